What follows belongs to an exercise in optimizing a design on an open flow for small area, a short achievable clock period and few clock cycles; a production flow would make more cautious choices.
Function was checked by simulation only, so behaviour that the tests miss may differ from the original.
The runs stand in the order in which they began. Some may have run side by side, so a run need not build on the results above it, and the first need not be the original design.
The series may have gaps, and a smaller design here may also do less where the tests do not look.
Power and IR drop assume default switching activity.

$ cat flow/design.v
module bram (
    input logic clk,
    input logic [7:0] addr,
    input logic [7:0] din,
    output logic [7:0] dout,
    input logic en,
    input logic wren
);
  logic [7:0] mem[256];
  always_ff @(posedge clk) begin
    if (en) begin
      if (wren) begin
        mem[addr] <= din;
        dout <= din;
      end else begin
        dout <= mem[addr];
      end
    end
  end
endmodule
module ct_rom (
    input logic clk,
    input logic [7:0] addr,
    output logic [7:0] dout
);
  logic [7:0] rom[256];
  initial $readmemh("ct.hex", rom);
  always_ff @(posedge clk) begin
    dout <= rom[addr];
  end
endmodule
module init (
    input logic rst_n,
    input logic clk,
    output logic rdy,
    input  logic en,
    output logic [7:0] ram_addr,
    output logic [7:0] ram_din,
    output logic ram_wren
);
  logic [8:0] i;
  logic running;
  always_ff @(posedge clk or negedge rst_n) begin
    if (~rst_n) begin
      rdy <= 0;
      i <= 0;
      running <= 0;
      ram_wren <= 0;
    end else begin
      if (~running) begin
        rdy <= 1;
      end
      if (~running && en) begin
        rdy <= 0;
        i <= 0;
        running <= 1;
        ram_wren <= 1;
      end
      if (running) begin
        i <= i + 1;
        if (i == 256) begin
          running  <= 0;
          ram_wren <= 0;
        end
      end
    end
  end
  always_ff @(posedge clk) begin
    if (running) begin
      ram_addr <= i;
      ram_din  <= i;
    end
  end
endmodule
module ksa #(
    parameter KEY_LENGTH = 3
) (
    input logic rst_n,
    input logic clk,
    output logic rdy,
    input  logic en,
    output logic [7:0] ram_addr,
    input logic [7:0] ram_dout,
    output logic [7:0] ram_din,
    output logic ram_wren,
    input logic [KEY_LENGTH-1:0][7:0] key
);
  logic [7:0] i, j;
  logic [7:0] si, sj;
  typedef enum {
    RESET,
    ADDR_SI,
    FETCH_SI,
    COPY_SI,
    UPDATE_J,
    ADDR_SJ,
    FETCH_SJ,
    COPY_SJ,
    STORE_SI,
    STORE_SJ,
    DONE
  } ksa_step_t;
  ksa_step_t current_step, next_step;
  always_ff @(posedge clk or negedge rst_n) begin
    if (~rst_n) current_step <= RESET;
    else current_step <= next_step;
  end
  always_comb begin
    next_step = current_step;
    case (current_step)
      RESET: begin
        if (en) next_step = ADDR_SI;
      end
      ADDR_SI: next_step = FETCH_SI;
      FETCH_SI: next_step = COPY_SI;
      COPY_SI: next_step = UPDATE_J;
      UPDATE_J: next_step = ADDR_SJ;
      ADDR_SJ: next_step = FETCH_SJ;
      FETCH_SJ: next_step = COPY_SJ;
      COPY_SJ: next_step = STORE_SI;
      STORE_SI: next_step = STORE_SJ;
      STORE_SJ: begin
        if (i == 0) next_step = DONE;
        else next_step = ADDR_SI;
      end
      DONE: next_step = RESET;
      default: next_step = RESET;
    endcase
  end
  always_ff @(posedge clk or negedge rst_n) begin
    if (~rst_n) begin
      i  <= 0;
      j  <= 0;
      si <= 0;
      sj <= 0;
    end else begin
      case (next_step)
        RESET: begin
          i  <= 0;
          j  <= 0;
          si <= 0;
          sj <= 0;
        end
        ADDR_SI: begin
        end
        FETCH_SI: begin
        end
        COPY_SI: begin
          si <= ram_dout;
        end
        UPDATE_J: begin
          j <= (j + si + key[i%KEY_LENGTH]) % 256;
        end
        ADDR_SJ: begin
        end
        FETCH_SJ: begin
        end
        COPY_SJ: begin
          sj <= ram_dout;
        end
        STORE_SI: begin
        end
        STORE_SJ: begin
          i <= i + 1;
        end
        DONE: begin
        end
        default: begin
        end
      endcase
    end
  end
  always_ff @(posedge clk) begin
    case (next_step)
      ADDR_SI: begin
        ram_din  <= 0;
        ram_addr <= i;
      end
      ADDR_SJ: begin
        ram_addr <= j;
      end
      STORE_SI: begin
        ram_addr <= j;
        ram_din  <= si;
      end
      STORE_SJ: begin
        ram_addr <= i;
        ram_din <= sj;
      end
      DONE: begin
      end
      default: begin
      end
    endcase
  end
  always_ff @(posedge clk or negedge rst_n) begin
    if (~rst_n) begin
      ram_wren <= 0;
    end else begin
      case (next_step)
        ADDR_SI: ram_wren <= 0;
        ADDR_SJ: ram_wren <= 0;
        STORE_SI: ram_wren <= 1;
        STORE_SJ: ram_wren <= 1;
        DONE: ram_wren <= 0;
        default: begin
        end
      endcase
    end
  end
  assign rdy = (current_step == RESET);
endmodule
module prga (
    input logic rst_n,
    input logic clk,
    output logic rdy,
    input  logic en,
    output logic [7:0] s_addr,
    input logic [7:0] s_dout,
    output logic [7:0] s_din,
    output logic s_wren,
    output logic [7:0] ct_addr,
    input  logic [7:0] ct_dout,
    output logic [7:0] pt_addr,
    output logic [7:0] pt_din,
    output logic pt_wren
);
  typedef enum {
    RESET,
    ADDR_LENGTH,
    FETCH_LENGTH,
    COPY_LENGTH,
    UPDATE_I,
    ADDR_SI,
    FETCH_SI,
    COPY_SI,
    UPDATE_J,
    ADDR_SJ,
    FETCH_SJ,
    COPY_SJ,
    STORE_SI,
    STORE_SJ,
    ADDR_PAD,
    FETCH_PAD,
    COPY_PAD,
    ADDR_CT,
    FETCH_CT,
    STORE_PT,
    DONE
  } prga_step_t;
  prga_step_t current_step, next_step;
  logic [7:0] i, j, k, len, si, sj, pad;
  always_ff @(posedge clk or negedge rst_n) begin
    if (~rst_n) current_step <= RESET;
    else current_step <= next_step;
  end
  always_comb begin
    case (current_step)
      RESET:
      if (en) next_step = ADDR_LENGTH;
      else next_step = RESET;
      STORE_PT:
      if (k == len) next_step = DONE;
      else next_step = UPDATE_I;
      DONE: next_step = RESET;
      default: next_step = prga_step_t'(current_step + 1);
    endcase
  end
  always_ff @(posedge clk or negedge rst_n) begin
    if (~rst_n) begin
      i   <= 0;
      j   <= 0;
      k   <= 0;
      len <= 0;
      si  <= 0;
      sj  <= 0;
      pad <= 0;
    end else begin
      case (next_step)
        RESET: begin
          i   <= 0;
          j   <= 0;
          k   <= 0;
          len <= 0;
          si  <= 0;
          sj  <= 0;
          pad <= 0;
        end
        ADDR_LENGTH: begin
        end
        FETCH_LENGTH: begin
        end
        COPY_LENGTH: begin
          len <= ct_dout;
        end
        UPDATE_I: begin
          i <= (i + 1) % 256;
        end
        ADDR_SI: begin
        end
        FETCH_SI: begin
        end
        COPY_SI: begin
          si <= s_dout;
        end
        UPDATE_J: begin
          j <= (j + si) % 256;
        end
        ADDR_SJ: begin
        end
        FETCH_SJ: begin
        end
        COPY_SJ: begin
          sj <= s_dout;
        end
        STORE_SI: begin
        end
        STORE_SJ: begin
        end
        ADDR_PAD: begin
        end
        FETCH_PAD: begin
        end
        COPY_PAD: begin
          pad <= s_dout;
        end
        ADDR_CT: begin
        end
        FETCH_CT: begin
        end
        STORE_PT: begin
          k <= k + 1;
        end
        DONE: begin
        end
        default: begin
        end
      endcase
    end
  end
  always_ff @(posedge clk) begin
    case (next_step)
      ADDR_LENGTH: begin
        ct_addr <= 0;
        pt_addr <= 0;
        pt_din  <= 0;
        s_addr  <= 0;
        s_din   <= 0;
      end
      COPY_LENGTH: begin
        pt_addr <= 0;
        pt_din <= ct_dout;
      end
      UPDATE_I: begin
      end
      ADDR_SI: begin
        s_addr <= i;
      end
      ADDR_SJ: begin
        s_addr <= j;
      end
      STORE_SI: begin
        s_addr <= j;
        s_din  <= si;
      end
      STORE_SJ: begin
        s_addr <= i;
        s_din  <= sj;
      end
      ADDR_PAD: begin
        s_addr <= (si + sj) % 256;
      end
      ADDR_CT: begin
        ct_addr <= k + 1;
      end
      STORE_PT: begin
        pt_addr <= k + 1;
        pt_din <= pad ^ ct_dout;
      end
      DONE: begin
      end
      default: begin
      end
    endcase
  end
  always_ff @(posedge clk or negedge rst_n) begin
    if (~rst_n) begin
      s_wren <= 0;
    end else begin
      case (next_step)
        ADDR_LENGTH: s_wren  <= 0;
        ADDR_SI: s_wren <= 0;
        ADDR_SJ: s_wren <= 0;
        STORE_SI: s_wren <= 1;
        STORE_SJ: s_wren <= 1;
        ADDR_PAD: s_wren <= 0;
        default: begin
        end
      endcase
    end
  end
  always_ff @(posedge clk or negedge rst_n) begin
    if (~rst_n) begin
      pt_wren <= 0;
    end else begin
      case (next_step)
        ADDR_LENGTH: pt_wren <= 0;
        COPY_LENGTH: pt_wren <= 1;
        UPDATE_I: pt_wren <= 0;
        STORE_PT: pt_wren <= 1;
        DONE: pt_wren <= 0;
        default: begin
        end
      endcase
    end
  end
  assign rdy = (current_step == RESET);
endmodule
module decrypt (
    input logic rst_n,
    input logic clk,
    input logic [23:0] key,
    input  logic [7:0] debug_addr,
    output logic [7:0] debug_data,
    output logic done
);
  logic [2:0][7:0] key_bytes;
  assign key_bytes[0] = key[23:16];
  assign key_bytes[1] = key[15:8];
  assign key_bytes[2] = key[7:0];
  logic init_rdy, init_en;
  logic [7:0] init_addr, init_din;
  logic init_wren;
  logic ksa_rdy, ksa_en;
  logic [7:0] ksa_addr, ksa_din;
  logic ksa_wren;
  logic prga_rdy, prga_en;
  logic [7:0] prga_addr, prga_din;
  logic prga_wren;
  logic [7:0] s_addr, s_din, s_dout;
  logic s_wren;
  logic [7:0] ct_addr, ct_dout;
  logic [7:0] pt_addr, prga_pt_addr, pt_din, pt_dout;
  logic pt_wren;
  typedef enum logic [3:0] {
    RESET,
    INIT_WAIT,
    INIT_RUNNING,
    KSA_WAIT,
    KSA_RUNNING,
    PRGA_WAIT,
    PRGA_RUNNING,
    DONE
  } state_t;
  state_t current_state, next_state;
  always_ff @(posedge clk or negedge rst_n) begin
    if (~rst_n) current_state <= RESET;
    else current_state <= next_state;
  end
  always_comb begin
    next_state = current_state;
    case (current_state)
      RESET: next_state = INIT_WAIT;
      INIT_WAIT: if (init_rdy) next_state = INIT_RUNNING;
      INIT_RUNNING: if (init_rdy) next_state = KSA_WAIT;
      KSA_WAIT: if (ksa_rdy) next_state = KSA_RUNNING;
      KSA_RUNNING: if (ksa_rdy) next_state = PRGA_WAIT;
      PRGA_WAIT: if (prga_rdy) next_state = PRGA_RUNNING;
      PRGA_RUNNING: if (prga_rdy) next_state = DONE;
      DONE: next_state = DONE;
      default: next_state = RESET;
    endcase
  end
  always_comb begin
    init_en = 0;
    ksa_en  = 0;
    prga_en = 0;
    case (current_state)
      RESET: begin
      end
      INIT_WAIT: begin
        if (init_rdy) init_en = 1;
      end
      INIT_RUNNING: begin
      end
      KSA_WAIT: begin
        if (ksa_rdy) ksa_en = 1;
      end
      KSA_RUNNING: begin
      end
      PRGA_WAIT: begin
        if (prga_rdy) prga_en = 1;
      end
      PRGA_RUNNING: begin
      end
      DONE: begin
      end
      default: begin
      end
    endcase
  end
  always_comb begin
    if (current_state == RESET || current_state == INIT_WAIT || current_state == INIT_RUNNING) begin
      s_addr = init_addr;
      s_din  = init_din;
      s_wren = init_wren;
    end else if (current_state == KSA_WAIT || current_state == KSA_RUNNING) begin
      s_addr = ksa_addr;
      s_din  = ksa_din;
      s_wren = ksa_wren;
    end else if (current_state == PRGA_WAIT || current_state == PRGA_RUNNING) begin
      s_addr = prga_addr;
      s_din  = prga_din;
      s_wren = prga_wren;
    end else begin
      s_addr = 0;
      s_din  = 0;
      s_wren = 0;
    end
  end
  assign pt_addr = (current_state == DONE) ? debug_addr : prga_pt_addr;
  assign debug_data = (current_state == DONE) ? pt_dout : 8'hFF;
  assign done = (current_state == DONE);
  init init_inst (
      .*,
      .rdy(init_rdy),
      .en(init_en),
      .ram_addr(init_addr),
      .ram_din(init_din),
      .ram_wren(init_wren)
  );
  ksa ksa_inst (
      .*,
      .key(key_bytes),
      .rdy(ksa_rdy),
      .en(ksa_en),
      .ram_addr(ksa_addr),
      .ram_dout(s_dout),
      .ram_din(ksa_din),
      .ram_wren(ksa_wren)
  );
  prga prga_inst (
      .*,
      .pt_addr(prga_pt_addr),
      .rdy(prga_rdy),
      .en(prga_en),
      .s_addr(prga_addr),
      .s_dout(s_dout),
      .s_din(prga_din),
      .s_wren(prga_wren)
  );
  bram s_ram (
      .*,
      .addr(s_addr),
      .dout(s_dout),
      .din (s_din),
      .en  (1),
      .wren(s_wren)
  );
  ct_rom ct_rom (
      .*,
      .addr(ct_addr),
      .dout(ct_dout)
  );
  bram pt_ram (
      .*,
      .addr(pt_addr),
      .dout(pt_dout),
      .din (pt_din),
      .en  (1),
      .wren(pt_wren)
  );
endmodule
$ cat flow/ct.hex
49
A7
FD
08
01
84
45
68
85
82
5C
85
97
43
4D
E7
07
25
0F
9A
EC
C2
6A
4E
A7
49
E0
EB
71
BC
AC
C7
D7
57
E9
E2
B1
1B
09
52
33
92
C1
B7
E8
4C
A1
D8
57
2F
FA
B8
72
B9
3A
FC
01
C3
E5
18
32
DF
BB
06
32
2E
4A
01
63
10
10
16
B5
D8
00
00
00
00
00
00
00
00
00
00
00
00
00
00
00
00
00
00
00
00
00
00
00
00
00
00
00
00
00
00
00
00
00
00
00
00
00
00
00
00
00
00
00
00
00
00
00
00
00
00
00
00
00
00
00
00
00
00
00
00
00
00
00
00
00
00
00
00
00
00
00
00
00
00
00
00
00
00
00
00
00
00
00
00
00
00
00
00
00
00
00
00
00
00
00
00
00
00
00
00
00
00
00
00
00
00
00
00
00
00
00
00
00
00
00
00
00
00
00
00
00
00
00
00
00
00
00
00
00
00
00
00
00
00
00
00
00
00
00
00
00
00
00
00
00
00
00
00
00
00
00
00
00
00
00
00
00
00
00
00
00
00
00
00
00
00
00
00
00
00
00
00
00
00
00
00
00
00
00
00
00
00
$ cat flow/run.sh
#!/bin/bash
# synth_recipe.tcl (not shown) runs the flow's synth.tcl, then flattens the netlist and writes it again
# the make line also repeats each setting of config.mk as NAME=value (left out here)
make -C /OpenROAD-flow-scripts/flow DESIGN_CONFIG=/design/flow/config.mk WORK_HOME=/design/flow/orfs CLKGATE_MAP_FILE= SYNTH_SCRIPT=/design/flow/synth_recipe.tcl finish
$ cat flow/config.mk
export PLATFORM = sky130hd
export DESIGN_NAME = decrypt
export DESIGN_NICKNAME = decrypt
export VERILOG_FILES = /design/flow/design.v
export SDC_FILE = /design/flow/constraint.sdc
export NUM_CORES = 4
export LEC_CHECK = 0
export CAP_MARGIN = 20
export CORE_MARGIN = 2
export CORE_UTILIZATION = 40
export PLACE_DENSITY = 0.6
export SLEW_MARGIN = 20
$ cat flow/constraint.sdc
create_clock -name core_clock -period 10.0 [get_ports {clk}]
set_input_delay 2.0000 -clock core_clock [delete_from_list [all_inputs] [get_ports {clk}]]
set_output_delay 2.0000 -clock core_clock [all_outputs]
set_load 0.01 [all_outputs]
==> results of run 1 <==
area by class of cell:
cell class                 count  area [um2]
antenna                        1        2.50
clock buffer                 534       11400
clock inverter               259        2580
fill                       35700      236000
inverter                      72         270
multi-input combinational   3145       40800
sequential                  4354      130000
tap                         5710        7140
timing repair buffer         180        1950
registers in the layout, indices dropped and copies added (netlist names), 9 cells and up, named ones only:
| signal | flops |
|---|---|
| pt_ram.mem | 2048 |
| s_ram.mem | 2048 |
| prga_inst.current_step | 32 |
| init_inst.i | 9 |
| ksa_inst.current_step | 32 |
through the flow:
stage | std cells | setup WS (ns) | hold WS (ns) | cell area (um2)
after floorplan | 8027 | 3.01 | 0.440 | 172000
final | 14300 | 2.60 | 0.492 | 194000
after CTS | 14200 | 2.39 | 0.484 | 194000
after global routing | 14300 | 2.08 | 0.512 | 194000
after global placement | 13500 | 2.90 | 0.456 | 180000
after detailed placement | 13500 | 2.93 | 0.475 | 180000
kinds of logic (layout without fill, tap and decap cells):
kind of cell,count (synthesis),count (layout),share of synthesized area
adder cells (fa/ha/maj),52,52,0.00421
flip-flops,4354,4354,0.752
AO/OA/AOI/OAI,438,438,0.0174
other,1,29,0.0000218
multiplexers,1395,1395,0.180
AND/OR/NAND/NOR,1161,1161,0.0300
XOR/XNOR,71,71,0.00365
buffers and inverters,528,1045,0.0122
worst register-to-register path: cells and delay by family (launching register included):
kind	cells	cell delay (ns)
xor gates and xnor gates	2	0.29
adders and majority gates	6	1.73
AOI/OAI and AO/OA	13	2.77
and+or+nand+nor	8	1.41
DFF	1	0.61
muxes	1	0.32
buffers and inverters	1	0.07
layer usage:
| metal | up-vias | share of wire |
|---|---|---|
| met3 | 595 | 0.059 |
| met1 | 43700 | 0.41 |
| met5 | - | 0.000053 |
| met2 | 2736 | 0.50 |
| met4 | 4 | 0.027 |
| li1 | 33800 | - |
worst paths after layout:
check	from	end	cells after the start
min	prga_inst.j[7]	prga_inst.j[7]	1
max reg2reg	ksa_inst.i[6]	ksa_inst.j[7]	31
min in group asynchronous	rst_n	ksa_inst.j[2]	1
max in group asynchronous	rst_n	prga_inst.current_step[29]	2
max	register	debug_data[6]	7
min reg2reg	prga_inst.j[7]	prga_inst.j[7]	1
placed cells by master, fill, tap and decap left out, drive strengths merged, types with 12 or more instances in the layout:
master | synthesis | layout
bufinv | 0 | 45
a21o | 17 | 17
and2 | 13 | 13
xnor2 | 42 | 42
o21ai | 122 | 122
ha | 42 | 42
o221ai | 18 | 18
o31ai | 21 | 21
nand4 | 18 | 18
clkinvlp | 0 | 18
mux4 | 1363 | 1363
mux2i | 22 | 22
xor2 | 29 | 29
clkdlybuf4s50 | 0 | 41
nor2 | 666 | 666
nor4 | 24 | 24
a31oi | 34 | 34
edfxtp | 4160 | 4160
nand2 | 215 | 215
nand2b | 24 | 24
a21oi | 79 | 79
a211oi | 12 | 12
buf | 148 | 139
dfxtp | 24 | 24
dfrtp | 170 | 170
nor2b | 29 | 29
clkinv | 2 | 189
and3 | 20 | 20
nand3 | 79 | 79
clkbuf | 308 | 534
nor3 | 36 | 36
conb | 1 | 28
inv | 70 | 79
a22o | 51 | 51
==> impl_metrics.py, run 1 <==
metrics = {
    "route": {
        "post_drt_via_cell_ratio": 5.67,
        "first_pass_iters": 6,
        "routed_wl_um": 397000,
        "wl_per_cell_um": 27.9,
        "drcViolationCount": 0,
        "dr_total_vias": 80800,
        "drt_iter0_markers": 9128,
        "ant_nets": 0,
    },
    "critical_path": {
        "path_class": "reg -> out",
        "critPathMostFrequentCell": "mux4_2",
        "reg2reg_setup_slack_ns": 2.66,
        "crit_path_top_delay_cell": "buf_4",
        "worst_path_largest_cell_delay_ns": 0.70,
        "crit_fanout": 37,
        "crit_chain": "buf_4 > mux4_2 > mux4_2 > mux4_2 > mux4_2 > nand2b_1 > clkdlybuf4s50_1",
        "start_kind": "register",
        "crit_arrival_ns": 5.40,
        "worstPathRequired_ns": 8.00,
        "cp-end-kind": "output pin",
        "crit_buf_inv": 2,
        "path_delay_family": "multiplexers",
    },
    "sta": {
        "rsz0062_at_grt": "no",
        "timing.final.crit_share": 0.740,
        "fin_tns_setup_ns": 0,
        "fin_skew_ns": 0.0609,
        "report.final.slew_viol_count": 0,
        "finalHoldViolCount": 0,
        "max_slew_margin": 0.232,
        "fin_crit_ns": 7.40,
        "fmax_ghz": 0.135,
        "worst_slew_pin_slew_ns": 1.15,
        "finalSetupViolations": 0,
    },
    "clock_network": {
        "post_cts_buffers": 0,
        "clkSlewWorstSetupHoldPaths_ns": 0.06,
        "cts_root_buffer": "clkbuf_16",
        "holdBufCountCts": 0,
        "cts_made_buffers": 434,
        "clkLatencyLatePin_ns": 0.99,
        "cts_buffer_depth": 4,
        "h-tree-depth": 5,
        "ctsResizeCount": 0,
        "cts_tree": "yes",
        "cts_sinks": 4354,
    },
    "global_route": {
        "grt_pass1_wl_um": 582000,
        "use_met3": 0.0245,
        "grtUsageMet2": 0.300,
        "grt_max_degree": 225,
        "gr-usage-all-layers": 0.180,
        "top_usage_layer": "met2",
        "grt_pass1_vias": 82500,
        "grt_util_met1": 0.250,
        "overflow": 0,
        "antenna_found_initial": 9,
    },
    "logic_synthesis": {
        "synth-seq-area-share": 0.752,
        "ys_ff_latch": 4354,
        "syn_area_mm2": 0.172,
        "async_reset_ff_frac": 0.0390,
        "synthTopCellsByArea": "edfxtp_1 (72%), mux4_2 (18%), dfrtp_1 (2.5%), nor2_1 (1.4%), clkbuf_1 (0.67%)",
        "ys_top_cells_by_count": "edfxtp_1 (4,160), mux4_2 (1,363), nor2_1 (651)",
        "synth_top_cell_by_area": "edfxtp_1",
        "yosys.area.top_type_share": 0.725,
        "synth.most_common_cell": "edfxtp_1",
        "syn_inst": 8000,
        "synthFlopType": "edfxtp_1",
        "synth-edff-count": 4160,
        "synth_warnings": 8,
        "ys_types": 94,
        "synth.avg_cell_area_um2": 21.5,
    },
    "die": {
        "design.core.area_mm2": 0.430,
        "core.rowCount": 241,
        "die_w_um": 660,
        "start_util": 0.401,
        "io_pins": 43,
        "die_area_mm2": 0.436,
        "die_h_um": 660,
    },
    "final_layout": {
        "area_growth_pct": 12.5,
        "layout.nets": 8273,
        "final_core_util": 0.451,
        "drive_gt1_frac": 0.258,
    },
    "job": {
        "cap_violations": 0,
    },
    "place": {
        "hpwl_um": 238000,
        "portBuffers": 42,
        "gp_congestion": 0.822,
    },
    "status": {
        "status": "finished clean",
    },
    "worst_hold_path": {
        "hold_class": "reg -> reg",
    },
}
Testbench counts, summed over its fixed seeds: cycles 89,808.
Power of run 1 is not shown: the default activity estimate is doubtful for this run.
==> inputs of run 2 (changes only) <==
==> flow/design.v (replaced) <==
module ct_rom (
    input  logic [7:0] addr,
    output logic [7:0] dout
);
  logic [7:0] rom[256];
  initial $readmemh("ct.hex", rom);
  assign dout = rom[addr];
endmodule
module decrypt (
    input logic rst_n,
    input logic clk,
    input logic [23:0] key,
    input  logic [7:0] debug_addr,
    output logic [7:0] debug_data,
    output logic done
);
  localparam int PT_LEN = 74;
  typedef enum logic [2:0] {
    INIT,
    KSA,
    TRANS,
    PRGA,
    FIN,
    DONE
  } phase_t;
  phase_t phase;
  logic [7:0] cnt;   
  logic [1:0] m3;   
  logic [7:0] q;   
  logic [7:0] ai;   
  logic pad_vld;   
  logic [7:0] R[256];
  logic [7:0] P[1:PT_LEN-1];
  logic [7:0] dd;
  logic [7:0] a, b, e, kb, t, pad, ct_byte, ct_len;
  assign a = R[0];
  assign e = q + a;
  assign b = R[8'(e+8'd1)];
  assign t = ai + R[255];
  assign pad = R[t];
  always_comb begin
    case (m3)
      2'd0: kb = key[23:16];
      2'd1: kb = key[15:8];
      default: kb = key[7:0];
    endcase
  end
  ct_rom ct_rom_i (
      .addr(8'(cnt - 8'd1)),
      .dout(ct_byte)
  );
  ct_rom ct_len_i (
      .addr(8'd0),
      .dout(ct_len)
  );
  always_ff @(posedge clk or negedge rst_n) begin
    if (~rst_n) begin
      phase <= INIT;
      cnt <= 0;
      m3 <= 0;
      pad_vld <= 0;
      done <= 0;
    end else begin
      pad_vld <= 0;
      case (phase)
        INIT: begin
          phase <= KSA;
          cnt <= 0;
          m3 <= 2'd1;
        end
        KSA: begin
          cnt <= cnt + 8'd1;
          m3 <= (m3 == 2'd2) ? 2'd0 : m3 + 2'd1;
          if (cnt == 8'd255) phase <= TRANS;
        end
        TRANS: begin
          phase <= PRGA;
          cnt <= 8'd1;
        end
        PRGA: begin
          cnt <= cnt + 8'd1;
          pad_vld <= 1;
          if (cnt == 8'(PT_LEN - 1)) phase <= FIN;
        end
        FIN: begin
          phase <= DONE;
          done <= 1;
        end
        default: ;
      endcase
    end
  end
  always_ff @(posedge clk) begin
    case (phase)
      INIT: q <= key[23:16] - 8'd1;
      KSA:
      if (cnt == 8'd255) begin
        q <= ~((e == 8'd0) ? a : R[1]);
      end else q <= e + kb - 8'd1;
      TRANS: q <= 8'd254;   
      default: begin
        q  <= e - 8'd1;
        ai <= a + ~cnt;
      end
    endcase
  end
  always_ff @(posedge clk) begin
    if (phase == INIT) begin
      for (int p = 0; p < 256; p++) R[p] <= 8'(p);
    end else begin
      for (int p = 0; p < 255; p++) R[p] <= (e == 8'(p)) ? a : R[p+1];
      R[255] <= b;
    end
  end
  always_ff @(posedge clk) begin
    for (int k = 1; k < PT_LEN; k++) if (pad_vld && cnt == 8'(k + 1)) P[k] <= pad ^ ct_byte;
  end
  always_ff @(posedge clk) begin
    if (debug_addr == 8'd0) dd <= ct_len;
    else if (debug_addr < 8'(PT_LEN)) dd <= P[debug_addr];
    else dd <= 8'hFF;
  end
  assign debug_data = dd;
endmodule
==> run 2 against run 1 <==
The flow now stops in 5_1_grt. Synthesized cell count grew 100%. Synthesized area shrank 25%.
==> impl_metrics.py, run 2 <==
metrics = {
    "status": {
        "status": "stopped before the end",
        "haltStage": "5_1_grt",
        "tool.error": "[ERROR GRT-0116] Global routing finished with congestion. Check the congestion regions in the DRC Viewer.",
    },
    "place": {
        "portBuffers": 42,
        "pre_cts_ws_ns": 1.64,
        "gp_congestion": 1.60,
        "hpwl_um": 1230000,
        "placed_area_mm2": 0.142,
    },
    "logic_synthesis": {
        "synth_top_cell_by_area": "dfxtp_1",
        "synth_warnings": 12,
        "ys_types": 99,
        "ys_top_cells_by_count": "nand2_1 (4,774), dfxtp_1 (2,064), a21oi_1 (1,365)",
        "syn_area_mm2": 0.129,
        "yosys.area.top_type_share": 0.321,
        "async_reset_ff_frac": 0.00562,
        "ys_ff_latch": 2671,
        "synthFlopType": "dfxtp_1",
        "synth-edff-count": 592,
        "syn_inst": 16100,
        "synth-seq-area-share": 0.461,
        "synth.avg_cell_area_um2": 8.02,
        "synth.most_common_cell": "nand2_1",
        "synthTopCellsByArea": "dfxtp_1 (32%), nand2_1 (14%), edfxtp_1 (14%), a21oi_1 (5.3%), a22oi_1 (5.3%)",
    },
    "clock_network": {
        "post_cts_buffers": 0,
        "cts_made_buffers": 283,
        "holdBufCountCts": 0,
        "cts_buffer_depth": 4,
        "cts_sinks": 2671,
        "cts_root_buffer": "clkbuf_16",
        "ctsResizeCount": 0,
        "h-tree-depth": 5,
    },
    "die": {
        "io_pins": 43,
        "die_h_um": 572,
        "start_util": 0.402,
        "core.rowCount": 208,
        "die_w_um": 572,
    },
    "global_route": {
        "grt_pass1_wl_um": 2250000,
        "overflow": 15400,
        "gr-usage-all-layers": 1.01,
        "grt_pass1_vias": 196000,
        "grt_max_degree": 185,
    },
}
[run 2: worst max path at each step]
stage | to | from | slack [ns]
after floorplan | P[10][2] | R[255][0] | 3.41
after global placement | P[27][1] | R[255][0] | 1.46
after detailed placement | P[21][1] | R[255][1] | 1.64
after CTS | P[45][1] | R[255][1] | 1.57
[run 2: per-layer routing]
metal  global-route usage  overflow
met5                0.897       248
met4                 1.02      3074
met3                0.971      1964
met2                 1.09      8036
met1                0.983      2085
[run 2: stage by stage]
| step | hold slack (ns) | instances |
|---|---|---|
| CTS | 0.442 | 20900 |
| detailed placement | 0.456 | 20400 |
| global placement | 0.449 | 20400 |
| floorplan | 0.431 | 16100 |
[run 2: kinds of logic after synthesis]
kind of cell	Yosys count	share of synthesized area
adder cells (fa/ha/maj)	57	0.00575
AND/OR/NAND/NOR	7570	0.246
AO/OA/AOI/OAI	4370	0.236
XOR/XNOR	60	0.00482
buffers and inverters	1251	0.0373
multiplexers	99	0.00804
flip-flops	2671	0.461
[run 2: power by group through the flow]
stage	logic (mW)	registers [mW]	clock network, mW
2_1_floorplan	18.7	18.9	0
3_3_place_gp	52.8	27.0	0
3_5_place_dp	52.9	26.9	0
4_1_cts	53.2	26.7	11.2
Testbench counts for the RTL of run 2, summed over its fixed seeds: cycles 7,968.
==> inputs of run 3 (changes only) <==
==> flow/design.v (replaced) <==
module ct_rom (
    input  logic [7:0] addr,
    output logic [7:0] dout
);
  logic [7:0] rom[256];
  initial $readmemh("ct.hex", rom);
  assign dout = rom[addr];
endmodule
module decrypt (
    input logic rst_n,
    input logic clk,
    input logic [23:0] key,
    input  logic [7:0] debug_addr,
    output logic [7:0] debug_data,
    output logic done
);
  localparam int PT_LEN = 74;
  typedef enum logic [2:0] {
    INIT,
    KSA,
    TRANS,
    PRGA,
    FIN,
    DONE
  } phase_t;
  phase_t phase;
  logic init;
  logic [23:0] kr;   
  logic [7:0] cnt;   
  logic [1:0] m3;   
  logic [7:0] km1;   
  logic [7:0] q;   
  logic [7:0] ai;   
  logic pad_vld;   
  logic [31:0] ce, tc;   
  logic [7:0] th, tg, tp;
  logic [7:0] Rs[256];   
  logic [7:0] Rd[256];   
  logic [7:0] P[1:PT_LEN-1];
  logic [7:0] dd;
  logic [7:0] a, r1, b, pad, ct_shift, ct_last, ct_len;
  logic [7:0] q_d, ai_d;
  logic [31:0] ce_d;
  logic [255:0] dec, tdec;
  assign init = (phase == INIT);
  assign a = Rs[0];
  assign r1 = Rs[1];
  sum_lines8 dec_e (
      .c(ce),
      .en(~init),
      .l(dec)
  );
  sum_chk8 chk_t (
      .h(th),
      .g(tg),
      .p(tp),
      .c(tc)
  );
  sum_lines8 dec_t (
      .c(tc),
      .en(1'b1),
      .l(tdec)
  );
  logic [31:0] ce_run, ce_init;
  sum_pre8 pre_e (
      .x(q_d),
      .y(Rd[0]),
      .c(ce_run)
  );
  sum_pre8 pre_e0 (
      .x(key[23:16]),
      .y(8'hFF),
      .c(ce_init)
  );
  assign ce_d = init ? ce_init : ce_run;
  always_ff @(posedge clk) begin
    ce <= ce_d;
    th <= ai_d ^ b;
    tg <= ai_d & b;
    tp <= ai_d | b;
  end
  logic [255:0] sel_b;
  logic [7:0][255:0] d_lane;
  always_comb begin
    for (int p = 0; p < 256; p++) begin
      sel_b[p] = dec[(p+255)%256];
      for (int l = 0; l < 8; l++) d_lane[l][p] = Rs[p][l];
    end
  end
  for (genvar l = 0; l < 8; l++) begin : g_rd
    or_sel256 u_b (.s(sel_b), .d(d_lane[l]), .y(b[l]));
    or_sel256 u_t (.s(tdec),  .d(d_lane[l]), .y(pad[l]));
  end
  ct_rom ct_len_i (
      .addr(8'd0),
      .dout(ct_len)
  );
  always_ff @(posedge clk or negedge rst_n) begin
    if (~rst_n) begin
      phase <= INIT;
      cnt <= 0;
      pad_vld <= 0;
      done <= 0;
    end else begin
      pad_vld <= 0;
      case (phase)
        INIT: begin
          phase <= KSA;
          cnt <= 0;
        end
        KSA: begin
          cnt <= cnt + 8'd1;
          if (cnt == 8'd255) phase <= TRANS;
        end
        TRANS: begin
          phase <= PRGA;
          cnt <= 8'd1;
        end
        PRGA: begin
          cnt <= cnt + 8'd1;
          pad_vld <= 1;
          if (cnt == 8'(PT_LEN - 1)) phase <= FIN;
        end
        FIN: begin
          phase <= DONE;
          done <= 1;
        end
        default: ;
      endcase
    end
  end
  always_ff @(posedge clk) kr <= key;
  always_ff @(posedge clk) begin
    logic [1:0] m;
    m = init ? 2'd1 : (m3 == 2'd2) ? 2'd0 : m3 + 2'd1;
    m3 <= m;
    if (init) km1 <= key[15:8] - 8'd1;
    else
      case (m)
        2'd0: km1 <= kr[23:16] - 8'd1;
        2'd1: km1 <= kr[15:8] - 8'd1;
        default: km1 <= kr[7:0] - 8'd1;
      endcase
  end
  always_comb begin
    logic [7:0] k;
    k = (phase == KSA) ? km1 : 8'hFF;
    q_d  = q + a + k;
    ai_d = a + ~cnt;
    case (phase)
      INIT: q_d = key[23:16] - 8'd1;
      KSA:
      if (cnt == 8'd255) q_d = ~(dec[0] ? a : r1);
      TRANS: q_d = 8'd254;   
      default: ;
    endcase
  end
  always_ff @(posedge clk) begin
    q  <= q_d;
    ai <= ai_d;
  end
  for (genvar p = 0; p < 255; p++) begin : g_ring
    logic sel, nsel;
    assign sel = dec[p];
    nsel_gate u_sel (
        .d(dec[p]),
        .init(init),
        .nsel(nsel)
    );
    for (genvar l = 0; l < 8; l++) begin : g_lane
      if (((p >> l) & 1) == 1) begin : g_f1
        ao221 u_d (
            .a1(sel), .a2(a[l]),
            .b1(nsel), .b2(Rs[p+1][l]),
            .c(init),
            .y(Rd[p][l])
        );
      end else begin : g_f0
        ao22 u_d (
            .a1(sel), .a2(a[l]),
            .b1(nsel), .b2(Rs[p+1][l]),
            .y(Rd[p][l])
        );
      end
    end
  end
  assign Rd[255] = b | {8{init}};
  always_ff @(posedge clk) begin
    for (int p = 0; p < 256; p++) Rs[p] <= Rd[p];
  end
  ct_rom ct_rom_s (
      .addr(8'(cnt - 8'd2)),
      .dout(ct_shift)
  );
  ct_rom ct_rom_73 (
      .addr(8'(PT_LEN - 1)),
      .dout(ct_last)
  );
  always_ff @(posedge clk) begin
    if (pad_vld) begin
      for (int k = 1; k < PT_LEN - 2; k++) P[k] <= P[k+1];
      P[PT_LEN-2] <= P[PT_LEN-1] ^ ct_shift;
      P[PT_LEN-1] <= pad;
    end
  end
  always_ff @(posedge clk) begin
    if (debug_addr == 8'd0) dd <= ct_len;
    else if (debug_addr == 8'(PT_LEN - 1)) dd <= P[PT_LEN-1] ^ ct_last;
    else if (debug_addr < 8'(PT_LEN)) dd <= P[debug_addr];
    else dd <= 8'hFF;
  end
  assign debug_data = dd;
endmodule
module sum_pre8 (
    input  logic [7:0] x,
    input  logic [7:0] y,
    output logic [31:0] c
);
  sum_chk8 chk (
      .h(x ^ y),
      .g(x & y),
      .p(x | y),
      .c(c)
  );
endmodule
module sum_chk8 (
    input  logic [7:0] h,
    input  logic [7:0] g,
    input  logic [7:0] p,
    output logic [31:0] c
);
  always_comb begin
    c[3:0] = {h[0], h[0], ~h[0], ~h[0]};
    for (int i = 1; i < 8; i++) begin
      c[4*i+0] = ~(h[i] ^ p[i-1]);
      c[4*i+1] = ~(h[i] ^ g[i-1]);
      c[4*i+2] = h[i] ^ p[i-1];
      c[4*i+3] = h[i] ^ g[i-1];
    end
  end
endmodule
module sum_lines8 (
    input  logic [31:0] c,
    input  logic en,   
    output logic [255:0] l
);
  logic [3:0] g0;
  logic [7:0] g1, g2, g3;
  always_comb begin
    for (int v = 0; v < 4; v++) g0[v] = c[{v[0], 1'b0}] & c[4+v] & en;
    for (int v = 0; v < 8; v++) begin
      g1[v] = c[8+v[1:0]] & c[12+v[2:1]];
      g2[v] = c[16+v[1:0]] & c[20+v[2:1]];
      g3[v] = c[24+v[1:0]] & c[28+v[2:1]];
    end
    for (int k = 0; k < 256; k++) begin
      logic [7:0] kk;
      kk = 8'(k);
      l[k] = g0[kk[1:0]] & g1[kk[3:1]] & g2[kk[5:3]] & g3[kk[7:5]];
    end
  end
endmodule
module or_sel256 (
    input logic [255:0] s,
    input logic [255:0] d,
    output logic y
);
  logic [15:0] grp;
  for (genvar g = 0; g < 16; g++) begin : g_grp
    or_sel16 u_g (
        .s(s[16*g+:16]),
        .d(d[16*g+:16]),
        .y(grp[g])
    );
  end
  or16 u_or (
      .x(grp),
      .y(y)
  );
endmodule
module or_sel16 (
    input logic [15:0] s,
    input logic [15:0] d,
    output logic y
);
  assign y = |(s & d);
endmodule
module or16 (
    input  logic [15:0] x,
    output logic y
);
  assign y = |x;
endmodule
module nsel_gate (
    input  logic d,
    input  logic init,
    output logic nsel
);
  assign nsel = ~(d | init);
endmodule
module ao22 (
    input  logic a1,
    input  logic a2,
    input  logic b1,
    input  logic b2,
    output logic y
);
  assign y = (a1 & a2) | (b1 & b2);
endmodule
module ao221 (
    input  logic a1,
    input  logic a2,
    input  logic b1,
    input  logic b2,
    input  logic c,
    output logic y
);
  assign y = (a1 & a2) | (b1 & b2) | c;
endmodule
==> flow/flow/run.sh (new file) <==
#!/bin/bash
# Standard layout, with one change: after the standard synthesis, the cells
# of the state ring's write muxes and select gates (tiny modules that Yosys's
# ABC maps one at a time, and so sizes up for an assumed heavy load) are set
# back to their smallest drive strength; the placer's repair sizes up any that
# need it. Timing repair aims at a 3.5 ns period (the clock stays at 10 ns).
set -euo pipefail
RES=orfs/results/${FLOW_PLATFORM}/decrypt/base
bash standard.sh synth > synth.log 2>&1
python3 flow/downsize.py $RES/1_2_yosys.v > downsize.log 2>&1
bash standard.sh SETUP_SLACK_MARGIN=6.5 TNS_END_PERCENT=10 > layout.log 2>&1
==> flow/flow/downsize.py (new file) <==
"""Set the state ring's write-mux cells, and the select gates that feed only
them, to drive strength 1 in a Yosys netlist (rewritten in place).

The ring's muxes are the cells that drive the D pin of an Rs[..] register.
Usage: downsize.py NETLIST"""
import re
import sys

path = sys.argv[1]
text = open(path).read()
inst_re = re.compile(r"^  (sky130_fd_sc_hd__\w+) (\S+)\s*\((.*?)\n  \);", re.M | re.S)
pin_re = re.compile(r"\.(\w+)\(([^()]*?)\s*\)")
OUT_PINS = {"X", "Y", "Q", "Q_N", "HI", "LO", "COUT", "SUM"}

cells = []
for m in inst_re.finditer(text):
    pins = {p: n.strip() for p, n in pin_re.findall(m.group(3))}
    cells.append([m.group(1), m.group(2), pins, m.start(1), m.end(1)])
driver = {}
loads = {}
for i, (typ, name, pins, _, _) in enumerate(cells):
    for p, n in pins.items():
        if p in OUT_PINS:
            driver[n] = i
        else:
            loads.setdefault(n, []).append(i)

small = {}
mux = set()
for typ, name, pins, _, _ in cells:
    if name.startswith("\\Rs[") and "D" in pins:
        d = driver.get(pins["D"])
        if d is not None and re.search(r"__a221?oi?_\d+$", cells[d][0]):
            mux.add(d)
sel = set()
for i in mux:
    for p in ("A1", "A2", "B1", "B2"):
        d = driver.get(cells[i][2][p])
        if d is not None and all(x in mux for x in loads[cells[i][2][p]]):
            sel.add(d)

count = {}
edits = []
for i in mux | sel:
    typ = cells[i][0]
    base, drive = typ.rsplit("_", 1)
    if drive != "1" and re.search(r"__(a221?oi?|nor2b?|and2b?|nand2b?)$", base):
        edits.append((cells[i][3], cells[i][4], base + "_1"))
        count[typ] = count.get(typ, 0) + 1
for s, e, new in sorted(edits, reverse=True):
    text = text[:s] + new + text[e:]
open(path, "w").write(text)
print(f"{len(mux)} ring muxes, {len(sel)} select gates; downsized: {count}")
==> flow/standard.sh (new file) <==
#!/bin/bash
# synth_recipe.tcl (not shown) runs the flow's synth.tcl, then flattens the netlist and writes it again
# the make line also repeats each setting of config.mk as NAME=value (left out here)
make -C /OpenROAD-flow-scripts/flow DESIGN_CONFIG=/design/flow/config.mk WORK_HOME=/design/flow/orfs CLKGATE_MAP_FILE= SYNTH_SCRIPT=/design/flow/synth_recipe.tcl "${@:-finish}"
==> flow/config.mk (replaced) <==
export PLATFORM = sky130hd
export DESIGN_NAME = decrypt
export DESIGN_NICKNAME = decrypt
export VERILOG_FILES = /design/flow/design.v
export SDC_FILE = /design/flow/constraint.sdc
export NUM_CORES = 4
export LEC_CHECK = 0
export CAP_MARGIN = 40
export CORE_MARGIN = 2
export CORE_UTILIZATION = 35
export CTS_CLUSTER_DIAMETER = 100
export CTS_CLUSTER_SIZE = 30
export PLACE_DENSITY = 0.6
export SETUP_SLACK_MARGIN = 5
export SLEW_MARGIN = 60
export SYNTH_HIERARCHICAL = 1
removed: flow/run.sh
==> run 3 against run 2 <==
Now clean on timing, DRC and antenna. Synthesized area shrank 3.6%. Synthesized cell count shrank 37%.
==> impl_metrics.py, run 3 <==
metrics = {
    "status": {
        "status": "finished clean",
    },
    "power_and_ir_drop": {
        "ir_drop_mv": 0.221,
        "leakage_nw": 57.6,
        "clkPwrFrac": 0.168,
        "netSwitchingFraction": 0.432,
        "powerDensity_mw_per_mm2": 281,
        "power_frac_comb": 0.377,
        "seq_power_share": 0.454,
        "power_mw": 42.6,
        "p_int_mw": 24.2,
        "switchingPower_mw": 18.4,
    },
    "critical_path": {
        "r2r-end": "tg[3]",
        "crit_arrival_ns": 4.79,
        "worstPathRequired_ns": 10.81,
        "path_class": "reg -> reg",
        "cp-end-kind": "register",
        "ff2ff_path_depth": 15,
        "r2r_start": "phase[1]",
        "start_kind": "register",
        "reg2reg_setup_slack_ns": 6.02,
        "crit_fanout": 9,
    },
    "route": {
        "drt_iter0_markers": 15500,
        "ant_nets": 0,
        "wl_per_cell_um": 36.8,
        "first_pass_iters": 6,
        "drcViolationCount": 0,
        "dr_total_vias": 113000,
        "routed_wl_um": 595000,
        "post_drt_via_cell_ratio": 6.98,
    },
    "final_layout": {
        "regMostFlops": "Rs",
        "fin_cells": 16200,
        "layout_common_cells": "dfxtp_1 (2,119), a22o_1 (2,072), a221o_1 (1,018)",
        "largest_register_ffs": 2048,
        "seqCellArea_mm2": 0.0610,
        "final_common_cell": "dfxtp_1",
        "layout.nets": 11500,
        "final_core_util": 0.430,
        "area_growth_pct": 22.3,
        "largestRegisters": "Rs x2048, P x584, ce x30",
        "drive_gt1_frac": 0.300,
        "nFillCells": 32500,
        "multi_input_area_mm2": 0.0665,
    },
    "global_route": {
        "antenna_found_initial": 23,
        "grt_pass1_wl_um": 833000,
        "overflow": 0,
        "grt_max_degree": 126,
        "grt_pass1_vias": 107000,
        "gr-usage-all-layers": 0.317,
    },
    "place": {
        "portBuffers": 42,
        "gp_congestion": 1.02,
        "hpwl_um": 407000,
        "dp_cells": 15500,
    },
    "logic_synthesis": {
        "synth_warnings": 32,
        "syn_inst": 10100,
        "syn_area_mm2": 0.124,
        "synth.avg_cell_area_um2": 12.3,
    },
    "sta": {
        "max_slew_margin": 0.554,
        "fmax_ghz": 0.251,
        "finalSetupViolations": 0,
        "rsz0062_at_grt": "yes",
        "fin_crit_ns": 3.98,
        "fin_skew_ns": 0.0944,
        "report.final.slew_viol_count": 0,
        "timing.final.crit_share": 0.398,
        "finalHoldViolCount": 0,
        "worst_slew_pin_slew_ns": 0.669,
        "fin_tns_setup_ns": 0,
    },
    "worst_hold_path": {
        "hold_class": "reg -> reg",
        "min_to": "P[16][7]",
        "min_from": "P[17][7]",
        "hold_depth": 0,
    },
    "clock_network": {
        "clkLatencyLatePin_ns": 0.93,
        "holdBufCountCts": 0,
        "cts_sinks": 2747,
        "cts_root_buffer": "clkbuf_16",
        "cts_tree": "yes",
        "clkSlewWorstSetupHoldPaths_ns": 0.11,
        "cts_buffer_depth": 4,
        "cts_made_buffers": 136,
        "h-tree-depth": 4,
    },
    "die": {
        "io_pins": 43,
        "design.core.area_mm2": 0.353,
        "die_w_um": 600,
        "start_util": 0.352,
        "die_h_um": 600,
        "core.rowCount": 218,
        "die_area_mm2": 0.360,
    },
    "job": {
        "cap_violations": 0,
    },
}
-- run 3: power by group through the flow --
stage          registers, mW  logic [mW]  clock network, mW
4_1_cts                 19.2        15.1               7.25
2_1_floorplan           17.7        6.43                  0
3_5_place_dp            19.3        12.7                  0
6_report                19.4        16.1               7.18
3_3_place_gp            19.3        11.9                  0
5_1_grt                 19.6        16.4               7.61
-- run 3: cell type report --
| class | count | share of cell area |
|---|---|---|
| Antenna cell | 5 | 0.0000824 |
| Clock buffer | 163 | 0.0238 |
| Clock inverter | 71 | 0.00671 |
| Inverter | 130 | 0.00344 |
| Multi-Input combinational cell | 6983 | 0.438 |
| Sequential cell | 2747 | 0.402 |
| Tap cell | 4730 | 0.0390 |
| Timing Repair Buffer | 1332 | 0.0877 |
-- run 3: timing repair --
| item | 4_1_cts | 5_1_grt |
|---|---|---|
| pin swaps | 237 | 58 |
| setup buffers | 366 | 41 |
| gates cloned | 37 | 3 |
| endpoints found under the setup margin | 1501 | 147 |
| resized for setup | 544 | 59 |
-- run 3: worst max-delay path by stage --
stage,from,to,slack [ns],depth (start not counted)
floorplan,phase[1],ce[27],5.19,14
global placement,debug_addr[4],dd[0],3.76,9
detailed placement,debug_addr[6],dd[4],4.74,10
CTS,phase[2],ce[31],6.18,20
global route,phase[1],th[6],6.02,18
finish,phase[1],tg[3],6.02,15
-- run 3: critical path, cell delays in order, from the launching register on --
cell and delay (ns):
dfrtp_2 0.44, nor2_4 0.18, nand2_8 0.09, nand3_4 0.12, buf_12 0.19, buf_16 0.17, buf_16 0.20, nor3_2 0.08
buf_6 0.16, a22o_1 0.24, a221oi_4 0.27, nand4_1 0.50, nor4_4 0.56, nand4_1 0.25, buf_4 0.21, ha_2 0.17
-- run 3: stage by stage --
stage	instance area [um2]	hold WS (ns)	setup slack (ns)
after detailed placement	140000	0.432	4.74
final	152000	0.421	6.02
after CTS	151000	0.440	6.18
after global routing	152000	0.454	6.02
after global placement	136000	0.426	3.76
after floorplan	125000	0.417	5.19
-- run 3: routing by layer --
metal	wire length, um	GRT usage	share of wire
met4	38900	0.174	0.065
met1	237000	0.421	0.40
met3	65200	0.0777	0.11
met5	282	0	0.00047
met2	254000	0.473	0.43
Testbench counts for the RTL of run 3, summed over its fixed seeds: cycles 7,968.
==> inputs of run 4 (changes only) <==
--- a/flow/design.v
+++ b/flow/design.v
@@ -1,10 +1,14 @@
 module ct_rom (
     input  logic [7:0] addr,
-    output logic [7:0] dout
+    output logic [7:0] dout,
+    output logic [7:0] len,
+    output logic [7:0] last
 );
   logic [7:0] rom[256];
   initial $readmemh("ct.hex", rom);
   assign dout = rom[addr];
+  assign len  = rom[0];
+  assign last = rom[73];
 endmodule
 module decrypt (
     input logic rst_n,
@@ -28,57 +32,80 @@
   logic [23:0] kr;   
   logic [7:0] cnt;   
   logic [1:0] m3;   
-  logic [7:0] km1;   
-  logic [7:0] q;   
+  logic [7:0] kreg;   
+  logic [7:0] qs, qc;   
+  logic init_f;   
   logic [7:0] ai;   
   logic pad_vld;   
-  logic [31:0] ce, tc;   
-  logic [7:0] th, tg, tp;
+  logic [27:0] ge;   
+  logic [31:0] tc;   
   logic [7:0] Rs[256];   
   logic [7:0] Rd[256];   
   logic [7:0] P[1:PT_LEN-1];
   logic [7:0] dd;
   logic [7:0] a, r1, b, pad, ct_shift, ct_last, ct_len;
-  logic [7:0] q_d, ai_d;
+  logic [7:0] ai_d;
   logic [31:0] ce_d;
   logic [255:0] dec, tdec;
-  assign init = (phase == INIT);
+  assign init = init_f;
   assign a = Rs[0];
   assign r1 = Rs[1];
-  sum_lines8 dec_e (
-      .c(ce),
-      .en(~init),
+  sum_and8 dec_e (
+      .g(ge),
       .l(dec)
   );
-  sum_chk8 chk_t (
-      .h(th),
-      .g(tg),
-      .p(tp),
-      .c(tc)
-  );
-  sum_lines8 dec_t (
+  logic [27:0] gt;
+  sum_pd8 pd_t (
       .c(tc),
-      .en(1'b1),
+      .g(gt)
+  );
+  sum_and8 dec_t (
+      .g(gt),
       .l(tdec)
   );
-  logic [31:0] ce_run, ce_init;
-  sum_pre8 pre_e (
-      .x(q_d),
-      .y(Rd[0]),
-      .c(ce_run)
+  logic [7:0] s1, c1, s2, c2, qs_d, qc_d, s3a, c3a, s3b, c3b;
+  logic [31:0] ce_a, ce_b, ce_init, ce_trans;
+  csa8 u_c1 (.x(qs), .y(qc), .z(a), .s(s1), .c(c1));
+  csa8 u_c2 (.x(s1), .y(c1), .z(kreg), .s(s2), .c(c2));
+  always_comb begin
+    if (init) begin
+      qs_d = key[23:16];
+      qc_d = 8'hFF;
+    end else if (phase == TRANS) begin
+      qs_d = 8'd254;   
+      qc_d = 8'd0;
+    end else begin
+      qs_d = s2;
+      qc_d = c2;
+    end
+  end
+  csa8 u_c3a (.x(qs_d), .y(qc_d), .z(a), .s(s3a), .c(c3a));
+  csa8 u_c3b (.x(qs_d), .y(qc_d), .z(r1), .s(s3b), .c(c3b));
+  sum_pre8 pre_a (.x(s3a), .y(c3a), .c(ce_a));
+  sum_pre8 pre_b (.x(s3b), .y(c3b), .c(ce_b));
+  sum_pre8 pre_i (.x(key[23:16]), .y(8'hFF), .c(ce_init));
+  sum_pre8 pre_t (.x(8'd255), .y(8'd0), .c(ce_trans));
+  always_comb begin
+    if (init) ce_d = ce_init;
+    else if (phase == KSA && cnt == 8'd255) ce_d = ce_trans;
+    else ce_d = dec[0] ? ce_a : ce_b;
+  end
+  logic [27:0] ge_d;
+  logic [31:0] tc_d;
+  sum_pd8 pd_e (
+      .c(ce_d),
+      .g(ge_d)
   );
-  sum_pre8 pre_e0 (
-      .x(key[23:16]),
-      .y(8'hFF),
-      .c(ce_init)
+  sum_pre8 pre_tc (
+      .x(ai_d),
+      .y(b),
+      .c(tc_d)
   );
-  assign ce_d = init ? ce_init : ce_run;
-  always_ff @(posedge clk) begin
-    ce <= ce_d;
-    th <= ai_d ^ b;
-    tg <= ai_d & b;
-    tp <= ai_d | b;
+  always_ff @(posedge clk or negedge rst_n) begin
+    if (~rst_n) ge <= '0;
+    else ge <= ge_d;
   end
+  always_ff @(posedge clk) tc <= tc_d;
   logic [255:0] sel_b;
   logic [7:0][255:0] d_lane;
   always_comb begin
@@ -91,10 +118,6 @@
     or_sel256 u_b (.s(sel_b), .d(d_lane[l]), .y(b[l]));
     or_sel256 u_t (.s(tdec),  .d(d_lane[l]), .y(pad[l]));
   end
-  ct_rom ct_len_i (
-      .addr(8'd0),
-      .dout(ct_len)
-  );
   always_ff @(posedge clk or negedge rst_n) begin
     if (~rst_n) begin
       phase <= INIT;
@@ -130,33 +153,27 @@
     end
   end
   always_ff @(posedge clk) kr <= key;
+  always_ff @(posedge clk or negedge rst_n) begin
+    if (~rst_n) init_f <= 1'b1;
+    else init_f <= 1'b0;
+  end
   always_ff @(posedge clk) begin
     logic [1:0] m;
     m = init ? 2'd1 : (m3 == 2'd2) ? 2'd0 : m3 + 2'd1;
     m3 <= m;
-    if (init) km1 <= key[15:8] - 8'd1;
-    else
+    if (init) kreg <= key[15:8] - 8'd1;
+    else if (phase == KSA && cnt != 8'd255)
       case (m)
-        2'd0: km1 <= kr[23:16] - 8'd1;
-        2'd1: km1 <= kr[15:8] - 8'd1;
-        default: km1 <= kr[7:0] - 8'd1;
+        2'd0: kreg <= kr[23:16] - 8'd1;
+        2'd1: kreg <= kr[15:8] - 8'd1;
+        default: kreg <= kr[7:0] - 8'd1;
       endcase
+    else kreg <= 8'hFF;
   end
-  always_comb begin
-    logic [7:0] k;
-    k = (phase == KSA) ? km1 : 8'hFF;
-    q_d  = q + a + k;
-    ai_d = a + ~cnt;
-    case (phase)
-      INIT: q_d = key[23:16] - 8'd1;
-      KSA:
-      if (cnt == 8'd255) q_d = ~(dec[0] ? a : r1);
-      TRANS: q_d = 8'd254;   
-      default: ;
-    endcase
-  end
+  assign ai_d = a + ~cnt;
   always_ff @(posedge clk) begin
-    q  <= q_d;
+    qs <= qs_d;
+    qc <= qc_d;
     ai <= ai_d;
   end
   for (genvar p = 0; p < 255; p++) begin : g_ring
@@ -188,19 +205,29 @@
   always_ff @(posedge clk) begin
     for (int p = 0; p < 256; p++) Rs[p] <= Rd[p];
   end
-  ct_rom ct_rom_s (
+  ct_rom ct_rom_i (
       .addr(8'(cnt - 8'd2)),
-      .dout(ct_shift)
+      .dout(ct_shift),
+      .len(ct_len),
+      .last(ct_last)
   );
-  ct_rom ct_rom_73 (
-      .addr(8'(PT_LEN - 1)),
-      .dout(ct_last)
-  );
-  always_ff @(posedge clk) begin
-    if (pad_vld) begin
-      for (int k = 1; k < PT_LEN - 2; k++) P[k] <= P[k+1];
-      P[PT_LEN-2] <= P[PT_LEN-1] ^ ct_shift;
-      P[PT_LEN-1] <= pad;
+  logic [7:0] Pd[1:PT_LEN-1];
+  always_comb begin
+    for (int k = 1; k < PT_LEN - 2; k++) Pd[k] = P[k+1];
+    Pd[PT_LEN-2] = P[PT_LEN-1] ^ ct_shift;
+    Pd[PT_LEN-1] = pad;
+  end
+  logic shift_n;
+  assign shift_n = ~pad_vld;
+  for (genvar k = 1; k < PT_LEN; k++) begin : g_pt
+    for (genvar l = 0; l < 8; l++) begin : g_lane
+      logic pd;
+      ao22 u_h (
+          .a1(pad_vld), .a2(Pd[k][l]),
+          .b1(shift_n), .b2(P[k][l]),
+          .y(pd)
+      );
+      always_ff @(posedge clk) P[k][l] <= pd;
     end
   end
   always_ff @(posedge clk) begin
@@ -211,6 +238,16 @@
   end
   assign debug_data = dd;
 endmodule
+module csa8 (
+    input  logic [7:0] x,
+    input  logic [7:0] y,
+    input  logic [7:0] z,
+    output logic [7:0] s,
+    output logic [7:0] c
+);
+  assign s = x ^ y ^ z;
+  assign c = {(x[6:0] & y[6:0]) | (x[6:0] & z[6:0]) | (y[6:0] & z[6:0]), 1'b0};
+endmodule
 module sum_pre8 (
     input  logic [7:0] x,
     input  logic [7:0] y,
@@ -239,24 +276,28 @@
     end
   end
 endmodule
-module sum_lines8 (
+module sum_pd8 (
     input  logic [31:0] c,
-    input  logic en,   
-    output logic [255:0] l
+    output logic [27:0] g
 );
-  logic [3:0] g0;
-  logic [7:0] g1, g2, g3;
   always_comb begin
-    for (int v = 0; v < 4; v++) g0[v] = c[{v[0], 1'b0}] & c[4+v] & en;
+    for (int v = 0; v < 4; v++) g[v] = c[{v[0], 1'b0}] & c[4+v];
     for (int v = 0; v < 8; v++) begin
-      g1[v] = c[8+v[1:0]] & c[12+v[2:1]];
-      g2[v] = c[16+v[1:0]] & c[20+v[2:1]];
-      g3[v] = c[24+v[1:0]] & c[28+v[2:1]];
+      g[4+v]  = c[8+v[1:0]] & c[12+v[2:1]];
+      g[12+v] = c[16+v[1:0]] & c[20+v[2:1]];
+      g[20+v] = c[24+v[1:0]] & c[28+v[2:1]];
     end
+  end
+endmodule
+module sum_and8 (
+    input  logic [27:0] g,
+    output logic [255:0] l
+);
+  always_comb begin
     for (int k = 0; k < 256; k++) begin
       logic [7:0] kk;
       kk = 8'(k);
-      l[k] = g0[kk[1:0]] & g1[kk[3:1]] & g2[kk[5:3]] & g3[kk[7:5]];
+      l[k] = g[kk[1:0]] & g[4+kk[3:1]] & g[12+kk[5:3]] & g[20+kk[7:5]];
     end
   end
 endmodule
==> flow/flow/run.sh (replaced) <==
#!/bin/bash
# Standard layout, with two changes. After the standard synthesis, the cells
# of the state ring's write muxes and select gates, and the read trees'
# a221oi cells (tiny modules that Yosys's ABC maps one at a time, and so sizes
# up for an assumed heavy load) are set back to their smallest drive strength;
# the placer's repair sizes up any that need it. The read trees' group
# outputs, which drive wires across the ring, are set to drive strength 2.
# Timing repair aims at a
# 3.5 ns period (the clock stays at 10 ns).
set -euo pipefail
RES=orfs/results/${FLOW_PLATFORM}/decrypt/base
bash standard.sh synth > synth.log 2>&1
python3 flow/downsize.py $RES/1_2_yosys.v > downsize.log 2>&1
bash standard.sh SETUP_SLACK_MARGIN=6.5 TNS_END_PERCENT=10 > layout.log 2>&1
--- a/flow/flow/downsize.py
+++ b/flow/flow/downsize.py
@@ -1,5 +1,7 @@
-"""Set the state ring's write-mux cells, and the select gates that feed only
-them, to drive strength 1 in a Yosys netlist (rewritten in place).
+"""Set the state ring's write-mux cells, the select gates that feed only
+them, and the read trees' first-level a221oi cells to drive strength 1 in a
+Yosys netlist (rewritten in place); and set the read trees' group outputs
+(nand4 cells that drive a nor4, across the ring) to drive strength 2.
 
 The ring's muxes are the cells that drive the D pin of an Rs[..] register.
 Usage: downsize.py NETLIST"""
@@ -39,14 +41,22 @@
         if d is not None and all(x in mux for x in loads[cells[i][2][p]]):
             sel.add(d)
 
+trees = set(i for i, c in enumerate(cells) if re.search(r"__a221oi_[24]$", c[0]))
+
 count = {}
 edits = []
-for i in mux | sel:
+for i in mux | sel | trees:
     typ = cells[i][0]
     base, drive = typ.rsplit("_", 1)
     if drive != "1" and re.search(r"__(a221?oi?|nor2b?|and2b?|nand2b?)$", base):
         edits.append((cells[i][3], cells[i][4], base + "_1"))
         count[typ] = count.get(typ, 0) + 1
+for i, (typ, name, pins, _, _) in enumerate(cells):
+    if typ == "sky130_fd_sc_hd__nand4_1":
+        out = pins.get("Y")
+        if out and any(cells[x][0].startswith("sky130_fd_sc_hd__nor4_") for x in loads.get(out, [])):
+            edits.append((cells[i][3], cells[i][4], "sky130_fd_sc_hd__nand4_2"))
+            count["nand4_1 up"] = count.get("nand4_1 up", 0) + 1
 for s, e, new in sorted(edits, reverse=True):
     text = text[:s] + new + text[e:]
 open(path, "w").write(text)
--- a/flow/config.mk
+++ b/flow/config.mk
@@ -8,8 +8,8 @@
 export CAP_MARGIN = 40
 export CORE_MARGIN = 2
 export CORE_UTILIZATION = 35
-export CTS_CLUSTER_DIAMETER = 100
-export CTS_CLUSTER_SIZE = 30
+export CTS_CLUSTER_DIAMETER = 80
+export CTS_CLUSTER_SIZE = 22
 export PLACE_DENSITY = 0.6
 export SETUP_SLACK_MARGIN = 5
 export SLEW_MARGIN = 60
==> run 4 against run 3 <==
Clock skew fell by 0.030 ns. Worst hold slack improved by 0.047 ns. First-iteration DRC count rose by 9.7%. Sequential power fell by 37%. Sequential share of layout area fell by 0.10 points. Flip-flop and latch count rose by 15. Non-clock buffer count fell by 889. Still clean.
==> impl_metrics.py, run 4 <==
metrics = {
    "critical_path": {
        "crit_start": "tc[0]",
        "cp.depth": 10,
        "crit_chain": "and2_2 > buf_6 > and4_1 > a22o_1 > a221oi_1 > nand4_2 > nor4_4 > buf_2 > nand4_1 > a22o_1",
        "r2r_start": "tc[0]",
        "endpoint": "P[73][1]",
        "crit_path_top_delay_cell": "and4_1",
        "cp-end-kind": "register",
        "path_class": "reg -> reg",
        "worst_path_largest_cell_delay_ns": 0.45,
        "reg2reg_setup_slack_ns": 6.27,
        "path_delay_family": "simple AND/OR/NAND/NOR gates",
        "critPathMostFrequentCell": "a22o_1",
        "crit_fanout": 41,
        "r2r-end": "P[73][1]",
        "worstPathRequired_ns": 10.85,
        "ff2ff_path_depth": 10,
        "crit_arrival_ns": 4.58,
        "start_kind": "register",
        "crit_buf_inv": 2,
    },
    "final_layout": {
        "largest_register_ffs": 2048,
        "nFillCells": 32400,
        "regMostFlops": "Rs",
        "largestRegisters": "Rs x2048, P x584, tc x30",
        "layout.nets": 10900,
        "drive_gt1_frac": 0.172,
        "multi_input_area_mm2": 0.0663,
        "layout_common_cells": "dfxtp_1 (2,694), a22o_1 (2,661), a221o_1 (1,018)",
        "area_growth_pct": 15.0,
        "final_common_cell": "dfxtp_1",
        "fin_cells": 15500,
        "seqCellArea_mm2": 0.0556,
        "final_core_util": 0.405,
    },
    "die": {
        "start_util": 0.352,
        "io_pins": 43,
        "design.core.area_mm2": 0.343,
        "core.rowCount": 215,
        "die_w_um": 591,
        "die_area_mm2": 0.350,
        "die_h_um": 591,
    },
    "place": {
        "gp_congestion": 1.00,
        "hpwl_um": 388000,
        "pre_cts_ws_ns": 4.69,
        "dp_cells": 15100,
        "portBuffers": 42,
    },
    "logic_synthesis": {
        "syn_inst": 10500,
        "synth.avg_cell_area_um2": 11.5,
        "syn_area_mm2": 0.121,
        "synth_warnings": 35,
    },
    "route": {
        "dr_total_vias": 114000,
        "post_drt_via_cell_ratio": 7.35,
        "drt_iter0_markers": 17000,
        "first_pass_iters": 7,
        "routed_wl_um": 579000,
        "wl_per_cell_um": 37.4,
        "drcViolationCount": 0,
        "ant_nets": 0,
    },
    "power_and_ir_drop": {
        "p_int_mw": 17.2,
        "clkPwrFrac": 0.290,
        "seq_power_share": 0.463,
        "power_mw": 26.7,
        "leakage_nw": 50.5,
        "power_frac_comb": 0.247,
        "netSwitchingFraction": 0.356,
        "switchingPower_mw": 9.48,
        "powerDensity_mw_per_mm2": 192,
        "ir_drop_mv": 0.176,
    },
    "sta": {
        "fin_skew_ns": 0.0640,
        "fin_crit_ns": 3.73,
        "finalHoldViolCount": 0,
        "report.final.slew_viol_count": 0,
        "max_slew_margin": 0.552,
        "timing.hold.ws_ns": 0.469,
        "fmax_ghz": 0.268,
        "worst_slew_pin_slew_ns": 0.671,
        "layout_setup_ws_ns": 6.27,
        "timing.final.crit_share": 0.373,
        "rsz0062_at_grt": "yes",
        "finalSetupViolations": 0,
    },
    "global_route": {
        "overflow": 0,
        "gr-usage-all-layers": 0.314,
        "grt_pass1_wl_um": 810000,
        "antenna_found_initial": 39,
        "grt_pass1_vias": 107000,
        "grt_max_degree": 108,
    },
    "clock_network": {
        "cts_tree": "yes",
        "cts_buffer_depth": 4,
        "clkSlewWorstSetupHoldPaths_ns": 0.09,
        "h-tree-depth": 4,
        "clkLatencyLatePin_ns": 0.97,
        "cts_sinks": 2762,
        "cts_root_buffer": "clkbuf_16",
        "holdBufCountCts": 0,
        "cts_made_buffers": 169,
    },
    "job": {
        "cap_violations": 0,
    },
    "status": {
        "status": "finished clean",
    },
    "worst_hold_path": {
        "hold_class": "reg -> reg",
    },
}
[run 4: changes by cell type in the layout (fill, tap and decap cells not counted), sizes merged, moves of 513 or more]
cell,previous run,this run
buf,1281,382
a22o,2077,2661
edfxtp,584,0
dfxtp,2150,2720
nor3,542,17
and4,2,515
[run 4: through the flow]
stage | instance area, um2 | setup TNS (ns)
after CTS | 137000 | 0
after global placement | 127000 | 0
after global routing | 139000 | 0
after detailed placement | 129000 | 0
final | 139000 | 0
after floorplan | 121000 | -2273.25
[run 4: power groups by stage]
stage	sequential [mW]	combinational, mW	clock (mW)
final	12.3	6.60	7.73
after floorplan	12.2	3.27	0
after global routing	12.4	6.73	8.17
after global placement	12.6	5.26	0
after CTS	12.3	6.02	7.81
after detailed placement	12.6	5.55	0
[run 4: metal layers]
metal | part of all wire | vias to the layer above | track usage
met3 | 0.11 | 1743 | 0.0872
met1 | 0.40 | 57200 | 0.410
met5 | 0.00028 | - | 0
li1 | - | 46700 | -
met2 | 0.42 | 7960 | 0.467
met4 | 0.066 | 20 | 0.172
[run 4: how the worst min path moves through the flow]
stage | start | endpoint | slack (ns) | cells past startpoint
6_report | done | done | 0.47 | 1
5_1_grt | P[10][1] | P[9][1] | 0.48 | 1
4_1_cts | Rs[232][3] | Rs[231][3] | 0.46 | 1
3_5_place_dp | done | done | 0.46 | 1
3_3_place_gp | done | done | 0.46 | 1
2_1_floorplan | P[1][5] | dd[5] | 0.43 | 2
[run 4: cell type report]
cell class              count  share of cell area
diodes                     27            0.000487
multi-input cells        7265               0.477
repair buffers            443              0.0384
inverters                 148             0.00416
clock buffers             192              0.0321
clock inverters            71             0.00605
flip-flops and latches   2762               0.401
well taps                4557              0.0411
[run 4: timing repair]
item	in CTS	in global routing
gates cloned	10	5
setup buffers	50	28
pin swaps	63	73
setup endpoints to repair	147	137
gates resized for setup	457	259
Testbench counts for the RTL of run 4, summed over its fixed seeds: cycles 7,968.
==> inputs of run 5 (changes only) <==
--- a/flow/config.mk
+++ b/flow/config.mk
@@ -7,10 +7,10 @@
 export LEC_CHECK = 0
 export CAP_MARGIN = 40
 export CORE_MARGIN = 2
-export CORE_UTILIZATION = 35
+export CORE_UTILIZATION = 45
 export CTS_CLUSTER_DIAMETER = 80
 export CTS_CLUSTER_SIZE = 22
-export PLACE_DENSITY = 0.6
+export PLACE_DENSITY = 0.65
 export SETUP_SLACK_MARGIN = 5
 export SLEW_MARGIN = 60
 export SYNTH_HIERARCHICAL = 1
==> run 5 against run 4 <==
Final area decreased by 0.43%. Die area shrank 22%. Critical path depth increased by 2. Register-to-register slack hardly changed. Power decreased by 0.33%. Clock skew is 0.014 ns lower. Sequential power hardly changed. Clock-buffer cell count is 7 lower. Global-route usage grew 7.6 points. Via count hardly changed. Synthesized cell count did not move. Critical path type unchanged. Largest power group unchanged. Highest routed layer unchanged.
==> impl_metrics.py, run 5 <==
metrics = {
    "critical_path": {
        "r2r-end": "P[73][1]",
        "start_kind": "register",
        "cp-end-kind": "register",
        "crit_arrival_ns": 4.53,
        "ff2ff_path_depth": 12,
        "path_class": "reg -> reg",
        "crit_fanout": 12,
        "reg2reg_setup_slack_ns": 6.26,
        "worstPathRequired_ns": 10.79,
        "r2r_start": "tc[8]",
    },
    "sta": {
        "report.final.slew_viol_count": 0,
        "fin_crit_ns": 3.74,
        "finalHoldViolCount": 0,
        "timing.hold.ws_ns": 0.464,
        "max_slew_margin": 0.553,
        "fmax_ghz": 0.268,
        "worst_slew_pin_slew_ns": 0.671,
        "timing.final.crit_share": 0.374,
        "rsz0062_at_grt": "yes",
        "finalSetupViolations": 0,
        "layout_setup_ws_ns": 6.26,
        "fin_skew_ns": 0.0503,
    },
    "global_route": {
        "gr-usage-all-layers": 0.390,
        "grt_pass1_wl_um": 786000,
        "grt_max_degree": 133,
        "antenna_found_initial": 37,
        "grt_pass1_vias": 106000,
        "overflow": 0,
    },
    "place": {
        "pre_cts_ws_ns": 4.91,
        "gp_congestion": 1.07,
        "portBuffers": 42,
        "hpwl_um": 377000,
    },
    "route": {
        "routed_wl_um": 562000,
        "post_drt_via_cell_ratio": 7.86,
        "drt_iter0_markers": 17900,
        "drcViolationCount": 0,
        "wl_per_cell_um": 39.0,
        "ant_nets": 0,
        "dr_total_vias": 114000,
        "first_pass_iters": 8,
    },
    "die": {
        "start_util": 0.451,
        "io_pins": 43,
        "die_area_mm2": 0.272,
        "core.rowCount": 190,
        "design.core.area_mm2": 0.267,
        "die_w_um": 522,
        "die_h_um": 522,
    },
    "final_layout": {
        "regMostFlops": "Rs",
        "area_growth_pct": 14.6,
        "largestRegisters": "Rs x2048, P x584, tc x30",
        "layout.nets": 10900,
        "layout_common_cells": "dfxtp_1 (2,707), a22o_1 (2,660), a221o_1 (1,018)",
        "drive_gt1_frac": 0.177,
        "largest_register_ffs": 2048,
        "final_common_cell": "dfxtp_1",
    },
    "clock_network": {
        "cts_sinks": 2762,
        "cts_tree": "yes",
        "h-tree-depth": 4,
        "holdBufCountCts": 0,
        "cts_made_buffers": 167,
        "clkSlewWorstSetupHoldPaths_ns": 0.09,
        "cts_buffer_depth": 4,
        "cts_root_buffer": "clkbuf_16",
        "clkLatencyLatePin_ns": 0.93,
    },
    "power_and_ir_drop": {
        "switchingPower_mw": 9.29,
        "clkPwrFrac": 0.289,
        "netSwitchingFraction": 0.349,
        "powerDensity_mw_per_mm2": 192,
        "ir_drop_mv": 0.163,
        "p_int_mw": 17.3,
        "power_mw": 26.6,
        "leakage_nw": 50.7,
        "seq_power_share": 0.462,
        "power_frac_comb": 0.248,
    },
    "logic_synthesis": {
        "synth_warnings": 35,
        "syn_inst": 10500,
        "syn_area_mm2": 0.121,
        "synth.avg_cell_area_um2": 11.5,
    },
    "status": {
        "status": "finished clean",
    },
    "worst_hold_path": {
        "min_to": "done",
        "hold_depth": 1,
        "min_from": "done",
        "hold_class": "reg -> reg",
    },
    "job": {
        "cap_violations": 0,
    },
}
run 5: critical path: stages (launching register included):
cell	delay, ns
dfxtp_1	0.33
and2_4	0.19
buf_8	0.17
buf_12	0.18
buf_16	0.18
and4_4	0.21
a22o_1	0.24
a221oi_1	0.34
nand4_2	0.42
nor4_4	0.36
buf_2	0.24
nand4_1	0.39
a22o_1	0.33
run 5: layer usage:
layer	track usage	wire [um]
met3	0.0915	61700
met4	0.236	40400
met2	0.577	239000
met5	0	72
met1	0.513	221000
run 5: worst max path at each step:
| stage | slack (ns) | end | from |
|---|---|---|---|
| after floorplan | -3.89 | P[10][0] | pad_vld |
| after global placement | 4.40 | dd[0] | debug_addr[6] |
| after detailed placement | 4.91 | dd[0] | debug_addr[4] |
| after CTS | 6.42 | P[73][2] | tc[15] |
| after global routing | 6.36 | tc[9] | ge[1] |
| final | 6.26 | P[73][1] | tc[8] |
run 5: layout make-up:
type	count	area [um2]
Fill cell	23300	129000
Multi-Input combinational cell	7266	67200
Sequential cell	2762	55600
Timing Repair Buffer	418	5040
Tap cell	3552	4440
Clock buffer	185	4420
Clock inverter	70	871
Inverter	148	576
Antenna cell	39	97.6
run 5: through the flow:
| stage | utilization | instances | cell area [um2] | TNS [ns] |
|---|---|---|---|---|
| detailed placement | 0.477 | 14000 | 127000 | 0 |
| finish | 0.517 | 14400 | 138000 | 0 |
| floorplan | - | 10600 | 121000 | -2273.25 |
| global route | 0.517 | 14400 | 138000 | 0 |
| CTS | 0.508 | 14300 | 136000 | 0 |
| global placement | 0.469 | 14000 | 125000 | 0 |
run 5: repair_timing:
action,CTS,global route
buffers inserted,49,31
setup endpoints to repair,91,100
gates cloned,6,10
pin swaps,107,100
resized for setup,596,253
run 5: power by group through the flow:
stage	logic, mW	registers [mW]	clock network, mW
floorplan	3.27	12.2	0
global placement	5.25	12.5	0
detailed placement	5.53	12.5	0
CTS	6.00	12.2	7.74
global route	6.73	12.3	8.12
finish	6.60	12.3	7.69
==> inputs of run 6 (changes only) <==
--- a/flow/config.mk
+++ b/flow/config.mk
@@ -5,12 +5,12 @@
 export SDC_FILE = /design/flow/constraint.sdc
 export NUM_CORES = 4
 export LEC_CHECK = 0
-export CAP_MARGIN = 40
+export CAP_MARGIN = 20
 export CORE_MARGIN = 2
 export CORE_UTILIZATION = 45
 export CTS_CLUSTER_DIAMETER = 80
 export CTS_CLUSTER_SIZE = 22
 export PLACE_DENSITY = 0.65
 export SETUP_SLACK_MARGIN = 5
-export SLEW_MARGIN = 60
+export SLEW_MARGIN = 40
 export SYNTH_HIERARCHICAL = 1
==> run 6 against run 5 <==
Die area is the same. Synthesized cell count stayed put. Maximum frequency down 1.9%. Clock power rose by 1%. Setup slack got worse by 0.074 ns. Largest cell class unchanged. Worst hold slack improved by 0.0057 ns. Critical path type unchanged. Non-clock buffer count down 40. Via count is 0.70% higher. Clock-buffer cell count increased by 9. Sequential share of layout area grew 0.20 points.
==> impl_metrics.py, run 6 <==
metrics = {
    "status": {
        "status": "finished clean",
    },
    "critical_path": {
        "worstPathRequired_ns": 10.81,
        "path_class": "reg -> reg",
        "cp-end-kind": "register",
        "worst_path_largest_cell_delay_ns": 0.64,
        "ff2ff_path_depth": 10,
        "crit_fanout": 22,
        "crit_arrival_ns": 4.62,
        "crit_path_top_delay_cell": "a221oi_1",
        "crit_chain": "and2_4 > buf_12 > buf_16 > and4_1 > a221oi_1 > nand4_2 > nor4_1 > buf_4 > nand4_1 > a22o_1",
        "start_kind": "register",
    },
    "sta": {
        "timing.hold.ws_ns": 0.469,
        "timing.final.crit_share": 0.381,
        "fmax_ghz": 0.262,
        "fin_tns_setup_ns": 0,
        "fin_crit_ns": 3.81,
        "fin_skew_ns": 0.0496,
        "finalSetupViolations": 0,
        "finalHoldViolCount": 0,
        "rsz0062_at_grt": "yes",
        "worst_slew_pin_slew_ns": 1.04,
        "layout_setup_ws_ns": 6.19,
        "report.final.slew_viol_count": 0,
        "max_slew_margin": 0.305,
    },
    "clock_network": {
        "cts_buffer_depth": 4,
        "cts_root_buffer": "clkbuf_16",
        "h-tree-depth": 4,
        "cts_made_buffers": 168,
        "cts_tree": "yes",
        "cts_sinks": 2762,
        "holdBufCountCts": 0,
        "clkSlewWorstSetupHoldPaths_ns": 0.09,
        "clkLatencyLatePin_ns": 0.94,
    },
    "die": {
        "die_w_um": 522,
        "start_util": 0.451,
        "design.core.area_mm2": 0.267,
        "io_pins": 43,
        "die_area_mm2": 0.272,
        "core.rowCount": 190,
        "die_h_um": 522,
    },
    "worst_hold_path": {
        "hold_depth": 1,
        "hold_class": "reg -> reg",
    },
    "final_layout": {
        "final_common_cell": "dfxtp_1",
        "layout.nets": 10900,
        "drive_gt1_frac": 0.157,
        "largestRegisters": "Rs x2048, P x584, tc x30",
        "nFillCells": 23400,
        "seqCellArea_mm2": 0.0556,
        "largest_register_ffs": 2048,
        "area_growth_pct": 14.0,
        "regMostFlops": "Rs",
        "multi_input_area_mm2": 0.0670,
        "layout_common_cells": "dfxtp_1 (2,707), a22o_1 (2,661), a221o_1 (1,018)",
    },
    "global_route": {
        "gr-usage-all-layers": 0.396,
        "overflow": 0,
        "grt_max_degree": 197,
        "antenna_found_initial": 50,
        "grt_pass1_vias": 106000,
        "grt_pass1_wl_um": 796000,
    },
    "route": {
        "first_pass_iters": 9,
        "wl_met3_um": 65300,
        "met2_length_um": 240000,
        "routed_wl_um": 572000,
        "drt_iter0_markers": 17500,
        "wl_per_cell_um": 39.6,
        "post_drt_via_cell_ratio": 7.93,
        "dr_total_vias": 114000,
        "top_layer": "met5",
        "wl_met1_um": 221000,
        "drcViolationCount": 0,
        "ant_nets": 0,
    },
    "logic_synthesis": {
        "synth_warnings": 35,
        "synth.avg_cell_area_um2": 11.5,
        "syn_inst": 10500,
        "syn_area_mm2": 0.121,
    },
    "job": {
        "cap_violations": 0,
    },
    "power_and_ir_drop": {
        "leakage_nw": 50.5,
        "powerDensity_mw_per_mm2": 196,
        "ir_drop_mv": 0.156,
        "power_mw": 27.0,
    },
    "place": {
        "hpwl_um": 372000,
        "portBuffers": 42,
        "pre_cts_ws_ns": 4.42,
        "gp_congestion": 1.07,
    },
}
run 6: repair_timing:
item                       CTS  global route
gates resized for setup    949           236
setup endpoints to repair  621           337
buffers inserted            77            31
gates cloned                18            11
pin swaps                  128            71
run 6: cell type report:
| type | instances | area share |
|---|---|---|
| multi-input cells | 7272 | 0.487 |
| flip-flops and latches | 2762 | 0.404 |
| clock buffers | 194 | 0.0332 |
| repair buffers | 378 | 0.0324 |
| well taps | 3552 | 0.0323 |
| clock inverters | 65 | 0.00593 |
| inverters | 148 | 0.00418 |
| diodes | 49 | 0.000891 |
run 6: path summary, 6_finish.rpt:
kind                       start       end  slack [ns]
min in group asynchronous  rst_n      done        1.17
hold / removal              done      done        0.47
max in group asynchronous  rst_n     ge[1]        8.26
setup reg to reg           tc[0]  P[73][2]        6.19
setup / recovery           tc[0]  P[73][2]        6.19
hold reg to reg             done      done        0.47
run 6: worst max-delay path: cells and delay by family (launching register included):
family	cells	cell delay [ns]
AOI/OAI and AO/OA	2	0.99
DFF	1	0.32
and+or+nand+nor	5	1.61
buffers and inverters	3	0.68
run 6: routing by layer:
metal / vias to the layer above / GRT usage
met4: 10 / 0.261
met5: - / 0
met2: 8505 / 0.580
met1: 57200 / 0.514
met3: 1965 / 0.102
li1: 46600 / -
run 6: stage by stage:
stage               utilization  std cells  area [um2]
CTS                       0.508      14300      136000
global route              0.514      14400      137000
global placement          0.469      14000      125000
detailed placement        0.469      14000      126000
finish                    0.514      14400      138000
floorplan                     -      10600      121000
run 6: power by group:
part / leakage (nW) / total (mW) / switching [mW] / internal, mW
combinational: 24.9 / 6.91 / 4.60 / 2.31
clock: 2.61 / 7.77 / 4.21 / 3.56
sequential: 22.9 / 12.3 / 0.731 / 11.6
total: 50.5 / 27.0 / 9.54 / 17.4

## separate check: timing with driven ports
The results above use ideal ports. As a check the final layouts listed here were re-extracted and re-timed, cells and wires unchanged.
Step 1 sets driving cells, clkbuf_16 on the clock port and buf_2 on the other inputs (assumed; they add their load-dependent delay and slew).
Step 2 moves the port delays by t, midway between the first and last clock arrival at a register: inputs arrive t later, outputs are due t later. That takes back most of the time a late clock gives input paths.
a / b / c = ideal ports / drivers / drivers and shift; a / b = the first two.
| run | t, ns | slack for setup (ns) | worst setup path after step 2 | worst register clock-pin slew, ns |
|---|---|---|---|---|
| run 1 | 1.054 | 2.603 / 2.495 / 2.663 | register to register | 0.07 / 0.07 |
| run 3 | 1.004 | 6.023 / 6.023 / 5.432 | input to register | 0.12 / 0.12 |
| run 4 | 1.050 | 6.267 / 6.267 / 5.408 | input to register | 0.10 / 0.10 |
| run 5 | 1.013 | 6.264 / 6.264 / 5.549 | input to register | 0.10 / 0.10 |
| run 6 | 1.019 | 6.189 / 6.189 / 5.436 | input to register | 0.10 / 0.10 |
After both steps every run listed still meets setup and hold. The setup slack of run 4, which loses most, moves by 0.000 ns with the drivers and by -0.859 ns with both steps.
